What follows belongs to an exercise in optimizing a design on an open flow for small area, a short achievable clock period and few clock cycles; a production flow would make more cautious choices.
In this exercise RTL edits were held to simulation tests only and were not proved equivalent to the original.
The runs stand in the order in which they began. Some may have run side by side, so a run need not build on the results above it, and the first need not be the original design.
The series may have gaps, and a smaller design here may also do less where the tests do not look.

File: design/flow/run.sh
#!/bin/bash
# synth_recipe.tcl (not shown) runs the flow's synth.tcl, then flattens the netlist and writes it again
# the make line also repeats each setting of config.mk as NAME=value (left out here)
make -C /OpenROAD-flow-scripts/flow DESIGN_CONFIG=/design/flow/config.mk WORK_HOME=/design/flow/orfs CLKGATE_MAP_FILE= SYNTH_SCRIPT=/design/flow/synth_recipe.tcl finish
File: design/flow/config.mk
export PLATFORM = sky130hd
export DESIGN_NAME = cpu
export DESIGN_NICKNAME = cpu
export VERILOG_FILES = /design/flow/design.v
export SDC_FILE = /design/flow/constraint.sdc
export NUM_CORES = 4
export LEC_CHECK = 0
export CAP_MARGIN = 20
export CORE_MARGIN = 2
export CORE_UTILIZATION = 40
export SLEW_MARGIN = 20
File: design/flow/constraint.sdc
create_clock -name core_clock -period 9.0 [get_ports {clk}]
set_input_delay 1.8000 -clock core_clock [delete_from_list [all_inputs] [get_ports {clk}]]
set_output_delay 1.8000 -clock core_clock [all_outputs]
set_load 0.01 [all_outputs]
File: design/flow/design.v
module ula32 (
    input  wire [31:0] A,
    input  wire [31:0] B,
    input  wire [2:0]  Seletor,
    output reg  [31:0] S,
    output wire        Overflow,
    output wire        Negativo,
    output wire        z,
    output wire        Igual,
    output wire        Maior,
    output wire        Menor
);
    wire [31:0] novo_B = (Seletor == 3'b001) ? B :
                         (Seletor == 3'b100) ? 32'd1 : ~B;
    wire        cin    = Seletor[1];
    wire [31:0] low;
    wire        c30;
    assign {c30, low[30:0]} = {1'b0, A[30:0]} + {1'b0, novo_B[30:0]} + {31'd0, cin};
    assign low[31] = A[31] ^ novo_B[31] ^ c30;
    wire        c31 = (A[31] & novo_B[31]) | (c30 & (A[31] | novo_B[31]));
    wire [31:0] soma_temp = low;
    always @(*) begin
        case (Seletor)
            3'b000:  S = A;
            3'b001:  S = soma_temp;
            3'b010:  S = soma_temp;
            3'b011:  S = A & B;
            3'b110:  S = A ^ B;
            3'b101:  S = ~A;
            3'b100:  S = soma_temp;
            default: S = 32'd0;
        endcase
    end
    assign Overflow = c31 ^ c30;
    assign Negativo = S[31];
    assign z        = (S == 32'd0);
    assign Igual    = (soma_temp == 32'd0) & ~Overflow;
    assign Maior    = ((~soma_temp[31] & ~Overflow) | (Overflow & ~A[31])) & ~Igual;
    assign Menor    = (soma_temp[31] & ~Overflow) | (Overflow & A[31]);
endmodule
module Banco_reg (
    input  wire        Clk,
    input  wire        Reset,
    input  wire        RegWrite,
    input  wire [4:0]  ReadReg1,
    input  wire [4:0]  ReadReg2,
    input  wire [4:0]  WriteReg,
    input  wire [31:0] WriteData,
    output wire [31:0] ReadData1,
    output wire [31:0] ReadData2
);
    reg [31:0] Cluster [0:31];
    integer i;
    assign ReadData1 = Cluster[ReadReg1];
    assign ReadData2 = Cluster[ReadReg2];
    always @(posedge Clk) begin
        if (Reset) begin
            for (i = 0; i < 32; i = i + 1)
                Cluster[i] <= 32'd0;
        end else if (RegWrite) begin
            Cluster[WriteReg] <= WriteData;
        end
    end
endmodule
module RegDesloc (
    input  wire        Clk,
    input  wire        Reset,
    input  wire [2:0]  Shift,
    input  wire [4:0]  N,
    input  wire [31:0] Entrada,
    output wire [31:0] Saida
);
    reg [31:0] temp;
    reg [4:0]  n_shift;
    assign Saida = temp;
    always @(posedge Clk) begin
        if (Reset) begin
            temp    <= 32'd0;
            n_shift <= 5'd0;
        end else begin
            case (Shift)
                3'b001: begin
                    temp    <= Entrada;
                    n_shift <= N;
                end
                3'b010: temp <= temp << n_shift;
                3'b011: temp <= temp >> n_shift;
                3'b100: temp <= $signed(temp) >>> n_shift;
                3'b101: temp <= (temp >> n_shift) | (temp << (6'd32 - {1'b0, n_shift}));
                3'b110: temp <= (temp << n_shift) | (temp >> (6'd32 - {1'b0, n_shift}));
                default: temp <= temp;
            endcase
        end
    end
endmodule
module MULT (
    input  wire        clk,
    input  wire        rst,
    input  wire        start,
    input  wire [31:0] A,
    input  wire [31:0] B,
    output wire [31:0] Hi,
    output wire [31:0] Lo,
    output reg         done
);
    reg [63:0] multiplicando;
    reg [31:0] multiplicador;
    reg [63:0] product;
    reg [5:0]  repetitions;
    reg        busy;
    reg        sign;
    wire [63:0] result = sign ? (~product + 64'd1) : product;
    assign Hi = result[63:32];
    assign Lo = result[31:0];
    always @(posedge clk) begin
        if (rst) begin
            multiplicando <= 64'd0;
            multiplicador <= 32'd0;
            product       <= 64'd0;
            repetitions   <= 6'd0;
            busy          <= 1'b0;
            sign          <= 1'b0;
            done          <= 1'b0;
        end else begin
            done <= 1'b0;
            if (start) begin
                multiplicando <= {32'd0, A[31] ? (~A + 32'd1) : A};
                multiplicador <= B[31] ? (~B + 32'd1) : B;
                sign          <= A[31] ^ B[31];
                product       <= 64'd0;
                repetitions   <= 6'd0;
                busy          <= 1'b1;
            end else if (busy) begin
                if (multiplicador[0])
                    product <= product + multiplicando;
                multiplicando <= multiplicando << 1;
                multiplicador <= multiplicador >> 1;
                repetitions   <= repetitions + 6'd1;
                if (repetitions == 6'd31) begin
                    busy <= 1'b0;
                    done <= 1'b1;
                end
            end
        end
    end
endmodule
module DIV (
    input  wire        clk,
    input  wire        reset,
    input  wire        start,
    input  wire [31:0] A,
    input  wire [31:0] B,
    output wire [31:0] Hi,
    output wire [31:0] Lo,
    output reg         done
);
    reg [31:0] dividend;
    reg [31:0] divisor;
    reg [31:0] quotient;
    reg [32:0] remainder;
    reg [5:0]  counter;
    reg        busy;
    reg        sign;
    reg        sign_dividend;
    wire [32:0] shifted = {remainder[31:0], dividend[31]};
    wire [32:0] diff    = shifted - {1'b0, divisor};
    assign Lo = sign          ? (~quotient + 32'd1)        : quotient;
    assign Hi = sign_dividend ? (~remainder[31:0] + 32'd1) : remainder[31:0];
    always @(posedge clk) begin
        if (reset) begin
            dividend      <= 32'd0;
            divisor       <= 32'd0;
            quotient      <= 32'd0;
            remainder     <= 33'd0;
            counter       <= 6'd0;
            busy          <= 1'b0;
            sign          <= 1'b0;
            sign_dividend <= 1'b0;
            done          <= 1'b0;
        end else begin
            done <= 1'b0;
            if (start) begin
                dividend      <= A[31] ? (~A + 32'd1) : A;
                divisor       <= B[31] ? (~B + 32'd1) : B;
                sign          <= A[31] ^ B[31];
                sign_dividend <= A[31];
                quotient      <= 32'd0;
                remainder     <= 33'd0;
                counter       <= 6'd0;
                busy          <= 1'b1;
            end else if (busy) begin
                dividend <= dividend << 1;
                if (!diff[32]) begin
                    remainder <= diff;
                    quotient  <= {quotient[30:0], 1'b1};
                end else begin
                    remainder <= shifted;
                    quotient  <= {quotient[30:0], 1'b0};
                end
                counter <= counter + 6'd1;
                if (counter == 6'd31) begin
                    busy <= 1'b0;
                    done <= 1'b1;
                end
            end
        end
    end
endmodule
module ctrl_unit (
    input  wire        clk,
    input  wire        reset,
    input  wire        OF,
    input  wire        GT,
    input  wire        EQ,
    input  wire        LT,
    input  wire        DIV_0,
    input  wire        MD_done,
    input  wire [5:0]  OPCODE,
    input  wire [5:0]  FUNCT,
    output reg         PC_write,
    output reg         MEM_write,
    output reg         MDR_write,
    output reg         IR_write,
    output reg         REG_write,
    output reg         AB_write,
    output reg         ALU_Out_write,
    output reg         EPC_write,
    output reg         HILO_write,
    output reg  [2:0]  ALU_ctrl,
    output reg  [2:0]  shift_REG_ctrl,
    output reg  [2:0]  REG_dest,
    output reg  [3:0]  MEM_to_REG,
    output reg         ALU_src_A,
    output reg  [1:0]  ALU_src_B,
    output reg  [2:0]  PC_src,
    output reg  [1:0]  IorD,
    output reg         shift_AMT,
    output reg         shift_SRC,
    output reg  [1:0]  EXC_control,
    output reg         HILO_src,
    output reg         MULT_start,
    output reg         DIV_start
);
    localparam ST_RESET  = 6'd0;
    localparam ST_F0     = 6'd1;
    localparam ST_F1     = 6'd2;
    localparam ST_F2     = 6'd3;
    localparam ST_F3     = 6'd4;
    localparam ST_F4     = 6'd5;
    localparam ST_DECODE = 6'd6;
    localparam ST_RALU0  = 6'd7;
    localparam ST_RALU1  = 6'd8;
    localparam ST_SLT    = 6'd9;
    localparam ST_SH0    = 6'd10;
    localparam ST_SH1    = 6'd11;
    localparam ST_SH2    = 6'd12;
    localparam ST_MULT   = 6'd13;
    localparam ST_DIV    = 6'd14;
    localparam ST_MDWAIT = 6'd15;
    localparam ST_MDWB   = 6'd16;
    localparam ST_MFHI   = 6'd17;
    localparam ST_MFLO   = 6'd18;
    localparam ST_JR     = 6'd19;
    localparam ST_BREAK  = 6'd20;
    localparam ST_RTE    = 6'd21;
    localparam ST_XCHG0  = 6'd22;
    localparam ST_XCHG1  = 6'd23;
    localparam ST_ADDI0  = 6'd24;
    localparam ST_ADDI1  = 6'd25;
    localparam ST_SLTI   = 6'd26;
    localparam ST_LUI    = 6'd27;
    localparam ST_BR     = 6'd28;
    localparam ST_LD0    = 6'd29;
    localparam ST_LD1    = 6'd30;
    localparam ST_LD2    = 6'd31;
    localparam ST_LD3    = 6'd32;
    localparam ST_LD4    = 6'd33;
    localparam ST_ST0    = 6'd34;
    localparam ST_ST1    = 6'd35;
    localparam ST_ST2    = 6'd36;
    localparam ST_ST3    = 6'd37;
    localparam ST_ST4    = 6'd38;
    localparam ST_J      = 6'd39;
    localparam ST_JAL    = 6'd40;
    localparam ST_EXC0   = 6'd41;
    localparam ST_EXC1   = 6'd42;
    localparam ST_EXC2   = 6'd43;
    localparam ST_EXC3   = 6'd44;
    localparam R_TYPE = 6'b000000;
    localparam ADD   = 6'b100000;
    localparam AND   = 6'b100100;
    localparam DIV   = 6'b011010;
    localparam MULT  = 6'b011000;
    localparam JR    = 6'b001000;
    localparam MFHI  = 6'b010000;
    localparam MFLO  = 6'b010010;
    localparam SLL   = 6'b000000;
    localparam SLLV  = 6'b000100;
    localparam SLT   = 6'b101010;
    localparam SRA   = 6'b000011;
    localparam SRAV  = 6'b000111;
    localparam SRL   = 6'b000010;
    localparam SUB   = 6'b100010;
    localparam BREAK = 6'b001101;
    localparam RTE   = 6'b010011;
    localparam XCHG  = 6'b000101;
    localparam ADDI  = 6'b001000;
    localparam ADDIU = 6'b001001;
    localparam BEQ   = 6'b000100;
    localparam BNE   = 6'b000101;
    localparam BLE   = 6'b000110;
    localparam BGT   = 6'b000111;
    localparam LB    = 6'b100000;
    localparam LH    = 6'b100001;
    localparam LW    = 6'b100011;
    localparam SB    = 6'b101000;
    localparam SH    = 6'b101001;
    localparam SW    = 6'b101011;
    localparam SLTI  = 6'b001010;
    localparam LUI   = 6'b001111;
    localparam J     = 6'b000010;
    localparam JAL   = 6'b000011;
    reg [5:0] STATE;
    reg [5:0] NEXT;
    reg [1:0] EXC_track;       
    reg [1:0] EXC_next;
    reg       is_div;
    always @(*) begin
        NEXT     = STATE;
        EXC_next = EXC_track;
        case (STATE)
            ST_RESET:  NEXT = ST_F0;
            ST_F0:     NEXT = ST_F1;
            ST_F1:     NEXT = ST_F2;
            ST_F2:     NEXT = ST_F3;
            ST_F3:     NEXT = ST_F4;
            ST_F4:     NEXT = ST_DECODE;
            ST_DECODE: begin
                EXC_next = 2'd0;
                NEXT     = ST_EXC0;
                case (OPCODE)
                    R_TYPE: begin
                        case (FUNCT)
                            ADD, AND, SUB:          NEXT = ST_RALU0;
                            SLT:                    NEXT = ST_SLT;
                            SLL, SLLV, SRA, SRAV, SRL: NEXT = ST_SH0;
                            MULT:                   NEXT = ST_MULT;
                            DIV:                    NEXT = ST_DIV;
                            MFHI:                   NEXT = ST_MFHI;
                            MFLO:                   NEXT = ST_MFLO;
                            JR:                     NEXT = ST_JR;
                            BREAK:                  NEXT = ST_BREAK;
                            RTE:                    NEXT = ST_RTE;
                            XCHG:                   NEXT = ST_XCHG0;
                            default:                NEXT = ST_EXC0;
                        endcase
                    end
                    ADDI, ADDIU:            NEXT = ST_ADDI0;
                    SLTI:                   NEXT = ST_SLTI;
                    LUI:                    NEXT = ST_LUI;
                    BEQ, BNE, BLE, BGT:     NEXT = ST_BR;
                    LB, LH, LW:             NEXT = ST_LD0;
                    SB, SH, SW:             NEXT = ST_ST0;
                    J:                      NEXT = ST_J;
                    JAL:                    NEXT = ST_JAL;
                    default:                NEXT = ST_EXC0;
                endcase
            end
            ST_RALU0: begin
                if (OF && FUNCT != AND) begin
                    NEXT     = ST_EXC0;
                    EXC_next = 2'd1;
                end else begin
                    NEXT = ST_RALU1;
                end
            end
            ST_ADDI0: begin
                if (OF && OPCODE == ADDI) begin
                    NEXT     = ST_EXC0;
                    EXC_next = 2'd1;
                end else begin
                    NEXT = ST_ADDI1;
                end
            end
            ST_SH0:    NEXT = ST_SH1;
            ST_SH1:    NEXT = ST_SH2;
            ST_MULT:   NEXT = ST_MDWAIT;
            ST_DIV: begin
                if (DIV_0) begin
                    NEXT     = ST_EXC0;
                    EXC_next = 2'd2;
                end else begin
                    NEXT = ST_MDWAIT;
                end
            end
            ST_MDWAIT: if (MD_done) NEXT = ST_MDWB;
            ST_XCHG0:  NEXT = ST_XCHG1;
            ST_LD0:    NEXT = ST_LD1;
            ST_LD1:    NEXT = ST_LD2;
            ST_LD2:    NEXT = ST_LD3;
            ST_LD3:    NEXT = ST_LD4;
            ST_ST0:    NEXT = (OPCODE == SW) ? ST_ST4 : ST_ST1;
            ST_ST1:    NEXT = ST_ST2;
            ST_ST2:    NEXT = ST_ST3;
            ST_ST3:    NEXT = ST_ST4;
            ST_EXC0:   NEXT = ST_EXC1;
            ST_EXC1:   NEXT = ST_EXC2;
            ST_EXC2:   NEXT = ST_EXC3;
            default:   NEXT = ST_F0;    
        endcase
    end
    always @(posedge clk) begin
        if (reset) begin
            STATE     <= ST_RESET;
            EXC_track <= 2'd0;
            is_div    <= 1'b0;
        end else begin
            STATE     <= NEXT;
            EXC_track <= EXC_next;
            if (STATE == ST_MULT) is_div <= 1'b0;
            if (STATE == ST_DIV)  is_div <= 1'b1;
        end
    end
    always @(*) begin
        PC_write       = 1'b0;
        MEM_write      = 1'b0;
        MDR_write      = 1'b0;
        IR_write       = 1'b0;
        REG_write      = 1'b0;
        AB_write       = 1'b0;
        ALU_Out_write  = 1'b0;
        EPC_write      = 1'b0;
        HILO_write     = 1'b0;
        ALU_ctrl       = 3'b000;
        shift_REG_ctrl = 3'b000;
        REG_dest       = 3'b000;
        MEM_to_REG     = 4'b0000;
        ALU_src_A      = 1'b0;
        ALU_src_B      = 2'b00;
        PC_src         = 3'b000;
        IorD           = 2'b00;
        shift_AMT      = 1'b0;
        shift_SRC      = 1'b0;
        EXC_control    = EXC_track;
        HILO_src       = is_div;
        MULT_start     = 1'b0;
        DIV_start      = 1'b0;
        case (STATE)
            ST_RESET: begin                  
                REG_write  = 1'b1;
                REG_dest   = 3'b010;
                MEM_to_REG = 4'b1001;
            end
            ST_F3: begin                     
                IR_write  = 1'b1;
                PC_write  = 1'b1;
                ALU_ctrl  = 3'b001;
                ALU_src_B = 2'b01;
            end
            ST_F4: begin                     
                AB_write      = 1'b1;
                ALU_Out_write = 1'b1;
                ALU_ctrl      = 3'b001;
                ALU_src_B     = 2'b11;
            end
            ST_RALU0: begin                  
                ALU_Out_write = 1'b1;
                ALU_src_A     = 1'b1;
                ALU_ctrl      = (FUNCT == AND) ? 3'b011 :
                                (FUNCT == SUB) ? 3'b010 : 3'b001;
            end
            ST_RALU1: begin                  
                REG_write  = 1'b1;
                REG_dest   = 3'b001;
            end
            ST_SLT: begin                    
                ALU_src_A  = 1'b1;
                ALU_ctrl   = 3'b111;
                REG_write  = 1'b1;
                REG_dest   = 3'b001;
                MEM_to_REG = 4'b0100;
            end
            ST_SH0: begin                    
                shift_REG_ctrl = 3'b001;
                shift_AMT      = (FUNCT == SLLV || FUNCT == SRAV) ? 1'b0 : 1'b1;
                shift_SRC      = (FUNCT == SLLV || FUNCT == SRAV) ? 1'b0 : 1'b1;
            end
            ST_SH1: begin
                shift_REG_ctrl = (FUNCT == SRL)                  ? 3'b011 :
                                 (FUNCT == SRA || FUNCT == SRAV) ? 3'b100 : 3'b010;
            end
            ST_SH2: begin                    
                REG_write  = 1'b1;
                REG_dest   = 3'b001;
                MEM_to_REG = 4'b0110;
            end
            ST_MULT: MULT_start = 1'b1;
            ST_DIV:  DIV_start  = !DIV_0;
            ST_MDWB: HILO_write = 1'b1;
            ST_MFHI: begin
                REG_write  = 1'b1;
                REG_dest   = 3'b001;
                MEM_to_REG = 4'b0010;
            end
            ST_MFLO: begin
                REG_write  = 1'b1;
                REG_dest   = 3'b001;
                MEM_to_REG = 4'b0011;
            end
            ST_JR: begin                     
                PC_write  = 1'b1;
                ALU_src_A = 1'b1;
                ALU_ctrl  = 3'b000;
            end
            ST_BREAK: begin                  
                PC_write  = 1'b1;
                ALU_ctrl  = 3'b010;
                ALU_src_B = 2'b01;
            end
            ST_RTE: begin                    
                PC_write = 1'b1;
                PC_src   = 3'b011;
            end
            ST_XCHG0: begin                  
                REG_write  = 1'b1;
                REG_dest   = 3'b100;
                MEM_to_REG = 4'b0111;
            end
            ST_XCHG1: begin                  
                REG_write  = 1'b1;
                REG_dest   = 3'b000;
                MEM_to_REG = 4'b1000;
            end
            ST_ADDI0: begin                  
                ALU_Out_write = 1'b1;
                ALU_src_A     = 1'b1;
                ALU_src_B     = 2'b10;
                ALU_ctrl      = 3'b001;
            end
            ST_ADDI1: begin                  
                REG_write = 1'b1;
            end
            ST_SLTI: begin                   
                ALU_src_A  = 1'b1;
                ALU_src_B  = 2'b10;
                ALU_ctrl   = 3'b111;
                REG_write  = 1'b1;
                MEM_to_REG = 4'b0100;
            end
            ST_LUI: begin                    
                REG_write  = 1'b1;
                MEM_to_REG = 4'b0101;
            end
            ST_BR: begin                     
                ALU_src_A = 1'b1;
                ALU_ctrl  = 3'b111;
                PC_src    = 3'b001;
                case (OPCODE)
                    BEQ:     PC_write = EQ;
                    BNE:     PC_write = !EQ;
                    BLE:     PC_write = LT || EQ;
                    default: PC_write = GT;
                endcase
            end
            ST_LD0, ST_ST0: begin            
                ALU_Out_write = 1'b1;
                ALU_src_A     = 1'b1;
                ALU_src_B     = 2'b10;
                ALU_ctrl      = 3'b001;
            end
            ST_LD1, ST_LD2, ST_ST1, ST_ST2: IorD = 2'b01;
            ST_LD3, ST_ST3: begin            
                IorD      = 2'b01;
                MDR_write = 1'b1;
            end
            ST_LD4: begin                    
                REG_write  = 1'b1;
                MEM_to_REG = 4'b0001;
            end
            ST_ST4: begin                    
                IorD      = 2'b01;
                MEM_write = 1'b1;
            end
            ST_J: begin
                PC_write = 1'b1;
                PC_src   = 3'b010;
            end
            ST_JAL: begin                    
                PC_write   = 1'b1;
                PC_src     = 3'b010;
                REG_write  = 1'b1;
                REG_dest   = 3'b011;
                MEM_to_REG = 4'b1010;
            end
            ST_EXC0: begin                   
                EPC_write = 1'b1;
                ALU_ctrl  = 3'b000;
            end
            ST_EXC1, ST_EXC2: IorD = 2'b10;
            ST_EXC3: begin                   
                IorD     = 2'b10;
                PC_write = 1'b1;
                PC_src   = 3'b100;
            end
            default: ;
        endcase
    end
endmodule
module cpu (
    input  wire        clk,
    input  wire        reset,
    input  wire [31:0] mem_rdata,
    output wire [31:0] mem_addr,
    output wire [31:0] mem_wdata,
    output wire [3:0]  mem_wstrb
);
    wire        OF, GT, EQ, LT, ZR, NG;
    wire        DIV_0;
    wire        MD_done;
    wire        PC_write, MEM_write, MDR_write, IR_write, REG_write;
    wire        AB_write, ALU_Out_write, EPC_write, HILO_write;
    wire [2:0]  ALU_ctrl;
    wire [2:0]  shift_REG_ctrl;
    wire [2:0]  REG_dest;
    wire [3:0]  MEM_to_REG;
    wire        ALU_src_A;
    wire [1:0]  ALU_src_B;
    wire [2:0]  PC_src;
    wire [1:0]  IorD;
    wire        shift_AMT;
    wire        shift_SRC;
    wire [1:0]  EXC_control;
    wire        HILO_src;
    wire        MULT_start, DIV_start;
    reg  [31:0] PC_out, A_out, B_out, ALU_Out_out, EPC_out, MDR_out, HI_out, LO_out;
    reg  [5:0]  OPCODE;
    reg  [4:0]  RS, RT;
    reg  [15:0] OFFSET;
    wire [31:0] ALU_result;
    wire [31:0] REG_to_A, REG_to_B;
    wire [31:0] shift_REG_out;
    wire [31:0] MULT_HI_out, MULT_LO_out, DIV_HI_out, DIV_LO_out;
    wire [31:0] SE_16to32_out = {{16{OFFSET[15]}}, OFFSET};
    wire [31:0] SL_2_out      = {SE_16to32_out[29:0], 2'b00};
    wire [31:0] SL_16_out     = {OFFSET, 16'd0};
    wire [31:0] jump_addr     = {PC_out[31:28], RS, RT, OFFSET, 2'b00};
    wire [31:0] ALU_A_in = ALU_src_A ? A_out : PC_out;
    reg  [31:0] ALU_B_in;
    always @(*) begin
        case (ALU_src_B)
            2'b00:   ALU_B_in = B_out;
            2'b01:   ALU_B_in = 32'd4;
            2'b10:   ALU_B_in = SE_16to32_out;
            default: ALU_B_in = SL_2_out;
        endcase
    end
    wire [31:0] EXC_out = (EXC_control == 2'b00) ? 32'd253 :
                          (EXC_control == 2'b01) ? 32'd254 : 32'd255;
    assign mem_addr = (IorD == 2'b00) ? PC_out :
                      (IorD == 2'b01) ? ALU_Out_out : EXC_out;
    reg [31:0] LS_out;
    always @(*) begin
        case (OPCODE)
            6'b100001: LS_out = {16'd0, MDR_out[15:0]};         
            6'b100000: LS_out = {24'd0, MDR_out[7:0]};          
            6'b101011: LS_out = B_out;                          
            6'b101001: LS_out = {MDR_out[31:16], B_out[15:0]};  
            6'b101000: LS_out = {MDR_out[31:8], B_out[7:0]};    
            default:   LS_out = MDR_out;                        
        endcase
    end
    assign mem_wdata = LS_out;
    assign mem_wstrb = {4{MEM_write}};
    reg [4:0] REG_dest_out;
    always @(*) begin
        case (REG_dest)
            3'b000:  REG_dest_out = RT;
            3'b001:  REG_dest_out = OFFSET[15:11];    
            3'b010:  REG_dest_out = 5'd29;
            3'b011:  REG_dest_out = 5'd31;
            default: REG_dest_out = RS;
        endcase
    end
    reg [31:0] REG_write_data;
    always @(*) begin
        case (MEM_to_REG)
            4'd0:    REG_write_data = ALU_Out_out;
            4'd1:    REG_write_data = LS_out;
            4'd2:    REG_write_data = HI_out;
            4'd3:    REG_write_data = LO_out;
            4'd4:    REG_write_data = {31'd0, LT};
            4'd5:    REG_write_data = SL_16_out;
            4'd6:    REG_write_data = shift_REG_out;
            4'd7:    REG_write_data = B_out;
            4'd8:    REG_write_data = A_out;
            4'd9:    REG_write_data = 32'd227;
            default: REG_write_data = PC_out;
        endcase
    end
    reg [31:0] PC_src_out;
    always @(*) begin
        case (PC_src)
            3'b000:  PC_src_out = ALU_result;
            3'b001:  PC_src_out = ALU_Out_out;
            3'b010:  PC_src_out = jump_addr;
            3'b011:  PC_src_out = EPC_out;
            default: PC_src_out = {24'd0, mem_rdata[7:0]};
        endcase
    end
    wire [4:0]  shift_AMT_out = shift_AMT ? OFFSET[10:6] : B_out[4:0];
    wire [31:0] shift_SRC_out = shift_SRC ? B_out : A_out;
    assign DIV_0 = (B_out == 32'd0);
    always @(posedge clk) begin
        if (reset) begin
            PC_out      <= 32'd0;
            A_out       <= 32'd0;
            B_out       <= 32'd0;
            ALU_Out_out <= 32'd0;
            EPC_out     <= 32'd0;
            MDR_out     <= 32'd0;
            HI_out      <= 32'd0;
            LO_out      <= 32'd0;
            OPCODE      <= 6'd0;
            RS          <= 5'd0;
            RT          <= 5'd0;
            OFFSET      <= 16'd0;
        end else begin
            if (PC_write)      PC_out      <= PC_src_out;
            if (AB_write)      A_out       <= REG_to_A;
            if (AB_write)      B_out       <= REG_to_B;
            if (ALU_Out_write) ALU_Out_out <= ALU_result;
            if (EPC_write)     EPC_out     <= ALU_result;
            if (MDR_write)     MDR_out     <= mem_rdata;
            if (HILO_write) begin
                HI_out <= HILO_src ? DIV_HI_out : MULT_HI_out;
                LO_out <= HILO_src ? DIV_LO_out : MULT_LO_out;
            end
            if (IR_write) begin
                OPCODE <= mem_rdata[31:26];
                RS     <= mem_rdata[25:21];
                RT     <= mem_rdata[20:16];
                OFFSET <= mem_rdata[15:0];
            end
        end
    end
    Banco_reg REG_ (
        .Clk(clk), .Reset(reset), .RegWrite(REG_write),
        .ReadReg1(RS), .ReadReg2(RT), .WriteReg(REG_dest_out),
        .WriteData(REG_write_data), .ReadData1(REG_to_A), .ReadData2(REG_to_B)
    );
    ula32 ALU_ (
        .A(ALU_A_in), .B(ALU_B_in), .Seletor(ALU_ctrl), .S(ALU_result),
        .Overflow(OF), .Negativo(NG), .z(ZR), .Igual(EQ), .Maior(GT), .Menor(LT)
    );
    RegDesloc shift_REG_ (
        .Clk(clk), .Reset(reset), .Shift(shift_REG_ctrl), .N(shift_AMT_out),
        .Entrada(shift_SRC_out), .Saida(shift_REG_out)
    );
    wire MULT_done, DIV_done;
    assign MD_done = MULT_done | DIV_done;
    MULT MULT_ (
        .clk(clk), .rst(reset), .start(MULT_start), .A(A_out), .B(B_out),
        .Hi(MULT_HI_out), .Lo(MULT_LO_out), .done(MULT_done)
    );
    DIV DIV_ (
        .clk(clk), .reset(reset), .start(DIV_start), .A(A_out), .B(B_out),
        .Hi(DIV_HI_out), .Lo(DIV_LO_out), .done(DIV_done)
    );
    ctrl_unit CTRL_ (
        .clk(clk), .reset(reset),
        .OF(OF), .GT(GT), .EQ(EQ), .LT(LT), .DIV_0(DIV_0), .MD_done(MD_done),
        .OPCODE(OPCODE), .FUNCT(OFFSET[5:0]),
        .PC_write(PC_write), .MEM_write(MEM_write), .MDR_write(MDR_write),
        .IR_write(IR_write), .REG_write(REG_write), .AB_write(AB_write),
        .ALU_Out_write(ALU_Out_write), .EPC_write(EPC_write), .HILO_write(HILO_write),
        .ALU_ctrl(ALU_ctrl), .shift_REG_ctrl(shift_REG_ctrl),
        .REG_dest(REG_dest), .MEM_to_REG(MEM_to_REG),
        .ALU_src_A(ALU_src_A), .ALU_src_B(ALU_src_B), .PC_src(PC_src), .IorD(IorD),
        .shift_AMT(shift_AMT), .shift_SRC(shift_SRC), .EXC_control(EXC_control),
        .HILO_src(HILO_src), .MULT_start(MULT_start), .DIV_start(DIV_start)
    );
endmodule
==> results of run 1 <==
-- metal layers --
metal | GRT usage | vias up
met5 | 0 | -
met4 | 0.175 | 4
met3 | 0.0834 | 1046
met2 | 0.486 | 4952
met1 | 0.409 | 39654
li1 | - | 33574
-- worst max-delay path, cell delays in order (launching register included) --
cell	delay (ns)
dfxtp_1	0.61
nand2b_1	0.33
nor2_1	0.16
a21oi_1	0.05
a211oi_1	0.30
a21oi_1	0.12
o22ai_4	0.67
buf_4	0.38
mux2_2	0.41
ha_1	0.50
a21oi_1	0.15
o21ai_0	0.30
nor2_1	0.13
o211ai_1	0.24
o2111ai_1	0.19
a32oi_1	0.48
fa_1	0.57
nor2_1	0.12
nand3_1	0.08
nor4_1	0.35
nand4b_1	0.20
nor4b_1	0.43
nand4_2	0.22
mux2_2	0.63
buf_12	0.20
nor2_1	0.05
nor3_1	0.14
-- cell usage after synthesis, types with 57 or more instances --
cell type / instances
nor2_1: 1765
edfxtp_1: 1024
nand2_1: 752
clkbuf_1: 694
mux4_2: 653
dfxtp_1: 647
a21oi_1: 486
mux2i_1: 351
o21ai_0: 347
a211oi_1: 314
xnor2_1: 225
ha_1: 164
nand3_1: 118
buf_1: 113
xor2_1: 105
inv_1: 101
nor3_1: 99
a22oi_1: 85
a21o_1: 80
o211ai_1: 75
nand2b_1: 67
o31ai_1: 67
a222oi_1: 57
-- logic make-up after synthesis --
family / Yosys count
xor gates and xnor gates: 330
DFF: 1671
muxes: 1056
AOI/OAI and AO/OA: 1871
adders and majority gates: 170
buffers and inverters: 965
and+or+nand+nor: 3127
-- timing repair --
| item | 4_1_cts | 5_1_grt |
|---|---|---|
| endpoints found under the hold margin | 0 | 0 |
| resized for setup | 0 | 3 |
| endpoints found under the setup margin | 0 | 32 |
-- how the worst max path moves through the flow --
stage	start	end	slack (ns)	depth (start not counted)
global placement	CTRL_.STATE[4]	PC_out[13]	0.72	24
floorplan	CTRL_.STATE[2]	PC_out[17]	2.30	30
finish	CTRL_.STATE[3]	PC_out[20]	0.84	26
CTS	CTRL_.STATE[4]	PC_out[23]	0.54	24
global route	CTRL_.STATE[3]	PC_out[23]	0.12	29
detailed placement	CTRL_.STATE[4]	PC_out[31]	0.55	23
-- metrics by stage --
stage          hold WS (ns)  cells
6_report              0.457  12258
5_1_grt               0.471  12253
4_1_cts               0.456  12247
3_5_place_dp          0.448  11908
3_3_place_gp          0.443  11908
2_1_floorplan         0.431   9190
-- area by class of cell --
type,instances,area (um^2),area share
multi-input combinational,6554,49800,0.464
sequential,1671,43800,0.408
clock buffer,246,5040,0.0470
tap,3185,3990,0.0371
timing repair buffer,392,3280,0.0305
clock inverter,93,1010,0.00941
inverter,106,398,0.00371
antenna,11,27.5,0.000256
==> flow_summary.toml, run 1 <==
[grt]
grtUsageTotal = 0.317
first_global_vias = 75835
grt_start_max_net_pins = 168
grt_pass1_wl_um = 562000
grt_overflow = 0
antenna_found_initial = 14

[placed_design]
post-dp-hpwl_um = 264000
dp_worst_setup_slack_ns = 0.554
buffer_ports.inserted = 101
placed_area_mm2 = 0.101
place_congestion = 1.03

[synthesis]
mappedNetlistArea_mm2 = 0.0967
synth.mux.area_fraction = 0.195
yosys.area.top_type_share = 0.318
synthesis.yosys.warnings = 7
synth_async_sr_flop_share = 0
synth_area_leader_cell = "edfxtp_1"
synth_ff_type = "edfxtp_1"
synth_compound_gate_area_share = 0.127
yosys_register_bits = 1671
number_of_enable_type_register_cells_in_the_synthesized_netlist = 1024
synth_top_family_by_area = "multiplexers"
synthAdderAreaFrac = 0.0225
synth.area.top_cells = "edfxtp_1 (32%), mux4_2 (15%), dfxtp_1 (13%)"
post_synth_xor_area_fraction = 0.0299
syn_inst = 9190
synth_seq_area_share = 0.452
post_synth.cell_area_avg_um2 = 10.5
postSynthNetCount = 9394
synth_cell_type_count = 96
synth-simple-area-share = 0.136

[sta]
tns_ns = 0
worstMarginPinSlew_ns = 1.29
finalCriticalPeriod_ns = 8.16
post-route-period-util = 0.906
max_slew_margin = 0.114
rsz0062_at_grt = "false"
worst_slack_ns = 0.844
timing.final.setup_violations = 0
timing_max_transition_violations_final = 0
timing.clock.skew_ns = 0.0596
fmax_mhz = 123
final_hold_viol_count = 0

[layout]
mostFrequentLayoutCell = "nor2_1"
final.fill_count = 22309
layout_utilization = 0.446
layout.cell_area.non_filler_mm2 = 0.107
layout_top_registers = "REG_.Cluster (1024), MULT_.multiplicando (64), MULT_.product (64)"
flow.area_growth_from_synthesis_pct = 11.0
layout.cells.most_common_list = "nor2_1 (1755), edfxtp_1 (1024), nand2_1 (703)"
number_of_flip_flops_in_the_largest_register = 1024
nets = 9111
drive_gt1_frac = 0.162
largest_register = "REG_.Cluster"

[clock_tree]
clockRootBuffer = "clkbuf_16"
cts_tree = "done"
numCtsBuffers = 182
worst_setup_hold_path_clk_slew_ns = 0.06
clk_sinks = 1671
cts_max_path_buffers = 3
cts_setup_buffers = 0
clock_latency_of_the_later_clocked_register_in_the_worst_skew_pair_ns = 0.87
cts_hold_repair.buffers = 0
cts-htree-levels = 4

[worst_setup_path]
crit_type = "register to register"
timing.critical_path.required_ns = 9.74
critPathLaunchType = "register"
reg2reg_to = "PC_out[20]"
worst_r2r_startpoint = "CTRL_.STATE[3]"
worstPathMaxFanout = 16
setup.reg_to_reg.worst_slack_ns = 0.84
depth_of_the_worst_register_to_register_path = 26
critical_path.endpoint_type = "register"
arrival_ns = 8.90

[floorplanning]
number_of_standard_cell_rows_in_the_floorplan = 180
start_util = 0.402
core_mm2 = 0.241
die_width_um = 496
chipHeight_um = 496
dieArea_mm2 = 0.246
pin_count = 102

[hold_path]
worst_hold_path.num_cells = 2
hp-start = "MDR_out[22]"
holdPathEnd = "MDR_out[22]"
hp-class = "register to register"

[route]
routed-wl-met2_um = 179000
detailroute.wirelength.met3_um = 45700
antenna_left = 0
firstDrtPassIters = 9
met1_length_um = 148000
top_layer_used = "met5"
via_density_per_instance = 6.46
overall_routed_net_length_um = 398000
drtIter0Drc = 11413
post-route-drc-count = 0
wl_per_cell_um = 32.5
num_vias = 79230

[run]
number_of_max_capacitance_violations_reported = 0

[outcome]
status = "complete, no violations"
Testbench counts, summed over its fixed seeds: cycles 304,597.
Power of run 1 is not shown: the default activity estimate is doubtful for this run.
==> inputs of run 2 (changes only) <==
==> design/flow/design.v (replaced) <==
module addpfx #(
    parameter W = 32
) (
    input  wire [W-1:0] a,
    input  wire [W-1:0] b,
    input  wire         cin,
    output wire [W-1:0] s,
    output wire         cout
);
    localparam L = 6;    
    wire [W-1:0] g [0:L];
    wire [W-1:0] p [0:L];
    wire [W-1:0] x = a ^ b;
    assign g[0] = (a & b) | {{(W-1){1'b0}}, x[0] & cin};
    assign p[0] = x;
    genvar l, i;
    generate
        for (l = 0; l < L; l = l + 1) begin : lv
            for (i = 0; i < W; i = i + 1) begin : bt
                if (i >= (1 << l)) begin : cmb
                    assign g[l+1][i] = g[l][i] | (p[l][i] & g[l][i - (1 << l)]);
                    assign p[l+1][i] = p[l][i] & p[l][i - (1 << l)];
                end else begin : pas
                    assign g[l+1][i] = g[l][i];
                    assign p[l+1][i] = p[l][i];
                end
            end
        end
    endgenerate
    wire [W:0] c = {g[L], cin};
    assign s    = x ^ c[W-1:0];
    assign cout = c[W];
endmodule
module ula32 (
    input  wire [31:0] A,
    input  wire [31:0] B,
    input  wire        Cin,
    output wire [31:0] S,
    output wire        Overflow,
    output wire        Menor
);
    wire co;
    addpfx #(32) ADD_ (.a(A), .b(B), .cin(Cin), .s(S), .cout(co));
    assign Overflow = (A[31] == B[31]) & (S[31] != A[31]);
    assign Menor    = S[31] ^ Overflow;
endmodule
module Banco_reg (
    input  wire        Clk,
    input  wire        Reset,
    input  wire        RegWrite,
    input  wire [4:0]  ReadReg1,
    input  wire [4:0]  ReadReg2,
    input  wire [4:0]  WriteReg,
    input  wire [31:0] WriteData,
    output wire [31:0] ReadData1,
    output wire [31:0] ReadData2
);
    wire [31:0] Cluster [0:31];
    wire [31:0] wd_zero = Reset ? 32'd0   : WriteData;
    wire [31:0] wd_sp   = Reset ? 32'd227 : WriteData;
    genvar i;
    generate
        for (i = 0; i < 32; i = i + 1) begin : r
            reg [31:0] q;
            always @(posedge Clk)
                if (Reset | (RegWrite & (WriteReg == i)))
                    q <= (i == 29) ? wd_sp : wd_zero;
            assign Cluster[i] = q;
        end
    endgenerate
    assign ReadData1 = Cluster[ReadReg1];
    assign ReadData2 = Cluster[ReadReg2];
endmodule
module RegDesloc (
    input  wire [31:0] Entrada,
    input  wire [4:0]  N,
    input  wire        Left,
    input  wire        Arith,
    output wire [31:0] Saida
);
    function [31:0] rev(input [31:0] x);
        integer k;
        for (k = 0; k < 32; k = k + 1) rev[k] = x[31 - k];
    endfunction
    wire [31:0] x = Left ? rev(Entrada) : Entrada;
    wire [32:0] y = $signed({Arith & x[31], x}) >>> N;
    assign Saida = Left ? rev(y[31:0]) : y[31:0];
endmodule
module MULT #(
    parameter DB = 2
) (
    input  wire        clk,
    input  wire        rst,
    input  wire        start_mul,
    input  wire        start_div,
    input  wire [31:0] A,
    input  wire [31:0] B,
    output reg  [31:0] Hi,
    output reg  [31:0] Lo,
    output reg         busy
);
    localparam DCYC = 32 / DB;
    reg [31:0] m;
    reg        is_div, fix, bm1, sq, sr;
    reg [4:0]  cnt;
    function [35:0] brow(input [2:0] dg, input [31:0] mm, input integer sh);
        reg [33:0] v;
        reg [35:0] w;
        begin
            case (dg)
                3'b001, 3'b010, 3'b101, 3'b110: v = {{2{mm[31]}}, mm};
                3'b011, 3'b100:                 v = {mm[31], mm, 1'b0};
                default:                        v = 34'd0;
            endcase
            w = {{2{v[33]}}, v} << sh;
            brow = (dg[2] & ~(dg[1] & dg[0])) ? ~w : w;
        end
    endfunction
    wire [2:0]  d0 = {Lo[1], Lo[0], bm1};
    wire [2:0]  d1 = {Lo[3], Lo[2], Lo[1]};
    wire        n0 = d0[2] & ~(d0[1] & d0[0]);
    wire        n1 = d1[2] & ~(d1[1] & d1[0]);
    wire [35:0] x  = {{4{Hi[31]}}, Hi};
    wire [35:0] y  = brow(d0, m, 0);
    wire [35:0] z  = brow(d1, m, 2);
    wire [35:0] cs = x ^ y ^ z;
    wire [35:0] cc = {(x[34:0] & y[34:0]) | (x[34:0] & z[34:0]) | (y[34:0] & z[34:0]), n0};
    wire [35:0] msum;
    wire        mco;
    addpfx #(36) MADD_ (.a(cs), .b(cc), .cin(n1), .s(msum), .cout(mco));
    wire [31:0] dh [0:DB];
    wire [31:0] dl [0:DB];
    assign dh[0] = Hi;
    assign dl[0] = Lo;
    genvar k;
    generate
        for (k = 0; k < DB; k = k + 1) begin : dstep
            wire [33:0] t;
            wire        tco;
            addpfx #(34) SUB_ (.a({1'b0, dh[k], dl[k][31]}), .b(~{2'b00, m}),
                               .cin(1'b1), .s(t), .cout(tco));
            assign dh[k+1] = t[33] ? {dh[k][30:0], dl[k][31]} : t[31:0];
            assign dl[k+1] = {dl[k][30:0], ~t[33]};
        end
    endgenerate
    always @(posedge clk) begin
        if (rst) begin
            Hi   <= 32'd0;
            Lo   <= 32'd0;
            busy <= 1'b0;
        end else if (start_mul) begin
            m      <= A;
            Lo     <= B;
            Hi     <= 32'd0;
            bm1    <= 1'b0;
            is_div <= 1'b0;
            cnt    <= 5'd0;
            busy   <= 1'b1;
        end else if (start_div) begin
            m      <= B[31] ? -B : B;
            Lo     <= A[31] ? -A : A;
            Hi     <= 32'd0;
            sq     <= A[31] ^ B[31];
            sr     <= A[31];
            is_div <= 1'b1;
            fix    <= 1'b0;
            cnt    <= 5'd0;
            busy   <= 1'b1;
        end else if (busy) begin
            cnt <= cnt + 5'd1;
            if (!is_div) begin
                Hi  <= msum[35:4];
                Lo  <= {msum[3:0], Lo[31:4]};
                bm1 <= Lo[3];
                if (cnt == 5'd7) busy <= 1'b0;
            end else if (!fix) begin
                Hi <= dh[DB];
                Lo <= dl[DB];
                if (cnt == DCYC - 1) fix <= 1'b1;
            end else begin
                if (sr) Hi <= -Hi;
                if (sq) Lo <= -Lo;
                busy <= 1'b0;
            end
        end
    end
endmodule
module cpu (
    input  wire        clk,
    input  wire        reset,
    input  wire [31:0] mem_rdata,
    output reg  [31:0] mem_addr,
    output wire [31:0] mem_wdata,
    output reg  [3:0]  mem_wstrb
);
    reg  [31:0] fpc;         
    reg         dv;          
    reg         hv;          
    reg  [31:0] irh;
    reg  [31:0] hpc4;        
    reg         xph;         
    reg         e_we;        
    reg  [4:0]  e_wa;
    reg  [31:0] e_res;       
    reg  [31:0] e_aux;       
    reg         e_ld, e_st, e_redir, e_exc;
    reg  [1:0]  e_lty;       
    reg  [3:0]  e_strb;
    reg  [1:0]  e_cause;
    reg  [31:0] e_pc4;       
    reg         exc_v;       
    reg  [31:0] epc;
    reg         wv;          
    reg  [4:0]  wrd;
    reg  [1:0]  wty;
    wire [31:0] hi, lo;
    wire        md_busy;
    wire [11:0] sdist = e_res[11:0] - e_pc4[11:0];
    wire        ovl   = e_st & ((sdist < 12'd4) | (sdist > 12'd4092));
    wire        squash = e_redir | e_exc | ovl;
    wire [31:0] ldata = (wty == 2'd0) ? mem_rdata :
                        (wty == 2'd1) ? {16'd0, mem_rdata[15:0]} :
                                        {24'd0, mem_rdata[7:0]};
    wire        rf_we = wv | e_we;
    wire [4:0]  rf_wa = wv ? wrd : e_wa;
    wire [31:0] rf_wd = wv ? ldata : e_res;
    wire [31:0] di   = hv ? irh : mem_rdata;
    wire [31:0] dpc4 = hv ? hpc4 : fpc;
    wire        dval = hv | dv;
    wire [5:0]  op  = di[31:26];
    wire [5:0]  fn  = di[5:0];
    wire [4:0]  rs  = di[25:21];
    wire [4:0]  rt  = di[20:16];
    wire [4:0]  rd  = di[15:11];
    wire [4:0]  sha = di[10:6];
    wire [15:0] imm = di[15:0];
    wire [31:0] imm_se = {{16{imm[15]}}, imm};
    wire rtype  = (op == 6'h00);
    wire i_add  = rtype & (fn == 6'h20);
    wire i_sub  = rtype & (fn == 6'h22);
    wire i_and  = rtype & (fn == 6'h24);
    wire i_slt  = rtype & (fn == 6'h2a);
    wire i_sll  = rtype & (fn == 6'h00);
    wire i_srl  = rtype & (fn == 6'h02);
    wire i_sra  = rtype & (fn == 6'h03);
    wire i_sllv = rtype & (fn == 6'h04);
    wire i_srav = rtype & (fn == 6'h07);
    wire i_mult = rtype & (fn == 6'h18);
    wire i_div  = rtype & (fn == 6'h1a);
    wire i_mfhi = rtype & (fn == 6'h10);
    wire i_mflo = rtype & (fn == 6'h12);
    wire i_jr   = rtype & (fn == 6'h08);
    wire i_xchg = rtype & (fn == 6'h05);
    wire i_brk  = rtype & (fn == 6'h0d);
    wire i_rte  = rtype & (fn == 6'h13);
    wire i_addi = (op == 6'h08);
    wire i_addiu= (op == 6'h09);
    wire i_slti = (op == 6'h0a);
    wire i_lui  = (op == 6'h0f);
    wire i_beq  = (op == 6'h04);
    wire i_bne  = (op == 6'h05);
    wire i_ble  = (op == 6'h06);
    wire i_bgt  = (op == 6'h07);
    wire i_lw   = (op == 6'h23);
    wire i_lh   = (op == 6'h21);
    wire i_lb   = (op == 6'h20);
    wire i_sw   = (op == 6'h2b);
    wire i_sh   = (op == 6'h29);
    wire i_sb   = (op == 6'h28);
    wire i_j    = (op == 6'h02);
    wire i_jal  = (op == 6'h03);
    wire i_shift  = i_sll | i_srl | i_sra | i_sllv | i_srav;
    wire i_branch = i_beq | i_bne | i_ble | i_bgt;
    wire i_load   = i_lw | i_lh | i_lb;
    wire i_store  = i_sw | i_sh | i_sb;
    wire i_md     = i_mult | i_div | i_mfhi | i_mflo;
    wire i_known  = i_add | i_sub | i_and | i_slt | i_shift | i_mult | i_div |
                    i_mfhi | i_mflo | i_jr | i_xchg | i_brk | i_rte |
                    i_addi | i_addiu | i_slti | i_lui | i_branch | i_load |
                    i_store | i_j | i_jal;
    wire [31:0] rf_a, rf_b;
    Banco_reg REG_ (
        .Clk(clk), .Reset(reset), .RegWrite(rf_we),
        .ReadReg1(rs), .ReadReg2(rt), .WriteReg(rf_wa),
        .WriteData(rf_wd), .ReadData1(rf_a), .ReadData2(rf_b)
    );
    wire [31:0] va = (rf_we && rf_wa == rs) ? rf_wd : rf_a;
    wire [31:0] vb = (rf_we && rf_wa == rt) ? rf_wd : rf_b;
    wire        use_imm = ~rtype & ~i_branch;
    wire        subm    = i_sub | i_slt | i_slti | i_ble | i_bgt;
    wire [31:0] sum;
    wire        ovf, lt;
    ula32 ALU_ (.A(va), .B((use_imm ? imm_se : vb) ^ {32{subm}}), .Cin(subm),
                .S(sum), .Overflow(ovf), .Menor(lt));
    wire eq = (va == vb);
    wire [31:0] shout;
    RegDesloc SHIFT_ (.Entrada((i_sllv | i_srav) ? va : vb),
                      .N((i_sllv | i_srav) ? vb[4:0] : sha),
                      .Left(i_sll | i_sllv), .Arith(i_sra | i_srav),
                      .Saida(shout));
    wire exc_ov = (i_add | i_sub | i_addi) & ovf;
    wire exc_dz = i_div & (vb == 32'd0);
    wire exc_d  = ~i_known | exc_ov | exc_dz;
    wire [1:0] cause = ~i_known ? 2'd0 : i_div ? 2'd2 : 2'd1;
    wire taken = (i_beq & eq) | (i_bne & ~eq) | (i_ble & (lt | eq)) |
                 (i_bgt & ~(lt | eq));
    wire redir_d = ~exc_d & (taken | i_j | i_jal | i_jr | i_rte | i_brk);
    wire [31:0] btgt = dpc4 + {imm_se[29:0], 2'b00};
    reg  [31:0] aux_d;
    always @(*) begin
        if (i_branch)    aux_d = btgt;
        else if (i_jr)   aux_d = va;
        else if (i_rte)  aux_d = epc;
        else if (i_brk)  aux_d = dpc4 - 32'd4;
        else if (i_xchg) aux_d = va;
        else if (i_store) aux_d = vb;
        else             aux_d = {dpc4[31:28], di[25:0], 2'b00};
    end
    reg  [31:0] res_d;
    reg  [4:0]  wa_d;
    reg         wr_d;
    always @(*) begin
        res_d = sum;
        wa_d  = rtype ? rd : rt;
        wr_d  = i_add | i_sub | i_and | i_slt | i_shift | i_mfhi | i_mflo |
                i_xchg | i_addi | i_addiu | i_slti | i_lui | i_jal;
        if (i_and)              res_d = va & vb;
        if (i_slt | i_slti)     res_d = {31'd0, lt};
        if (i_lui)              res_d = {imm, 16'd0};
        if (i_shift)            res_d = shout;
        if (i_mfhi)             res_d = hi;
        if (i_mflo)             res_d = lo;
        if (i_jal)  begin       res_d = dpc4; wa_d = 5'd31; end
        if (i_xchg) begin       res_d = xph ? e_aux : vb; wa_d = xph ? rt : rs; end
    end
    wire wait_d = e_ld | (i_md & md_busy);
    wire emit   = dval & ~squash & ~wait_d;
    wire hold   = dval & ~squash & (wait_d | (i_xchg & ~xph));
    wire refetch = dv & hv & hold;
    MULT MD_ (
        .clk(clk), .rst(reset),
        .start_mul(emit & i_mult), .start_div(emit & i_div & ~exc_dz),
        .A(va), .B(vb), .Hi(hi), .Lo(lo), .busy(md_busy)
    );
    reg         fetch;
    reg  [31:0] faddr;
    always @(*) begin
        fetch     = 1'b1;
        faddr     = refetch ? hpc4 : fpc;
        mem_wstrb = 4'd0;
        if (exc_v)        faddr = {24'd0, mem_rdata[7:0]};
        else if (e_exc)   fetch = 1'b0;
        else if (e_redir) faddr = e_aux;
        else if (e_ld | e_st) begin
            fetch     = 1'b0;
            mem_wstrb = e_st ? e_strb : 4'd0;
        end
        if (fetch)      mem_addr = faddr;
        else if (e_exc) mem_addr = {24'd0, 8'd253 + {6'd0, e_cause}};
        else            mem_addr = e_res;
    end
    assign mem_wdata = e_aux;
    always @(posedge clk) begin
        if (reset) begin
            fpc     <= 32'd0;
            dv      <= 1'b0;
            hv      <= 1'b0;
            xph     <= 1'b0;
            e_we    <= 1'b0;
            e_ld    <= 1'b0;
            e_st    <= 1'b0;
            e_redir <= 1'b0;
            e_exc   <= 1'b0;
            exc_v   <= 1'b0;
            epc     <= 32'd0;
            wv      <= 1'b0;
        end else begin
            dv <= fetch;
            if (fetch)          fpc <= faddr + 32'd4;
            else if (ovl)       fpc <= e_pc4;
            else if (refetch)   fpc <= hpc4;
            if (squash) begin
                hv <= 1'b0;
            end else if (hv & hold) begin
                hv <= 1'b1;
            end else if (dv & (hv | hold)) begin
                hv   <= 1'b1;
                irh  <= mem_rdata;
                hpc4 <= fpc;
            end else begin
                hv <= 1'b0;
            end
            if (emit & i_xchg) xph <= ~xph;
            e_we    <= emit & wr_d & ~exc_d;
            e_ld    <= emit & i_load;
            e_st    <= emit & i_store;
            e_redir <= emit & redir_d;
            e_exc   <= emit & exc_d;
            if (emit) begin
                e_wa    <= wa_d;
                e_res   <= res_d;
                e_aux   <= aux_d;
                e_lty   <= i_lw ? 2'd0 : i_lh ? 2'd1 : 2'd2;
                e_strb  <= i_sw ? 4'b1111 : i_sh ? 4'b0011 : 4'b0001;
                e_cause <= cause;
                e_pc4   <= dpc4;
            end
            wv  <= e_ld;
            wrd <= e_wa;
            wty <= e_lty;
            exc_v <= e_exc;
            if (e_exc) epc <= e_pc4;
        end
    end
endmodule
--- a/design/flow/config.mk
+++ b/design/flow/config.mk
@@ -8,4 +8,5 @@
 export CAP_MARGIN = 20
 export CORE_MARGIN = 2
 export CORE_UTILIZATION = 40
+export SETUP_SLACK_MARGIN = 4.5
 export SLEW_MARGIN = 20
==> flow_summary.toml, run 2 <==
[outcome]
status = "stopped before the end"
flow.stopped_at = "global routing (5_1_grt)"
first-error = "[ERROR GRT-0232] Routing congestion too high. Check the congestion heatmap in the GUI."

[synthesis]
synth_cell_type_count = 120
synth.area.top_cells = "edfxtp_1 (42%), o21ai_0 (3.9%), a22oi_1 (3.6%)"
mappedNetlistArea_mm2 = 0.0895
yosys_register_bits = 1383
synth_async_sr_flop_share = 0
post_synth.cell_area_avg_um2 = 9.87
synth_ff_type = "edfxtp_1"
number_of_enable_type_register_cells_in_the_synthesized_netlist = 1244
yosys.area.top_type_share = 0.417
synth_seq_area_share = 0.448
most_common_cell_in_the_netlist = "edfxtp_1"
syn_inst = 9069
yosys-top-cells-count = "edfxtp_1 (1244), nand2_1 (703), o21ai_0 (693), nor2_1 (684), clkbuf_1 (537)"
synthesis.yosys.warnings = 7
synth_area_leader_cell = "edfxtp_1"
postSynthNetCount = 9354

[clock_tree]
numCtsBuffers = 167
cts_max_path_buffers = 3
clk_sinks = 1383
cts-htree-levels = 4
clockRootBuffer = "clkbuf_16"

[grt]
grt_start_max_net_pins = 85
grt_overflow = 1
grtUsageTotal = 0.641

[floorplanning]
chipHeight_um = 477
die_width_um = 477
number_of_standard_cell_rows_in_the_floorplan = 173
start_util = 0.403
pin_count = 102

[placed_design]
place_congestion = 1.21
buffer_ports.inserted = 101
dp_cells = 12593
placed_area_mm2 = 0.104
post-dp-hpwl_um = 491000
run 2: how the worst max path moves through the flow:
stage / startpoint / to / slack, ns
after global placement: mem_rdata[19] / e_res[28] / -0.31
after detailed placement: mem_rdata[18] / e_res[28] / -0.19
after floorplan: mem_rdata[17] / e_res[28] / 1.94
after CTS: mem_rdata[22] / e_res[28] / 2.09
run 2: metal layers:
layer | global-route usage | GRT overflow
met1 | 0.652 | 0
met2 | 0.843 | 1
met3 | 0.409 | 0
met4 | 0.677 | 0
met5 | 0.118 | 0
run 2: cells by family after synthesis:
logic type / share of synthesized area
adders and majority gates: 0.0387
xor gates and xnor gates: 0.0361
muxes: 0.0447
DFF: 0.448
and+or+nand+nor: 0.135
buffers and inverters: 0.0443
AOI/OAI and AO/OA: 0.253
run 2: through the flow:
step / hold slack [ns] / setup TNS (ns) / setup slack, ns / util
CTS: 0.425 / 0 / 2.09 / 0.545
floorplan: 0.400 / 0 / 1.94 / -
global placement: 0.410 / -1.40 / -0.314 / 0.465
detailed placement: 0.408 / -0.565 / -0.194 / 0.466
run 2: repair_timing:
action,4_1_cts
cloned,44
buffers inserted,608
pin swaps,485
gates resized for setup,1593
hold buffers,0
setup endpoints to repair,460
Testbench counts for the RTL of run 2, summed over its fixed seeds: cycles 49,653.
==> inputs of run 3 (changes only) <==
==> design/flow/design.v (replaced) <==
module ula32 (
    input  wire [31:0] A,
    input  wire [31:0] B,
    input  wire        Cin,
    output wire [31:0] S,
    output wire        Overflow,
    output wire        Menor
);
    assign S = A + B + {31'd0, Cin};
    assign Overflow = (A[31] == B[31]) & (S[31] != A[31]);
    assign Menor    = S[31] ^ Overflow;
endmodule
module Banco_reg (
    input  wire        Clk,
    input  wire        Reset,
    input  wire        RegWrite,
    input  wire [4:0]  ReadReg1,
    input  wire [4:0]  ReadReg2,
    input  wire [4:0]  WriteReg,
    input  wire [31:0] WriteData,
    output wire [31:0] ReadData1,
    output wire [31:0] ReadData2
);
    wire [31:0] Cluster [0:31];
    wire [31:0] wd_zero = Reset ? 32'd0   : WriteData;
    wire [31:0] wd_sp   = Reset ? 32'd227 : WriteData;
    genvar i;
    generate
        for (i = 0; i < 32; i = i + 1) begin : r
            reg [31:0] q;
            always @(posedge Clk)
                if (Reset | (RegWrite & (WriteReg == i)))
                    q <= (i == 29) ? wd_sp : wd_zero;
            assign Cluster[i] = q;
        end
    endgenerate
    assign ReadData1 = Cluster[ReadReg1];
    assign ReadData2 = Cluster[ReadReg2];
endmodule
module RegDesloc (
    input  wire [31:0] Entrada,
    input  wire [4:0]  N,
    input  wire        Left,
    input  wire        Arith,
    output wire [31:0] Saida
);
    function [31:0] rev(input [31:0] x);
        integer k;
        for (k = 0; k < 32; k = k + 1) rev[k] = x[31 - k];
    endfunction
    wire [31:0] x = Left ? rev(Entrada) : Entrada;
    wire [32:0] y = $signed({Arith & x[31], x}) >>> N;
    assign Saida = Left ? rev(y[31:0]) : y[31:0];
endmodule
module MULT (
    input  wire        clk,
    input  wire        rst,
    input  wire        start_mul,
    input  wire        start_div,
    input  wire [31:0] A,
    input  wire [31:0] B,
    output wire [31:0] Hi,
    output wire [31:0] Lo,
    output reg         busy
);
    reg [31:0] hr, lr;       
    reg        nh, nl;       
    reg        fix;          
    reg [31:0] m;            
    reg        is_div, bm1, dci;
    reg [4:0]  cnt;
    reg        first;        
    reg [1:0]  sk;           
    assign Hi = hr;
    assign Lo = lr;
    function [35:0] brow(input [2:0] dg, input [31:0] mm, input integer sh);
        reg [33:0] v;
        reg [35:0] w;
        begin
            case (dg)
                3'b001, 3'b010, 3'b101, 3'b110: v = {{2{mm[31]}}, mm};
                3'b011, 3'b100:                 v = {mm[31], mm, 1'b0};
                default:                        v = 34'd0;
            endcase
            w = {{2{v[33]}}, v} << sh;
            brow = (dg[2] & ~(dg[1] & dg[0])) ? ~w : w;
        end
    endfunction
    wire [2:0]  d0 = {lr[1], lr[0], bm1};
    wire [2:0]  d1 = {lr[3], lr[2], lr[1]};
    wire        n0 = d0[2] & ~(d0[1] & d0[0]);
    wire        n1 = d1[2] & ~(d1[1] & d1[0]);
    wire [35:0] x  = {{4{hr[31]}}, hr};
    wire [35:0] y  = brow(d0, m, 0);
    wire [35:0] z  = brow(d1, m, 2);
    wire [35:0] cs = x ^ y ^ z;
    wire [35:0] cc = {(x[34:0] & y[34:0]) | (x[34:0] & z[34:0]) | (y[34:0] & z[34:0]), n0};
    wire        mneg = start_div | fix;
    wire [35:0] msum = (mneg ? {4'd0, ~(start_div ? A : lr)} : cs) +
                       (mneg ? 36'd0 : cc) + {35'd0, mneg | n1};
    reg [31:0] h0, l0;
    always @(*) begin
        h0 = hr;
        l0 = lr;
        if (first)
            case (sk)
                2'd1: begin h0 = {24'd0, lr[31:24]}; l0 = {lr[23:0], 8'd0};  end
                2'd2: begin h0 = {16'd0, lr[31:16]}; l0 = {lr[15:0], 16'd0}; end
                2'd3: begin h0 = {8'd0,  lr[31:8]};  l0 = {lr[7:0], 24'd0};  end
                default: ;
            endcase
    end
    wire big8  = B[31] ? ~&B[31:8]  : |B[31:8];
    wire big16 = B[31] ? ~&B[31:16] : |B[31:16];
    wire big24 = B[31] ? ~&B[31:24] : |B[31:24];
    wire fit8  = A[31] ? &A[31:7]  : ~|A[31:8];
    wire fit16 = A[31] ? &A[31:15] : ~|A[31:16];
    wire fit24 = A[31] ? &A[31:23] : ~|A[31:24];
    wire [1:0] skb = big24 ? 2'd3 : big16 ? 2'd2 : big8 ? 2'd1 : 2'd0;
    wire [1:0] ska = fit8 ? 2'd3 : fit16 ? 2'd2 : fit24 ? 2'd1 : 2'd0;
    wire [2:0] skt = {1'b0, ska} + {1'b0, skb};
    wire [33:0] t = (fix ? {1'b0, ~hr, 1'b1} : {1'b0, h0, l0[31]}) +
                    (fix ? 34'd0 : {2'b11, m}) + {33'd0, fix | dci};
    wire [31:0] dh1 = t[33] ? {h0[30:0], l0[31]} : t[31:0];
    wire [31:0] dl1 = {l0[30:0], ~t[33]};
    always @(posedge clk) begin
        if (rst) begin
            hr   <= 32'd0;
            lr   <= 32'd0;
            nh   <= 1'b0;
            nl   <= 1'b0;
            fix  <= 1'b0;
            first <= 1'b0;
            busy <= 1'b0;
        end else if (start_mul) begin
            m      <= A;
            lr     <= B;
            hr     <= 32'd0;
            nh     <= 1'b0;
            nl     <= 1'b0;
            bm1    <= 1'b0;
            is_div <= 1'b0;
            first  <= 1'b0;
            cnt    <= 5'd0;
            busy   <= 1'b1;
        end else if (start_div) begin
            m      <= B[31] ? B : ~B;
            dci    <= ~B[31];
            lr     <= A[31] ? msum[31:0] : A;
            hr     <= 32'd0;
            nh     <= A[31];
            nl     <= A[31] ^ B[31];
            is_div <= 1'b1;
            first  <= 1'b1;
            sk     <= skt[2] ? 2'd3 : skt[1:0];
            cnt    <= 5'd0;
            busy   <= 1'b1;
        end else if (busy) begin
            if (first) cnt <= {sk, 3'd0} + 5'd1;
            else       cnt <= cnt + 5'd1;
            if (!is_div) begin
                hr  <= msum[35:4];
                lr  <= {msum[3:0], lr[31:4]};
                bm1 <= lr[3];
                if (cnt == 5'd7) busy <= 1'b0;
            end else if (fix) begin
                if (nh) hr <= t[32:1];
                if (nl) lr <= msum[31:0];
                nh   <= 1'b0;
                nl   <= 1'b0;
                fix  <= 1'b0;
                busy <= 1'b0;
            end else begin
                hr <= dh1;
                lr <= dl1;
                first <= 1'b0;
                if ((first ? {sk, 3'd0} : cnt) == 5'd31) begin
                    if (nh | nl) fix  <= 1'b1;
                    else         busy <= 1'b0;
                end
            end
        end
    end
endmodule
module cpu (
    input  wire        clk,
    input  wire        reset,
    input  wire [31:0] mem_rdata,
    output reg  [31:0] mem_addr,
    output wire [31:0] mem_wdata,
    output reg  [3:0]  mem_wstrb
);
    localparam N_DEC = 40;
    localparam D_ADD = 0,  D_SUB = 1,  D_AND = 2,  D_SLT = 3,  D_SLL = 4,
               D_SRL = 5,  D_SRA = 6,  D_SLLV = 7, D_SRAV = 8, D_MULT = 9,
               D_DIV = 10, D_MFHI = 11, D_MFLO = 12, D_JR = 13, D_XCHG = 14,
               D_BRK = 15, D_RTE = 16, D_ADDI = 17, D_ADDIU = 18, D_SLTI = 19,
               D_LUI = 20, D_BEQ = 21, D_BNE = 22, D_BLE = 23, D_BGT = 24,
               D_LW = 25, D_LH = 26, D_LB = 27, D_SW = 28, D_SH = 29,
               D_SB = 30, D_J = 31, D_JAL = 32,
               D_UD = 33,      
               D_IMM = 34,     
               D_SUBM = 35,    
               D_SUM = 36,     
               D_WR = 37,      
               D_JMP = 38,     
               D_MD = 39;      
    function [N_DEC-1:0] decode(input [31:0] w);
        reg [5:0] o, f;
        reg       r;
        reg [N_DEC-1:0] d;
        begin
            o = w[31:26];
            f = w[5:0];
            r = (o == 6'h00);
            d = {N_DEC{1'b0}};
            d[D_ADD]   = r & (f == 6'h20);
            d[D_SUB]   = r & (f == 6'h22);
            d[D_AND]   = r & (f == 6'h24);
            d[D_SLT]   = r & (f == 6'h2a);
            d[D_SLL]   = r & (f == 6'h00);
            d[D_SRL]   = r & (f == 6'h02);
            d[D_SRA]   = r & (f == 6'h03);
            d[D_SLLV]  = r & (f == 6'h04);
            d[D_SRAV]  = r & (f == 6'h07);
            d[D_MULT]  = r & (f == 6'h18);
            d[D_DIV]   = r & (f == 6'h1a);
            d[D_MFHI]  = r & (f == 6'h10);
            d[D_MFLO]  = r & (f == 6'h12);
            d[D_JR]    = r & (f == 6'h08);
            d[D_XCHG]  = r & (f == 6'h05);
            d[D_BRK]   = r & (f == 6'h0d);
            d[D_RTE]   = r & (f == 6'h13);
            d[D_ADDI]  = (o == 6'h08);
            d[D_ADDIU] = (o == 6'h09);
            d[D_SLTI]  = (o == 6'h0a);
            d[D_LUI]   = (o == 6'h0f);
            d[D_BEQ]   = (o == 6'h04);
            d[D_BNE]   = (o == 6'h05);
            d[D_BLE]   = (o == 6'h06);
            d[D_BGT]   = (o == 6'h07);
            d[D_LW]    = (o == 6'h23);
            d[D_LH]    = (o == 6'h21);
            d[D_LB]    = (o == 6'h20);
            d[D_SW]    = (o == 6'h2b);
            d[D_SH]    = (o == 6'h29);
            d[D_SB]    = (o == 6'h28);
            d[D_J]     = (o == 6'h02);
            d[D_JAL]   = (o == 6'h03);
            d[D_UD]    = ~|d[D_JAL:D_ADD];
            d[D_IMM]   = d[D_ADDI] | d[D_ADDIU] | d[D_SLTI] | d[D_LW] | d[D_LH] |
                         d[D_LB] | d[D_SW] | d[D_SH] | d[D_SB];
            d[D_SUBM]  = d[D_SUB] | d[D_SLT] | d[D_SLTI] | d[D_BLE] | d[D_BGT];
            d[D_SUM]   = d[D_ADD] | d[D_SUB] | d[D_ADDI] | d[D_ADDIU] |
                         d[D_LW] | d[D_LH] | d[D_LB] | d[D_SW] | d[D_SH] | d[D_SB];
            d[D_WR]    = d[D_ADD] | d[D_SUB] | d[D_AND] | d[D_SLT] | d[D_SLL] |
                         d[D_SRL] | d[D_SRA] | d[D_SLLV] | d[D_SRAV] | d[D_MFHI] |
                         d[D_MFLO] | d[D_XCHG] | d[D_ADDI] | d[D_ADDIU] |
                         d[D_SLTI] | d[D_LUI] | d[D_JAL];
            d[D_JMP]   = d[D_J] | d[D_JAL] | d[D_JR] | d[D_RTE] | d[D_BRK];
            d[D_MD]    = d[D_MULT] | d[D_DIV] | d[D_MFHI] | d[D_MFLO];
            decode = d;
        end
    endfunction
    reg  [31:0] fpc;         
    reg         dv;          
    reg         hv;          
    reg  [31:0] irh;
    reg  [31:0] hpc4;        
    reg         x_v;         
    reg  [N_DEC-1:0] x_dc;   
    reg  [25:0] x_ir;        
    reg  [31:0] x_pc4;       
    reg  [31:0] x_a, x_b;    
    reg         xph;         
    reg         x_dep;       
    reg         e_we;        
    reg  [4:0]  e_wa;
    reg  [31:0] e_res;       
    reg  [31:0] e_aux;       
    reg         e_ld, e_st, e_redir, e_exc;
    reg  [1:0]  e_lty;       
    reg  [3:0]  e_strb;
    reg  [1:0]  e_cause;
    reg  [31:0] e_pc4;       
    reg         exc_v;       
    reg  [31:0] epc;
    reg         wv;          
    reg  [4:0]  wrd;
    reg  [1:0]  wty;
    wire [31:0] hi, lo;
    wire        md_busy;
    wire [11:0] sdist = e_res[11:0] - e_pc4[11:0];
    wire        ovl   = e_st & ((sdist < 12'd4) | (sdist > 12'd4092));
    wire        squash = e_redir | e_exc | ovl;
    wire [31:0] ldata = (wty == 2'd0) ? mem_rdata :
                        (wty == 2'd1) ? {16'd0, mem_rdata[15:0]} :
                                        {24'd0, mem_rdata[7:0]};
    wire        rf_we = wv | e_we;
    wire [4:0]  rf_wa = wv ? wrd : e_wa;
    wire [31:0] rf_wd = wv ? ldata : e_res;
    wire i_add  = x_dc[D_ADD],  i_sub  = x_dc[D_SUB],  i_and  = x_dc[D_AND];
    wire i_slt  = x_dc[D_SLT],  i_sll  = x_dc[D_SLL],  i_srl  = x_dc[D_SRL];
    wire i_sra  = x_dc[D_SRA],  i_sllv = x_dc[D_SLLV], i_srav = x_dc[D_SRAV];
    wire i_mult = x_dc[D_MULT], i_div  = x_dc[D_DIV],  i_mfhi = x_dc[D_MFHI];
    wire i_mflo = x_dc[D_MFLO], i_xchg = x_dc[D_XCHG], i_addi = x_dc[D_ADDI];
    wire i_slti = x_dc[D_SLTI], i_lui  = x_dc[D_LUI];
    wire i_beq  = x_dc[D_BEQ],  i_bne  = x_dc[D_BNE],  i_ble  = x_dc[D_BLE];
    wire i_bgt  = x_dc[D_BGT],  i_lw   = x_dc[D_LW],   i_lh   = x_dc[D_LH];
    wire i_sw   = x_dc[D_SW],   i_sh   = x_dc[D_SH],   i_jal  = x_dc[D_JAL];
    wire i_shift  = i_sll | i_srl | i_sra | i_sllv | i_srav;
    wire i_branch = i_beq | i_bne | i_ble | i_bgt;
    wire i_load   = x_dc[D_LW] | x_dc[D_LH] | x_dc[D_LB];
    wire i_store  = x_dc[D_SW] | x_dc[D_SH] | x_dc[D_SB];
    wire [4:0]  x_rs = x_ir[25:21];
    wire [4:0]  x_rt = x_ir[20:16];
    wire [4:0]  x_rd = x_ir[15:11];
    wire [15:0] x_imm = x_ir[15:0];
    wire [31:0] sum;
    wire        ovf, lt;
    ula32 ALU_ (.A(x_a),
                .B((x_dc[D_IMM] ? {{16{x_imm[15]}}, x_imm} : x_b) ^ {32{x_dc[D_SUBM]}}),
                .Cin(x_dc[D_SUBM]), .S(sum), .Overflow(ovf), .Menor(lt));
    wire eq = (x_a == x_b);
    wire [31:0] shout;
    RegDesloc SHIFT_ (.Entrada((i_sllv | i_srav) ? x_a : x_b),
                      .N((i_sllv | i_srav) ? x_b[4:0] : x_ir[10:6]),
                      .Left(i_sll | i_sllv), .Arith(i_sra | i_srav),
                      .Saida(shout));
    wire exc_dz = i_div & (x_b == 32'd0);
    wire exc_x  = x_dc[D_UD] | ((i_add | i_sub | i_addi) & ovf) | exc_dz;
    wire [1:0] cause = x_dc[D_UD] ? 2'd0 : i_div ? 2'd2 : 2'd1;
    wire taken = (i_beq & eq) | (i_bne & ~eq) | (i_ble & (lt | eq)) |
                 (i_bgt & ~(lt | eq));
    wire [31:0] res_x = (sum   & {32{x_dc[D_SUM]}}) |
                        (shout & {32{i_shift}}) |
                        ((x_a & x_b) & {32{i_and}}) |
                        ({31'd0, lt & (i_slt | i_slti)}) |
                        ({x_imm, 16'd0} & {32{i_lui}}) |
                        (hi    & {32{i_mfhi}}) |
                        (lo    & {32{i_mflo}}) |
                        (x_pc4 & {32{i_jal}}) |
                        (e_aux & {32{i_xchg & xph}}) |
                        (x_b   & {32{i_xchg & ~xph}});
    wire [4:0] wa_x = i_jal ? 5'd31 : i_xchg ? (xph ? x_rt : x_rs) :
                      (x_dc[D_IMM] | i_lui) ? x_rt : x_rd;
    wire [31:0] x_jt  = (x_dc[D_J] | i_jal) ? {x_pc4[31:28], x_ir[25:0], 2'b00} :
                        x_dc[D_JR] ? x_a : epc;
    wire [31:0] x_bt  = x_pc4 + {{14{x_imm[15]}}, x_imm, 2'b00};
    wire [31:0] aux_x = i_store ? x_b : i_xchg ? x_a : i_branch ? x_bt :
                        x_dc[D_BRK] ? x_pc4 - 32'd4 : x_jt;
    wire x_wait = e_ld | x_dep | (x_dc[D_MD] & md_busy);
    wire x_emit = x_v & ~squash & ~x_wait;
    wire x_fin  = ~x_wait & ~(i_xchg & ~xph);
    wire x_we   = x_emit & x_dc[D_WR] & ~exc_x;
    wire x_jmp  = x_v & x_dc[D_JMP] & ~x_dc[D_BRK] & ~x_wait &
                  ~(e_ld | e_st | e_redir | e_exc | exc_v);
    MULT MD_ (
        .clk(clk), .rst(reset),
        .start_mul(x_emit & i_mult), .start_div(x_emit & i_div & ~exc_dz),
        .A(x_a), .B(x_b), .Hi(hi), .Lo(lo), .busy(md_busy)
    );
    wire [31:0] di   = hv ? irh : mem_rdata;
    wire [31:0] dpc4 = hv ? hpc4 : fpc;
    wire        dval = hv | dv;
    wire [N_DEC-1:0] ddc = decode(di);
    wire [4:0]  rs  = di[25:21];
    wire [4:0]  rt  = di[20:16];
    wire [31:0] rf_a, rf_b;
    Banco_reg REG_ (
        .Clk(clk), .Reset(reset), .RegWrite(rf_we),
        .ReadReg1(rs), .ReadReg2(rt), .WriteReg(rf_wa),
        .WriteData(rf_wd), .ReadData1(rf_a), .ReadData2(rf_b)
    );
    wire        x_wr = x_v & x_dc[D_WR];
    wire [31:0] va = (x_wr && wa_x == rs) ? res_x :
                     (rf_we && rf_wa == rs) ? rf_wd : rf_a;
    wire [31:0] vb = (x_wr && wa_x == rt) ? res_x :
                     (rf_we && rf_wa == rt) ? rf_wd : rf_b;
    wire kill_d = squash | x_jmp;
    wire x_free = ~x_v | x_fin;
    wire d_go   = dval & ~kill_d & x_free;
    wire refetch = dv & hv & ~x_free;
    reg         fetch;
    reg  [31:0] faddr;
    always @(*) begin
        fetch     = 1'b1;
        faddr     = refetch ? hpc4 : fpc;
        mem_wstrb = 4'd0;
        if (exc_v)        faddr = {24'd0, mem_rdata[7:0]};
        else if (e_exc)   fetch = 1'b0;
        else if (e_redir) faddr = e_aux;
        else if (e_ld | e_st) begin
            fetch     = 1'b0;
            mem_wstrb = e_st ? e_strb : 4'd0;
        end
        else if (x_jmp)   faddr = x_jt;
        if (fetch)      mem_addr = faddr;
        else if (e_exc) mem_addr = {24'd0, 8'd253 + {6'd0, e_cause}};
        else            mem_addr = e_res;
    end
    assign mem_wdata = e_aux;
    always @(posedge clk) begin
        if (reset) begin
            fpc     <= 32'd0;
            dv      <= 1'b0;
            hv      <= 1'b0;
            x_v     <= 1'b0;
            xph     <= 1'b0;
            e_we    <= 1'b0;
            e_ld    <= 1'b0;
            e_st    <= 1'b0;
            e_redir <= 1'b0;
            e_exc   <= 1'b0;
            exc_v   <= 1'b0;
            epc     <= 32'd0;
            wv      <= 1'b0;
            x_dep   <= 1'b0;
        end else begin
            dv <= fetch;
            if (fetch)          fpc <= faddr + 32'd4;
            else if (ovl)       fpc <= e_pc4;
            else if (refetch)   fpc <= hpc4;
            if (kill_d) begin
                hv <= 1'b0;
            end else if (hv & ~d_go) begin
                hv <= 1'b1;
            end else if (dv & (hv | ~d_go)) begin
                hv   <= 1'b1;
                irh  <= mem_rdata;
                hpc4 <= fpc;
            end else begin
                hv <= 1'b0;
            end
            if (d_go)
                x_v <= 1'b1;
            else if (squash | (x_emit & x_fin))
                x_v <= 1'b0;
            if (x_emit & i_xchg) xph <= ~xph;
            e_we    <= x_we;
            e_ld    <= x_emit & i_load;
            e_st    <= x_emit & i_store;
            e_redir <= x_emit & ~exc_x & (taken | (x_dc[D_JMP] & ~x_jmp));
            e_exc   <= x_emit & exc_x;
            wv    <= e_ld;
            x_dep <= e_ld & (x_v ? ((e_wa == x_rs) | (e_wa == x_rt)) :
                                   (d_go & ((e_wa == rs) | (e_wa == rt))));
            exc_v <= e_exc;
            if (e_exc) epc <= e_pc4;
        end
        if (d_go) begin
            x_dc  <= ddc;
            x_ir  <= di[25:0];
            x_pc4 <= dpc4;
            x_a   <= va;
            x_b   <= vb;
        end else begin
            if (wv && wrd == x_rs) x_a <= ldata;
            if (wv && wrd == x_rt) x_b <= ldata;
        end
        e_wa    <= wa_x;
        e_res   <= res_x;
        e_aux   <= aux_x;
        e_lty   <= i_lw ? 2'd0 : i_lh ? 2'd1 : 2'd2;
        e_strb  <= i_sw ? 4'b1111 : i_sh ? 4'b0011 : 4'b0001;
        e_cause <= cause;
        e_pc4   <= x_pc4;
        wrd     <= e_wa;
        wty     <= e_lty;
    end
endmodule
==> design/flow/flow/run.sh (new file) <==
#!/bin/bash
# Standard layout (standard.sh), with two synthesis settings changed:
#  - ADDER_MAP_FILE empty: adders are left to ABC instead of being cut into
#    full/half adder cells;
#  - SYNTH_KEEP_MODULES=ula32: ABC maps the ALU adder on its own (delay
#    optimal); synth_recipe.tcl flattens it afterwards. ula32 holds no
#    registers, so the registers are the standard synthesis's.
# make's output goes to flow.log; each ORFS step logs under orfs/logs/.
set -o pipefail
bash standard.sh ADDER_MAP_FILE= SYNTH_KEEP_MODULES=ula32 finish > flow.log 2>&1
status=$?
tail -20 flow.log
exit $status
==> design/flow/standard.sh (new file) <==
#!/bin/bash
# synth_recipe.tcl (not shown) runs the flow's synth.tcl, then flattens the netlist and writes it again
# the make line also repeats each setting of config.mk as NAME=value (left out here)
make -C /OpenROAD-flow-scripts/flow DESIGN_CONFIG=/design/flow/config.mk WORK_HOME=/design/flow/orfs CLKGATE_MAP_FILE= SYNTH_SCRIPT=/design/flow/synth_recipe.tcl "${@:-finish}"
--- a/design/flow/config.mk
+++ b/design/flow/config.mk
@@ -8,5 +8,5 @@
 export CAP_MARGIN = 20
 export CORE_MARGIN = 2
 export CORE_UTILIZATION = 40
-export SETUP_SLACK_MARGIN = 4.5
+export SETUP_SLACK_MARGIN = 4.0
 export SLEW_MARGIN = 20
removed: design/flow/run.sh
==> flow_summary.toml, run 3 <==
[synthesis]
post_synth.cell_area_avg_um2 = 10.2
yosys-top-cells-count = "edfxtp_1 (1290), nor2_1 (758), nand2_1 (756), clkbuf_1 (646), o21ai_0 (511)"
synth_ff_type = "edfxtp_1"
yosys_register_bits = 1549
synth_cell_type_count = 117
most_common_cell_in_the_netlist = "edfxtp_1"
syn_inst = 8859
yosys.area.top_type_share = 0.431
synth.area.top_cells = "edfxtp_1 (43%), dfxtp_1 (5.8%), mux2i_1 (4.0%)"
synth_seq_area_share = 0.488
postSynthNetCount = 8893
synth_async_sr_flop_share = 0
mappedNetlistArea_mm2 = 0.0899
synthesis.yosys.warnings = 4
number_of_enable_type_register_cells_in_the_synthesized_netlist = 1290
synth_area_leader_cell = "edfxtp_1"

[placed_design]
dp_worst_setup_slack_ns = 2.45
buffer_ports.inserted = 101
post-dp-hpwl_um = 299000
place_congestion = 1.01
dp_cells = 11502

[worst_setup_path]
critical_path_start = "e_pc4[7]"
depth_of_the_worst_register_to_register_path = 19
crit_type = "register to register"
timing.critical_path.to = "MD_.hr[30]"
worst_r2r_startpoint = "e_pc4[7]"
critical_path.endpoint_type = "register"
reg2reg_to = "MD_.hr[30]"
critPathLaunchType = "register"
timing.critical_path.required_ns = 9.78
worstPathMaxFanout = 8
arrival_ns = 6.30
setup.reg_to_reg.worst_slack_ns = 3.48

[floorplanning]
pin_count = 102
core_mm2 = 0.224
die_width_um = 478
number_of_standard_cell_rows_in_the_floorplan = 174
dieArea_mm2 = 0.229
chipHeight_um = 478
start_util = 0.401

[route]
firstDrtPassIters = 14
drtIter0Drc = 16506
wl_per_cell_um = 41.1
post-route-drc-count = 0
overall_routed_net_length_um = 503000
num_vias = 89975
via_density_per_instance = 7.35
antenna_left = 0

[clock_tree]
cts_hold_repair.buffers = 0
cts_tree = "done"
worst_setup_hold_path_clk_slew_ns = 0.07
clk_sinks = 1549
cts_max_path_buffers = 3
numCtsBuffers = 172
clockRootBuffer = "clkbuf_16"
clock_latency_of_the_later_clocked_register_in_the_worst_skew_pair_ns = 0.88
cts-htree-levels = 4

[grt]
grt_start_max_net_pins = 86
grt_overflow = 0
antenna_found_initial = 28
grtUsageTotal = 0.417
grt_pass1_wl_um = 673000
first_global_vias = 82947

[sta]
timing_max_transition_violations_final = 0
finalCriticalPeriod_ns = 5.52
worst_slack_ns = 3.48
rsz0062_at_grt = "true"
final_hold_viol_count = 0
post-route-period-util = 0.613
timing.final.setup_violations = 0
fmax_mhz = 181
timing.clock.skew_ns = 0.0867
max_slew_margin = 0.0803
worstMarginPinSlew_ns = 1.38
tns_ns = 0

[layout]
layout_utilization = 0.485
layout_top_registers = "REG_.r.q (1024), x_dc (38)"
layout.cells.most_common_list = "edfxtp_1 (1290), nand2_1 (693), nor2_1 (659)"
flow.area_growth_from_synthesis_pct = 21.0
final.fill_count = 20157
number_of_flip_flops_in_the_largest_register = 1024
drive_gt1_frac = 0.203
nets = 9122
finish.cell_count_without_fillers = 12248
mostFrequentLayoutCell = "edfxtp_1"
largest_register = "REG_.r.q"
regArea_mm2 = 0.0440
multi_input_area_mm2 = 0.0470

[hold_path]
hp-class = "register to register"

[run]
number_of_max_capacitance_violations_reported = 0

[outcome]
status = "complete, no violations"
==> run 3: cell count changes after synthesis, sizes merged, moves of 69 or more <==
cell    delta
xnor2    +118
o221ai   -118
ha       -210
inv      -102
dfxtp    +120
a221oi   +288
clkbuf   +110
a22o     +170
nor2      +69
mux2i     +80
o22ai    -117
o21ai    -190
==> run 3: stage by stage <==
step | area, um^2 | hold slack, ns
global route | 109000 | 0.343
CTS | 106000 | 0.326
detailed placement | 95200 | 0.316
global placement | 95200 | 0.313
finish | 109000 | 0.332
floorplan | 90000 | 0.310
==> run 3: final cells by class <==
class | instances | share of cell area
sequential | 1549 | 0.404
clock buffer | 227 | 0.0429
tap | 2992 | 0.0344
clock inverter | 85 | 0.00816
multi-input combinational | 6379 | 0.432
timing repair buffer | 858 | 0.0728
inverter | 128 | 0.00477
antenna | 30 | 0.000690
==> run 3: kinds of logic (layout without fill, tap and decap cells) <==
logic type                 after synthesis  after routing  share of synthesized area
muxes                                  456            459                     0.0523
other                                    0             30                          0
adders and majority gates               69             69                    0.00775
AOI/OAI and AO/OA                     2884           2884                      0.229
DFF                                   1549           1549                      0.488
xor gates and xnor gates               563            563                     0.0576
and+or+nand+nor                       2398           2404                      0.124
buffers and inverters                  940           1298                     0.0410
==> run 3: Yosys stat by module, one instance, submodules excluded <==
module	cells	flip-flops and latches	cell area, um^2
ula32	310	0	2010
cpu	8549	1549	87900
==> run 3: worst min-delay path by stage <==
stage	startpoint	endpoint	slack [ns]	cells after the start
final	e_lty[0]	wty[0]	0.33	0
after global routing	e_lty[0]	wty[0]	0.34	0
after CTS	e_lty[0]	wty[0]	0.33	0
after detailed placement	e_lty[1]	wty[1]	0.32	0
after global placement	e_lty[0]	wty[0]	0.31	0
after floorplan	e_lty[0]	wty[0]	0.31	0
==> run 3: critical path: stages, from the launching register on <==
cell and delay [ns]:
dfxtp_1 0.54, nor2b_2 0.13, maj3_1 0.37, a211oi_1 0.20
a211o_1 0.19, mux2i_1 0.21, nor4b_4 0.27, or4_4 0.31
mux2i_4 0.27, buf_12 0.25, or4_4 0.48, a22oi_2 0.25
o2111ai_2 0.18, nand3_2 0.15, a31oi_4 0.10, maj3_2 0.36
maj3_2 0.36, or3_1 0.35, a311o_1 0.34, a21oi_2 0.11
==> run 3: repair_timing <==
action | in CTS | in global routing
pin swaps | 146 | 174
setup buffers | 210 | 165
resized for setup | 710 | 398
setup endpoints to repair | 416 | 345
gates cloned | 20 | 8
==> run 3: routing by layer <==
| metal | share of wire | GRT usage |
|---|---|---|
| met1 | 0.33 | 0.484 |
| met3 | 0.16 | 0.177 |
| met4 | 0.11 | 0.345 |
| met5 | 0.00066 | 0.00987 |
| met2 | 0.40 | 0.593 |
Testbench counts for the RTL of run 3, summed over its fixed seeds: cycles 49,948.
Power of run 3 is not shown: the default activity estimate is doubtful for this run.

-- what the ideal ports hide --
Ports are ideal in the flow. The routed layouts listed here were re-timed in OpenROAD.
Step 1, drivers: a clkbuf_16 drives clk and a buf_2 each remaining input, both assumed.
Step 2 times the ports against the registers' clock, not the clock port: input delays grow and output delays shrink by t, the midpoint of the rising clock arrivals with the driver on.
a / b / c = no drivers / after step 1 / after step 2; a / b = the first two.
| run | t, ns | setup slack, ns | slew at the worst register clock pin (ns) |
|---|---|---|---|
| run 1 | 0.939 | 0.844 / 0.844 / 0.844 | 0.07 / 0.07 |
| run 3 | 0.928 | 3.481 / 3.481 / 3.014 | 0.07 / 0.07 |
After both steps setup and hold are still met in every run listed. For run 3, which loses most, drivers alone change the setup slack by 0.000 ns; drivers and shift together by -0.467 ns.
